Background: an optimization exercise with open tools, aiming at small area. Do not read the settings as production practice.
Only simulation tests tie the RTL to the original design; equivalence was not proved.
The runs stand in the order in which they began. Some may have run side by side, so a run need not build on the results above it, and the first need not be the original design.
Not every run is shown, and edits may drop behaviour that the tests do not exercise.
Power and IR drop assume default switching activity.

File: design/flow/run.sh
#!/bin/bash
# synth_recipe.tcl (not shown) runs the flow's synth.tcl, then flattens the netlist and writes it again
# the make line also repeats each setting of config.mk as NAME=value (left out here)
make -C /OpenROAD-flow-scripts/flow DESIGN_CONFIG=/design/flow/config.mk WORK_HOME=/design/flow/orfs CLKGATE_MAP_FILE= SYNTH_SCRIPT=/design/flow/synth_recipe.tcl finish
File: design/flow/config.mk
export PLATFORM = sky130hd
export DESIGN_NAME = PE
export DESIGN_NICKNAME = PE
export VERILOG_FILES = /design/flow/design.v
export SDC_FILE = /design/flow/constraint.sdc
export NUM_CORES = 4
export LEC_CHECK = 0
export CAP_MARGIN = 20
export CORE_MARGIN = 2
export CORE_UTILIZATION = 35
export PLACE_DENSITY = 0.55
export SLEW_MARGIN = 20
File: design/flow/constraint.sdc
create_clock -name core_clock -period 10.0 [get_ports {clk_i}]
set_input_delay 2.0000 -clock core_clock [delete_from_list [all_inputs] [get_ports {clk_i}]]
set_output_delay 2.0000 -clock core_clock [all_outputs]
set_load 0.01 [all_outputs]
File: design/flow/design.v
module RAM_SP_generic 
#(
    parameter AddrWidth = 12,
    parameter DataWidth = 8,
    parameter Pipelined = 0
) (
    input  wire                     clk,
    input  wire                     cen,
    input  wire                     rdwen,
    input  wire  [AddrWidth-1:0]    a,
    input  wire  [DataWidth-1:0]    d,
    output reg   [DataWidth-1:0]    q
);
    reg     [DataWidth-1:0]     mem[0:(2**AddrWidth)-1];
    reg     [DataWidth-1:0]     memout;
    generate
    if (Pipelined) begin 
        always @(posedge clk) q <= memout;
    end else begin
        always @* q = memout;
    end
    endgenerate
    always @(posedge clk) begin
        if (!cen && !rdwen) begin
            mem[a] <= d;
        end
    end
    always @(posedge clk) begin
        if (!cen && rdwen) begin
            memout <= mem[a];
        end
    end
endmodule
module spad_mem
#(
    parameter AddrWidth = 4,
    parameter DataWidth = 8,
    parameter Depth     = 16,
    parameter Zero0     = 0
) (
    input  wire                     clk,
    input  wire                     re,
    input  wire                     we,
    input  wire  [AddrWidth-1:0]    a,
    input  wire  [DataWidth-1:0]    d,
    output reg   [DataWidth-1:0]    q
);
    reg     [DataWidth-1:0]     mem[Zero0:Depth-1];
    always @(posedge clk) begin
        if (we && a < Depth && (!Zero0 || a != 0)) begin
            mem[a] <= d;
        end
    end
    always @(posedge clk) begin
        if (re && !we) begin
            q <= (a < Depth && (!Zero0 || a != 0)) ? mem[a] : {DataWidth{1'b0}};
        end
    end
endmodule
module RAM_DP_RW_generic 
#(
    parameter AddrWidth = 16,
    parameter DataWidth = 32,
    parameter Pipelined = 0
) (
    input   wire                        clk_i,
    input   wire                        rd_en_a_i,
    input   wire                        rd_en_b_i,
    input   wire                        wr_en_a_i,
    input   wire                        wr_en_b_i,
    input   wire    [AddrWidth-1:0]     addr_r_a_i,
    input   wire    [AddrWidth-1:0]     addr_r_b_i,
    input   wire    [AddrWidth-1:0]     addr_w_a_i,
    input   wire    [AddrWidth-1:0]     addr_w_b_i,
    input   wire    [DataWidth-1:0]     data_a_i,
    input   wire    [DataWidth-1:0]     data_b_i,
    output  reg     [DataWidth-1:0]     data_a_o,
    output  reg     [DataWidth-1:0]     data_b_o
);
localparam Depth = 2 ** AddrWidth;
reg [DataWidth-1:0] mem [Depth];
reg [DataWidth-1:0] memout_a;
reg [DataWidth-1:0] memout_b;
always @(posedge clk_i) begin
    if (wr_en_a_i) begin
        mem[addr_w_a_i] <= data_a_i;
    end
    if (wr_en_b_i) begin
        mem[addr_w_b_i] <= data_b_i;
    end
end
always @(posedge clk_i) begin
    if (rd_en_a_i) begin
        memout_a <= mem[addr_r_a_i];
    end
    if (rd_en_b_i) begin
        memout_b <= mem[addr_r_b_i];
    end
end
generate
    if (Pipelined) begin 
        always @(posedge clk_i) begin
            data_a_o <= memout_a;
            data_b_o <= memout_b;
        end
    end else begin
        always @(*) begin
            data_a_o = memout_a;
            data_b_o = memout_b;
        end
    end
endgenerate
endmodule
module RAM_SP 
#(
    parameter AddrWidth = 16,
    parameter DataWidth = 32,
    parameter Pipelined = 0,
    parameter Implementation = 0
) (
    input   wire                        clk_i,
    input   wire                        rd_en_i,
    input   wire                        wr_en_i,
    input   wire    [AddrWidth-1:0]     addr_i,
    input   wire    [DataWidth-1:0]     data_i,
    output  wire    [DataWidth-1:0]     data_o
);
    wire                    clk;
    wire                    cen;
    wire                    rdwen;
    wire  [AddrWidth-1:0]   addr;
    wire  [DataWidth-1:0]   d;
    wire  [DataWidth-1:0]   q;
    assign clk          = clk_i;
    assign cen          = !(rd_en_i || wr_en_i);
    assign rdwen        = !wr_en_i;
    assign addr         = addr_i;
    assign d            = data_i;
    assign data_o = q;
        RAM_SP_generic #(
            .AddrWidth          (AddrWidth),
            .DataWidth          (DataWidth),
            .Pipelined          (Pipelined)
        ) impl (
            .clk                (clk),
            .cen                (cen),
            .rdwen              (rdwen),
            .a                  (addr),
            .d                  (d),
            .q                  (q)
        );
endmodule
module RAM_DP_RW 
#(
    parameter AddrWidth = 16,
    parameter DataWidth = 32,
    parameter Pipelined = 0,
    parameter Implementation = "generic"
) (
    input   wire                        clk_i,
    input   wire                        re_a_i,
    input   wire                        re_b_i,
    input   wire                        we_a_i,
    input   wire                        we_b_i,
    input   wire    [AddrWidth-1:0]     addr_r_a_i,
    input   wire    [AddrWidth-1:0]     addr_r_b_i,
    input   wire    [AddrWidth-1:0]     addr_w_a_i,
    input   wire    [AddrWidth-1:0]     addr_w_b_i,
    input   wire    [DataWidth-1:0]     data_a_i,
    input   wire    [DataWidth-1:0]     data_b_i,
    output  wire    [DataWidth-1:0]     data_a_o,
    output  wire    [DataWidth-1:0]     data_b_o
);
    RAM_DP_RW_generic #(
        .AddrWidth          (AddrWidth),
        .DataWidth          (DataWidth),
        .Pipelined          (Pipelined)
    ) impl (
        .clk_i              (clk_i),
        .rd_en_a_i          (re_a_i),
        .rd_en_b_i          (re_b_i),
        .wr_en_a_i          (we_a_i),
        .wr_en_b_i          (we_b_i),
        .addr_r_a_i         (addr_r_a_i),
        .addr_r_b_i         (addr_r_b_i),
        .addr_w_a_i         (addr_w_a_i),
        .addr_w_b_i         (addr_w_b_i),
        .data_a_i           (data_a_i),
        .data_b_i           (data_b_i),
        .data_a_o           (data_a_o),
        .data_b_o           (data_b_o)
    );
endmodule
`timescale 1ns / 1ps
module SPad_SP
#( 
  parameter DATA_WIDTH = 8,
  parameter ADDR_WIDTH = 10,
  parameter Implementation = 0
) ( 
  input                           clk_i,
  input                      re_i,
  input                      we_i,
  input   [ADDR_WIDTH-1:0]   addr_i,
  input   [DATA_WIDTH-1:0]   data_i,
  output  [DATA_WIDTH-1:0]   data_o
);
  RAM_SP #(
    .AddrWidth      (ADDR_WIDTH),
    .DataWidth      (DATA_WIDTH),
    .Pipelined      (0),
    .Implementation (Implementation)
  ) ram (
    .clk_i          (clk_i),
    .rd_en_i        (re_i),
    .wr_en_i        (we_i),
    .addr_i         (addr_i),
    .data_i         (data_i),
    .data_o         (data_o)
  );
endmodule
`timescale 1ns / 1ps
module SPad_DP_RW 
#( 
  parameter DATA_WIDTH = 8,
  parameter ADDR_WIDTH = 10,
  parameter Implementation = 0
) ( 
  input  wire                       clk_i,
  input  wire                       re_a_i,
  input  wire                       re_b_i,
  input  wire                       we_a_i,
  input  wire                       we_b_i,
  input  wire   [ADDR_WIDTH-1:0]    addr_r_a_i,
  input  wire   [ADDR_WIDTH-1:0]    addr_r_b_i,
  input  wire   [ADDR_WIDTH-1:0]    addr_w_a_i,
  input  wire   [ADDR_WIDTH-1:0]    addr_w_b_i,
  input  wire   [DATA_WIDTH-1:0]    data_a_i,
  input  wire   [DATA_WIDTH-1:0]    data_b_i,
  output wire   [DATA_WIDTH-1:0]    data_a_o,
  output wire   [DATA_WIDTH-1:0]    data_b_o
);
  RAM_DP_RW 
  #(
    .AddrWidth        (ADDR_WIDTH),
    .DataWidth        (DATA_WIDTH),
    .Pipelined        (0)
  ) ram (
    .clk_i            (clk_i),
    .re_a_i           (re_a_i),
    .re_b_i           (re_b_i),
    .we_a_i           (we_a_i),
    .we_b_i           (we_b_i),
    .addr_r_a_i       (addr_r_a_i),
    .addr_r_b_i       (addr_r_b_i),
    .addr_w_a_i       (addr_w_a_i),
    .addr_w_b_i       (addr_w_b_i),
    .data_a_i         (data_a_i),
    .data_b_i         (data_b_i),
    .data_a_o         (data_a_o),
    .data_b_o         (data_b_o)
  );
endmodule
`timescale 1ns / 1ps
module mux_iact 
#( 
    parameter WIDTH = 20,
    parameter I_COUNT = 3
) (
    input      [WIDTH*I_COUNT-1:0]  a_i,
    input      [I_COUNT-1:0]        b_i,
    output reg [I_COUNT-1:0]        c_o,
    input      [$clog2(I_COUNT)-1:0]sel_i,
    output reg [WIDTH-1:0]          a_o,
    output reg                      b_o,
    input                           c_i
);
integer j;
  wire [WIDTH-1:0] a_1;
  wire [WIDTH-1:0] a_2;
  wire [WIDTH-1:0] a_3;
  assign a_1 = a_i[(WIDTH)  -1:      0];
  assign a_2 = a_i[(WIDTH*2)-1:WIDTH  ];
  assign a_3 = a_i[(WIDTH*3)-1:WIDTH*2];
  always @(*) begin : configure_mux
    a_o = (sel_i == 0) ? a_1 : (sel_i == 1) ? a_2 : (sel_i == 2) ? a_3 : 0;
    b_o = b_i[sel_i];
    if(sel_i == I_COUNT)begin
      a_o = 0;
      b_o = 0;
    end
    for(j=0; j<I_COUNT; j=j+1)begin
      c_o[j] = c_i | (!(sel_i == j[1:0]));
    end
  end
endmodule
`timescale 1ns / 1ps
module mux2 
#( 
  parameter DATA_WIDTH = 20
) (
  input [DATA_WIDTH-1:0] a_in,
  input [DATA_WIDTH-1:0] b_in,
  input                  sel_i,
  output[DATA_WIDTH-1:0] y_o
);
  assign y_o = sel_i ? a_in : b_in;
endmodule
`timescale 1ns / 1ps
module multiplier 
#( 
  parameter DATA_WIDTH_FAC1 = 8,
  parameter DATA_WIDTH_FAC2 = 8,
  parameter DATA_WIDTH_PROD = 20,
  parameter Q_BITWIDTH      = $clog2(DATA_WIDTH_PROD)
) (
  input                                   clk_i,
  input                                   rst_ni,
  input                                   multiplier_en_i,
  input signed      [DATA_WIDTH_FAC1-1:0] factor_1,
  input signed      [DATA_WIDTH_FAC2-1:0] factor_2,
  output reg signed [DATA_WIDTH_PROD-1:0] product,
  input             [Q_BITWIDTH-1:0]      fraction_bit_i
);
  always@(posedge clk_i, negedge rst_ni) begin
    if(!rst_ni) begin  
      product <= 0;
    end else begin
      if(multiplier_en_i) begin
        product <= factor_1 * factor_2;
      end else begin
        product <= 0;
      end
    end
  end
endmodule
`timescale 1ns / 1ps
module adder 
#( 
  parameter DATA_WIDTH_SUM = 20
) (
  input                             clk_i,
  input                             rst_ni,
  input                             adder_en_i,
  input signed [DATA_WIDTH_SUM-1:0] summand_1_i,
  input signed [DATA_WIDTH_SUM-1:0] summand_2_i,
  output reg signed [DATA_WIDTH_SUM-1:0] sum_o
);
  always@(posedge clk_i, negedge rst_ni) begin
    if(!rst_ni) begin  
      sum_o<= 0;
    end else begin
      if(adder_en_i) begin
        sum_o <= summand_1_i + summand_2_i;
      end else begin  
        sum_o <= sum_o;
      end
    end
  end
endmodule
`timescale 1ns / 1ps
module data_pipeline 
#(
    parameter DATA_WIDTH                = 24,
    parameter FIRST_SPAD_ADDR           = 16,
    parameter FIRST_SPAD_DATA           = 7,
    parameter SECOND_SPAD_ADDR          = 96,
    parameter SECOND_SPAD_DATA          = 24,
    parameter FIRST_SPAD_ADDR_BITWIDTH  = $clog2(FIRST_SPAD_ADDR),
    parameter SECOND_SPAD_ADDR_BITWIDTH = $clog2(SECOND_SPAD_ADDR),
    parameter FIRST_SPAD_DATA_CYCLE     = DATA_WIDTH / FIRST_SPAD_DATA,
    parameter SECOND_SPAD_DATA_CYCLE    = DATA_WIDTH / SECOND_SPAD_DATA
) (
    input                                        clk_i,
    input                                        rst_ni,
    input                                        compute_i,
    input      [DATA_WIDTH-1 : 0]                data_i,
    input                                        enable_i,
    output reg [$clog2(FIRST_SPAD_ADDR+1)-1 : 0]  first_spad_words_o, 
    output reg [$clog2(SECOND_SPAD_ADDR+1)-1 : 0] second_spad_words_o, 
    output reg [FIRST_SPAD_ADDR_BITWIDTH-1 : 0]  first_spad_addr_o,
    output     [FIRST_SPAD_DATA-1 : 0]           first_spad_data_o,
    output reg                                   first_spad_en_o,
    output reg [SECOND_SPAD_ADDR_BITWIDTH-1 : 0] second_spad_addr_o,
    output     [SECOND_SPAD_DATA-1 : 0]          second_spad_data_o,
    output reg                                   second_spad_en_o
);
  enum bit [0:0] {   
    LOADING_ADDR     = 0,   
    LOADING_DATA     = 1    
  } fsm_mode;
  reg                                     current_state;   
  reg                                     fsm_state;   
  reg [DATA_WIDTH-1 : 0]                  data_storage;   
  reg [$clog2(SECOND_SPAD_ADDR) : 0]      address_temp;   
  reg [$clog2(FIRST_SPAD_DATA_CYCLE) : 0] cycle_counter;   
  genvar i;
  for(i=0; i<FIRST_SPAD_DATA; i=i+1) begin
    assign first_spad_data_o[i] = data_storage[i];   
  end
  for(i=0; i<SECOND_SPAD_DATA; i=i+1) begin
    assign second_spad_data_o[i] = data_storage[i];   
  end
  always@(*) begin:fsm_state_comb
    fsm_state = current_state;   
  end
  always@(posedge clk_i, negedge rst_ni) begin
    if (!rst_ni) begin  
      current_state         <= LOADING_ADDR;
      first_spad_words_o    <= 0;
      second_spad_words_o   <= 0;
      first_spad_addr_o     <= 0;
      first_spad_en_o       <= 0;
      second_spad_addr_o    <= 0;
      second_spad_en_o      <= 0;
      data_storage          <= 0;
      address_temp          <= 0;
      cycle_counter         <= 0;
    end
    else begin
      case(fsm_state)
        LOADING_ADDR : begin  
          second_spad_en_o  <= 0;
          second_spad_addr_o <= 0;
          if (enable_i == 1) begin
            first_spad_en_o   <= 1;
            first_spad_addr_o <= address_temp[FIRST_SPAD_ADDR_BITWIDTH-1:0];
            address_temp      <= address_temp + 1;
            cycle_counter     <= cycle_counter + 1;
            data_storage      <= data_storage >> FIRST_SPAD_DATA;
            if (cycle_counter == 0) begin
              data_storage  <= data_i;
              if ((data_i == 0) & (first_spad_data_o != 0)) begin
                first_spad_words_o <= ($clog2(FIRST_SPAD_ADDR+1)-1)'(first_spad_addr_o) + 1;
                current_state      <= LOADING_DATA;
                address_temp       <= 0;
                cycle_counter      <= 0;
              end
            end
            else begin
              if (((data_storage >> FIRST_SPAD_DATA) == 0) & (first_spad_data_o != 0)) begin
                first_spad_words_o <= ($clog2(FIRST_SPAD_ADDR+1)-1)'(first_spad_addr_o) + 1;
                current_state      <= LOADING_DATA;
                address_temp       <= 0;
                cycle_counter      <= 0;
              end
            end
            if (cycle_counter == (FIRST_SPAD_DATA_CYCLE[$clog2(FIRST_SPAD_DATA_CYCLE):0]-1)) begin
              cycle_counter <= 0;
            end
            if (address_temp == FIRST_SPAD_ADDR - 1) begin
              first_spad_words_o <= ($clog2(FIRST_SPAD_ADDR+1)-1)'(first_spad_addr_o) + 1;
              current_state      <= LOADING_DATA;
              address_temp       <= 0;
              cycle_counter      <= 0;
            end
          end
          else begin
            first_spad_en_o   <= 0;
            first_spad_addr_o <= 0;
          end
        end
        LOADING_DATA : begin  
          first_spad_en_o <= 0;
          first_spad_addr_o <= 0;
          if (enable_i == 1) begin
            second_spad_en_o    <= 1;
            second_spad_addr_o  <= address_temp[SECOND_SPAD_ADDR_BITWIDTH-1:0];
            second_spad_words_o <= ($clog2(SECOND_SPAD_ADDR+1))'(32'(second_spad_addr_o) + 2);
            address_temp        <= address_temp + 1;
            cycle_counter       <= cycle_counter + 1;
            data_storage        <= data_storage >> SECOND_SPAD_DATA;
            if (cycle_counter == 0) begin
              data_storage  <= data_i;
            end
            if (cycle_counter == SECOND_SPAD_DATA_CYCLE[$clog2(FIRST_SPAD_DATA_CYCLE):0] - 1) begin
              cycle_counter <= 0;
            end
            if (address_temp == SECOND_SPAD_ADDR - 1) begin
              if (enable_i == 1) begin
                current_state <= LOADING_ADDR;
              end
              address_temp    <= 0;
              cycle_counter   <= 0;
            end
          end else begin
            second_spad_en_o   <= 0;
            second_spad_addr_o <= 0;
          end
        end
        default : begin
          current_state <= LOADING_ADDR;   
        end
      endcase
      if (compute_i) begin  
        current_state         <= LOADING_ADDR;
        data_storage          <= 0;
        address_temp          <= 0;
        cycle_counter         <= 0;
      end
    end
  end
endmodule
`timescale 1ns / 1ps
module PE 
#(
  parameter         IS_TOPLEVEL             = 1,
  parameter         CREATE_VCD              = 0,
  parameter integer PARALLEL_MACS           = 2,
  parameter integer DATA_IACT_BITWIDTH      = 8,
  parameter integer DATA_WGHT_BITWIDTH      = 8,
  parameter integer DATA_PSUM_BITWIDTH      = 20,
  parameter integer DATA_IACT_IGNORE_ZEROS  = 4,
  parameter integer DATA_WGHT_IGNORE_ZEROS  = 4,
  parameter integer IACT_DATA_ADDR          = 16,
  parameter integer IACT_ADDR_ADDR          = 9,
  parameter integer WGHT_DATA_ADDR          = 96,
  parameter integer WGHT_ADDR_ADDR          = 16,
  parameter integer PSUM_ADDR               = 32,
  parameter integer TRANS_BITWIDTH_IACT     = 24,  
  parameter integer TRANS_BITWIDTH_WGHT     = 24,  
  parameter integer NUM_GLB_IACT            = 3,
  localparam integer IACT_ADDR_DATA          = $clog2(IACT_DATA_ADDR),
  localparam integer WGHT_ADDR_DATA          = $clog2(WGHT_DATA_ADDR),
  localparam integer IACT_ADDR_ADDR_BITWIDTH = $clog2(IACT_ADDR_ADDR),
  localparam integer IACT_ADDR_DATA_BITWIDTH = $clog2(IACT_ADDR_DATA),
  localparam integer IACT_DATA_DATA          = DATA_IACT_BITWIDTH + DATA_IACT_IGNORE_ZEROS,
  localparam integer IACT_DATA_ADDR_BITWIDTH = $clog2(IACT_DATA_ADDR),
  localparam integer IACT_DATA_DATA_BITWIDTH = $clog2(IACT_DATA_DATA),
  localparam integer WGHT_DATA_DATA          = (DATA_WGHT_BITWIDTH + DATA_WGHT_IGNORE_ZEROS) * PARALLEL_MACS,
  localparam integer WGHT_ADDR_ADDR_BITWIDTH = $clog2(WGHT_ADDR_ADDR),
  localparam integer WGHT_ADDR_DATA_BITWIDTH = $clog2(WGHT_ADDR_DATA),
  localparam integer WGHT_DATA_ADDR_BITWIDTH = $clog2(WGHT_DATA_ADDR),
  localparam integer WGHT_DATA_DATA_BITWIDTH = $clog2(WGHT_DATA_DATA),
  localparam integer PSUM_DATA               = DATA_PSUM_BITWIDTH,
  localparam integer PSUM_ADDR_BITWIDTH      = $clog2(PSUM_ADDR),
  localparam integer PSUM_DATA_BITWIDTH      = $clog2(PSUM_DATA),
  localparam integer PSUM_WORDS_PER_TRANSFER = PARALLEL_MACS,
  localparam integer TRANS_BITWIDTH_PSUM     = DATA_PSUM_BITWIDTH * PSUM_WORDS_PER_TRANSFER
) ( 
  input                                              clk_i,
  input                                              rst_ni,
  input       [$clog2(NUM_GLB_IACT)-1:0]             iact_select_i,
  input       [TRANS_BITWIDTH_IACT*NUM_GLB_IACT-1:0] iact_data_i,
  input       [NUM_GLB_IACT-1:0]                     iact_enable_i,
  output      [NUM_GLB_IACT-1:0]                     iact_ready_o,
  input       [TRANS_BITWIDTH_WGHT-1:0]              wght_data_i,
  input                                              wght_enable_i,
  output reg                                         wght_ready_o,
  input       [TRANS_BITWIDTH_PSUM-1:0]              psum_data_i,
  input                                              psum_enable_i,
  output                                             psum_ready_o,
  output      [TRANS_BITWIDTH_PSUM-1:0]              psum_data_o,
  output reg                                         psum_enable_o,
  input                                              psum_ready_i,
  input                                              compute_i,
  input                                              enable_stream_i,
  input       [7:0]                                  data_stream_i
);
  reg [$clog2(16)-1:0]                        current_state_computing;
  reg [IACT_ADDR_DATA-1 : 0]                  iact_addr_SPad_data_r;
  reg [IACT_DATA_DATA-1 : 0]                  iact_data_SPad_data_r;
  reg [WGHT_ADDR_DATA-1 : 0]                  wght_addr_SPad_data_r;
  reg [WGHT_DATA_DATA-1 : 0]                  wght_data_SPad_data_r;
  reg [IACT_ADDR_ADDR_BITWIDTH-1:0]           iact_addr_SPad_addr;
  reg [IACT_DATA_ADDR_BITWIDTH-1:0]           iact_data_SPad_addr;
  wire [WGHT_ADDR_ADDR_BITWIDTH-1:0]           wght_addr_SPad_addr;
  wire [WGHT_DATA_ADDR_BITWIDTH-1:0]           wght_data_SPad_addr;
  wire [DATA_IACT_BITWIDTH-1:0]                iact_data_spad_pay;
  wire [DATA_IACT_IGNORE_ZEROS-1:0]            iact_data_spad_oh;
  reg [DATA_IACT_IGNORE_ZEROS-1:0]            iact_oh_delay_1;
  reg [DATA_IACT_IGNORE_ZEROS-1:0]            iact_oh_delay_2;
  wire [DATA_WGHT_BITWIDTH-1:0]                wght_data_spad_pay_1;
  wire [DATA_WGHT_IGNORE_ZEROS-1:0]            wght_data_spad_oh_1;
  wire [DATA_WGHT_BITWIDTH-1:0]                wght_data_spad_pay_2;
  wire [DATA_WGHT_IGNORE_ZEROS-1:0]            wght_data_spad_oh_2;
  reg                                         psum_data_SPad_en_a_r;
  reg                                         psum_data_SPad_en_b_r;
  reg                                         psum_data_SPad_en_a_w;
  reg                                         psum_data_SPad_en_b_w;
  reg                                         psum_select;
  reg                                         psum_enable;
  reg [TRANS_BITWIDTH_PSUM/2-1:0]             psum_data_1_delay;
  reg [TRANS_BITWIDTH_PSUM/2-1:0]             psum_data_2_delay;
  reg                                         mux_iact_ready;
  reg                                         adder_1_en;
  reg                                         adder_2_en;
  reg                                         fast_cycle;
  reg                                         next_iact;
  reg                                         next_iact2;
  reg                                         computing;
  reg [TRANS_BITWIDTH_IACT-1:0]               mux_iact_a_o_w;
  reg                                         mux_iact_b_o_w;
  wire                                        mux_iact_c_i_w;
  reg [WGHT_ADDR_DATA-1 : 0]                  wght_addr_current;
  reg [IACT_ADDR_DATA-1 : 0]                  iact_addr_current;
  reg [IACT_ADDR_DATA-1 : 0]                  iact_addr_count;
  reg [DATA_IACT_BITWIDTH-1 : 0]              iact_data_current_1;
  reg [DATA_IACT_BITWIDTH-1 : 0]              iact_data_current_2;
  reg [DATA_IACT_BITWIDTH-1 : 0]              iact_data_current_3;
  reg                                         iact_addr_SPad_en_r;
  reg                                         iact_data_SPad_en_r;
  reg                                         wght_addr_SPad_en_r;
  reg                                         wght_data_SPad_en_r;
  wire [PSUM_ADDR_BITWIDTH-1 : 0]              psum_spad_addr_a_r;
  wire [PSUM_ADDR_BITWIDTH-1 : 0]              psum_spad_addr_b_r;
  reg [PSUM_ADDR_BITWIDTH-1 : 0]              psum_spad_addr_a_mem;
  reg [PSUM_ADDR_BITWIDTH-1 : 0]              psum_spad_addr_b_mem;
  reg [PSUM_ADDR_BITWIDTH-1 : 0]              psum_spad_addr_a_delay;
  reg [PSUM_ADDR_BITWIDTH-1 : 0]              psum_spad_addr_b_delay;
  wire [DATA_WGHT_BITWIDTH-1 : 0]              mult_1_fac_1;
  wire [DATA_IACT_BITWIDTH-1 : 0]              mult_1_fac_2;
  wire [DATA_WGHT_BITWIDTH-1 : 0]              mult_2_fac_1;
  wire [DATA_IACT_BITWIDTH-1 : 0]              mult_2_fac_2;
  reg [PSUM_ADDR-1:0]                         used_psum_memory;
  reg                                         use_psum_1;
  reg                                         use_psum_2;
  wire [PSUM_DATA-1 : 0]                       psum_spad_data_a_o;
  wire [PSUM_DATA-1 : 0]                       psum_spad_data_b_o;
  wire [DATA_PSUM_BITWIDTH-1 : 0]              adder_1_summand_1;
  wire [DATA_PSUM_BITWIDTH-1 : 0]              adder_2_summand_1;
  wire [DATA_PSUM_BITWIDTH-1 : 0]              adder_1_summand_2;
  wire [DATA_PSUM_BITWIDTH-1 : 0]              adder_2_summand_2;
  wire [DATA_PSUM_BITWIDTH-1 : 0]              mult_1_o_w;
  wire [DATA_PSUM_BITWIDTH-1 : 0]              mult_2_o_w;
  wire [DATA_PSUM_BITWIDTH-1 : 0]              adder_1_o_w;
  wire [DATA_PSUM_BITWIDTH-1 : 0]              adder_2_o_w;
  wire [IACT_ADDR_ADDR_BITWIDTH-1 : 0]         first_spad_iact_addr_w;
  wire [IACT_ADDR_DATA-1 : 0]                  first_spad_iact_data_w;
  wire                                         first_spad_iact_en_w;
  wire                                         fifo_iact_addr_spad_empty_w;
  wire                                         fifo_iact_addr_spad_full_w;
  wire [IACT_DATA_ADDR_BITWIDTH-1 : 0]         second_spad_iact_addr_w;
  wire [IACT_DATA_DATA-1 : 0 ]                 second_spad_iact_data_w;
  wire                                         second_spad_iact_en_w;
  wire [WGHT_ADDR_ADDR_BITWIDTH-1 : 0]         first_spad_wght_addr_w;
  wire [WGHT_ADDR_DATA-1 : 0]                  first_spad_wght_data_w;
  wire                                         first_spad_wght_en_w;
  wire [WGHT_DATA_ADDR_BITWIDTH-1 : 0]         second_spad_wght_addr_w;
  wire [WGHT_DATA_DATA-1 : 0 ]                 second_spad_wght_data_w;
  wire                                         second_spad_wght_en_w;
  reg [DATA_PSUM_BITWIDTH-1 : 0]              psum_spad_data_a_i;
  reg [DATA_PSUM_BITWIDTH-1 : 0]              psum_spad_data_b_i;
  reg [PSUM_ADDR_BITWIDTH-1 : 0]              psum_spad_addr_a_w;
  reg [PSUM_ADDR_BITWIDTH-1 : 0]              psum_spad_addr_b_w;
  reg                                         reuse_psum_spad_a;
  reg                                         reuse_psum_spad_b;
  reg [DATA_PSUM_BITWIDTH-1 : 0]              reused_data_a;
  reg [DATA_PSUM_BITWIDTH-1 : 0]              reused_data_b;
  wire                                        reuse_adder_data_a2a;
  wire                                        reuse_adder_data_a2b;
  wire                                        reuse_adder_data_b2a;
  wire                                        reuse_adder_data_b2b;
  reg                                         wght_addr_use_vec;
  reg [WGHT_ADDR_ADDR_BITWIDTH-1:0]           wght_addr_vec;
  reg                                         wght_data_use_vec;
  reg [WGHT_DATA_ADDR_BITWIDTH-1:0]           wght_data_vec;
  reg [WGHT_DATA_ADDR_BITWIDTH-1:0]           wght_data_start;
  reg [WGHT_DATA_ADDR_BITWIDTH-1:0]           wght_data_end;
  reg [WGHT_DATA_ADDR_BITWIDTH-1:0]           wght_data_end_pre;
  reg [WGHT_DATA_ADDR_BITWIDTH-1:0]           wght_data_start_pre;
  reg                                         wght_start_set;
  reg                                         wght_end_set;
  reg                                         next_end_set;
  wire [3 : 0]                                 first_spad_words_iact;
  wire [4 : 0]                                 second_spad_words_iact;
  wire [4 : 0]                                 first_spad_words_wght;
  wire [6 : 0]                                 second_spad_words_wght;
  reg                                         values_valid;
  wire                                         psum_data_SPad_en_a_w_i;
  wire                                         psum_data_SPad_en_b_w_i;
  reg                                         data_mode_reg;
  reg  [$clog2(DATA_PSUM_BITWIDTH)-1: 0]      fraction_bit_reg;
  reg  [1 : 0]                                current_state_stream;
  enum bit [1:0]{
    FIRST_PARAMS  = 0,
    SECOND_PARAMS = 1,
    THIRD_PARAMS  = 2,
    FOURTH_PARAMS = 3
  } fsm_mode_stream;
  enum bit [$clog2(16)-1:0]{
    IDLE               = 0,
    LOADING_1          = 1,
    LOADING_2          = 2,
    LOADING_3          = 3,
    LOADING_4          = 4,
    LOADING_5          = 5,
    CALCULATING        = 6,
    WAIT_TO_SEND_PSUM  = 7,
    SEND_PSUM          = 8
  } fsm_mode_computing;
  assign mux_iact_c_i_w = mux_iact_ready;
  assign {iact_data_spad_oh,iact_data_spad_pay} = iact_data_SPad_data_r;
  assign {wght_data_spad_oh_2,wght_data_spad_pay_2,wght_data_spad_oh_1,wght_data_spad_pay_1} = wght_data_SPad_data_r;
  assign psum_data_o = {adder_2_o_w,adder_1_o_w};
  assign wght_addr_SPad_addr = wght_addr_use_vec ? wght_addr_vec : iact_data_spad_oh;
  assign wght_data_SPad_addr = wght_data_use_vec ? wght_data_vec : wght_addr_SPad_data_r;
  assign mult_1_fac_1 = wght_data_spad_pay_1;
  assign mult_2_fac_1 = wght_data_spad_pay_2;
  assign mult_1_fac_2 = iact_data_current_3;
  assign mult_2_fac_2 = iact_data_current_3;
  assign reuse_adder_data_a2a = (psum_spad_addr_a_delay == psum_spad_addr_a_w) & (current_state_computing != SEND_PSUM);
  assign reuse_adder_data_a2b = (psum_spad_addr_b_delay == psum_spad_addr_a_w) & (current_state_computing != SEND_PSUM);
  assign reuse_adder_data_b2a = (psum_spad_addr_a_delay == psum_spad_addr_b_w) & (current_state_computing != SEND_PSUM);
  assign reuse_adder_data_b2b = (psum_spad_addr_b_delay == psum_spad_addr_b_w) & (current_state_computing != SEND_PSUM);
  assign adder_1_summand_1 =
                 !use_psum_1 ? 0 :
                (reuse_adder_data_a2a ? adder_1_o_w :
                (reuse_adder_data_b2a ? adder_2_o_w :
                (reuse_psum_spad_a ? reused_data_a :
                 psum_spad_data_a_o)));
  assign adder_2_summand_1 =
                 !use_psum_2 ? 0 :
                (reuse_adder_data_b2b ? adder_2_o_w :
                (reuse_adder_data_a2b ? adder_1_o_w :
                (reuse_psum_spad_b ? reused_data_b :
                 psum_spad_data_b_o)));
  assign psum_spad_data_a_i = adder_1_o_w;
  assign psum_spad_data_b_i = adder_2_o_w;
  assign psum_spad_addr_a_r = ((current_state_computing == WAIT_TO_SEND_PSUM) | (current_state_computing == SEND_PSUM)) ? 
                                psum_spad_addr_a_mem : 
                                wght_data_spad_oh_1 + psum_spad_addr_a_mem;
  assign psum_spad_addr_b_r = ((current_state_computing == WAIT_TO_SEND_PSUM) | (current_state_computing == SEND_PSUM)) ?
                                psum_spad_addr_b_mem :
                                wght_data_spad_oh_1 + wght_data_spad_oh_2 + psum_spad_addr_b_mem;
  assign psum_data_SPad_en_a_w_i = !psum_data_SPad_en_a_w ? 0 :
                                      !psum_data_SPad_en_a_r ? 1 :
                                       (psum_spad_addr_a_w == psum_spad_addr_a_r) ?  0 :
                                       (psum_spad_addr_a_w != psum_spad_addr_b_r) ?  1 : 0;
  assign psum_data_SPad_en_b_w_i = !psum_data_SPad_en_b_w ? 0 :
                                      !psum_data_SPad_en_b_r ? 1 :
                                       (psum_spad_addr_b_w == psum_spad_addr_b_r) ?  0 :
                                       (psum_spad_addr_b_w != psum_spad_addr_a_r) ?  1 : 0;
  assign psum_ready_o = psum_ready_i & psum_select;
  always @(posedge clk_i, negedge rst_ni) begin
    if (!rst_ni) begin
      data_mode_reg        <= 0;
      fraction_bit_reg     <= 0;
      current_state_stream <= 0;
    end else begin
      case (current_state_stream)
        FIRST_PARAMS : begin
          if (enable_stream_i) begin
            current_state_stream <= SECOND_PARAMS;
          end
        end
        SECOND_PARAMS : begin
          if (enable_stream_i) begin
            current_state_stream <= THIRD_PARAMS;
          end else begin
            current_state_stream <= FIRST_PARAMS;
          end
        end
        THIRD_PARAMS : begin
          if (enable_stream_i) begin
            current_state_stream <= FOURTH_PARAMS;
          end else begin
            current_state_stream <= FIRST_PARAMS;
          end
        end
        FOURTH_PARAMS : begin
          if (enable_stream_i) begin
            current_state_stream <= FIRST_PARAMS;
          end else begin
            current_state_stream <= FIRST_PARAMS;
          end
        end
        default : begin
        end
      endcase
    end
  end
  always @(posedge clk_i, negedge rst_ni) begin
    if (!rst_ni) begin
      current_state_computing   <= IDLE;
      iact_addr_SPad_addr       <= 0;
      iact_addr_SPad_en_r       <= 0;
      iact_addr_current         <= 0;
      iact_addr_count           <= 0;
      iact_data_SPad_addr       <= 0;
      iact_data_SPad_en_r       <= 0;
      wght_addr_SPad_en_r       <= 0;
      wght_addr_use_vec         <= 1;
      wght_data_use_vec         <= 1;
      wght_addr_vec             <= 0;
      wght_data_vec             <= 0;
      wght_data_start           <= 0;
      wght_start_set            <= 0;
      wght_data_end             <= 0;
      wght_data_end_pre         <= 0;
      wght_data_start_pre       <= 0;
      wght_end_set              <= 0;
      next_end_set              <= 0;
      wght_data_SPad_en_r       <= 0;
      psum_data_SPad_en_a_r     <= 0;
      psum_data_SPad_en_b_r     <= 0;
      psum_data_SPad_en_a_w     <= 0;
      psum_data_SPad_en_b_w     <= 0;
      iact_data_current_1       <= 0;
      iact_data_current_2       <= 0;
      iact_data_current_3       <= 0;
      iact_oh_delay_1           <= 0;
      iact_oh_delay_2           <= 0;
      computing                 <= 0;
      fast_cycle                <= 0;
      next_iact                 <= 0;
      next_iact2                <= 0;
      used_psum_memory          <= 0;
      use_psum_1                <= 0;
      use_psum_2                <= 0;
      adder_1_en                <= 0;
      adder_2_en                <= 0;
      mux_iact_ready            <= 1;
      wght_ready_o              <= 1;
      psum_select               <= 1;
      psum_data_1_delay         <= 0;
      psum_data_2_delay         <= 0;
      psum_enable               <= 0;
      psum_enable_o             <= 0;
      psum_spad_addr_a_mem      <= 0;
      psum_spad_addr_b_mem      <= 1;
      reuse_psum_spad_a         <= 0;
      reuse_psum_spad_b         <= 0;
      reused_data_a             <= 0;
      reused_data_b             <= 0;
      values_valid              <= 0;
      psum_spad_addr_a_delay    <= 0;
      psum_spad_addr_b_delay    <= 1;
      psum_spad_addr_a_w        <= 0;
      psum_spad_addr_b_w        <= 1;
    end else begin  
      {psum_data_2_delay,psum_data_1_delay} <= psum_data_i;
      if (psum_ready_i) begin
        psum_enable                         <= psum_enable_i;
      end else begin
        psum_enable                         <= 0;
      end
      psum_enable_o                         <= psum_enable;
      iact_oh_delay_1                       <= iact_data_spad_oh;
      iact_oh_delay_2                       <= iact_oh_delay_1;
      case (current_state_computing)
        IDLE : begin
          mux_iact_ready         <= 1;
          iact_addr_current      <= 0;
          iact_addr_count        <= 0;
          wght_ready_o           <= 1;
          wght_addr_vec          <= 0;
          wght_data_vec          <= 0;
          wght_data_start        <= 0;
          wght_start_set         <= 0;
          wght_data_end          <= 0;
          wght_data_end_pre      <= 0;
          wght_data_start_pre    <= 0;
          wght_end_set           <= 0;
          next_end_set           <= 0;
          fast_cycle             <= 0;
          next_iact              <= 0;
          next_iact2             <= 0;
          iact_addr_SPad_addr    <= 0;
          iact_addr_SPad_en_r    <= 0;
          iact_data_SPad_addr    <= 0;
          iact_data_SPad_en_r    <= 0;
          iact_oh_delay_1        <= 0;
          iact_oh_delay_2        <= 0;
          wght_addr_SPad_en_r    <= 0;
          wght_addr_use_vec      <= 1;
          wght_data_use_vec      <= 1;
          wght_data_SPad_en_r    <= 0;
          psum_data_SPad_en_a_r  <= computing;
          psum_data_SPad_en_b_r  <= computing;
          psum_data_SPad_en_a_w  <= 0;
          psum_data_SPad_en_b_w  <= 0;
          computing              <= 0;
          values_valid           <= 0;
          psum_spad_addr_a_delay <= 0;
          psum_spad_addr_b_delay <= 1;
          psum_spad_addr_a_w     <= 0;
          psum_spad_addr_b_w     <= 1;
          psum_spad_addr_a_mem   <= 0;
          psum_spad_addr_b_mem   <= 1;
          adder_1_en             <= 0;
          adder_2_en             <= 0;
          psum_select            <= 0;
          reuse_psum_spad_a      <= 0;
          reuse_psum_spad_b      <= 0;
          reused_data_a          <= 0;
          reused_data_b          <= 0;
          use_psum_1             <= 0;
          use_psum_2             <= 0;
          used_psum_memory       <= 0;
          if (psum_enable_i) begin
            current_state_computing    <= SEND_PSUM;
            adder_1_en       <= 1;
            adder_2_en       <= 1;
            psum_select      <= 1;
            use_psum_1       <= 0;
            use_psum_2       <= 0;
            used_psum_memory <= 0;
          end
          if (compute_i) begin 
            current_state_computing         <= LOADING_1;
            mux_iact_ready        <= 0;
            wght_ready_o          <= 0;
            iact_addr_SPad_addr   <= 0;
            iact_addr_SPad_en_r   <= 1;
            iact_data_SPad_addr   <= 0;
            iact_data_SPad_en_r   <= 1;
            psum_data_SPad_en_a_r <= 0;
            psum_data_SPad_en_b_r <= 0;
            wght_addr_use_vec     <= 0;
            wght_data_use_vec     <= 0;
            use_psum_1            <= 0;
            use_psum_2            <= 0;
            used_psum_memory      <= 0;
          end
        end
        LOADING_1 : begin
          current_state_computing       <= LOADING_2;
          iact_data_SPad_addr <= iact_data_SPad_addr + 1;
          wght_addr_SPad_en_r <= 1;
          iact_addr_SPad_addr <= iact_addr_SPad_addr + 1;
          psum_select         <= 0;
        end
        LOADING_2 : begin
          current_state_computing       <= LOADING_3;
          if (iact_addr_SPad_data_r == 0) begin
            if (iact_addr_SPad_addr == 4) begin
              current_state_computing         <= WAIT_TO_SEND_PSUM;
              computing             <= 0;
              psum_data_SPad_en_a_r <= 0;
              psum_data_SPad_en_b_r <= 0;
              psum_data_SPad_en_a_w <= 1;
              psum_data_SPad_en_b_w <= 1;
              values_valid          <= 0;
            end else begin
              current_state_computing       <= LOADING_1;
              iact_addr_SPad_addr <= iact_addr_SPad_addr + 1;
              iact_addr_SPad_en_r <= 1;
            end
          end else begin
            wght_data_SPad_en_r <= 1;
            wght_addr_vec       <= iact_data_spad_oh + 1;
            wght_addr_use_vec   <= 1;
            iact_data_current_1 <= iact_data_spad_pay;
            iact_data_SPad_addr <= iact_data_SPad_addr + 1;
            iact_addr_current   <= iact_addr_SPad_data_r;
            iact_addr_SPad_en_r <= 0;
            iact_addr_SPad_addr <= iact_addr_SPad_addr - 1;
          end
        end
        LOADING_3 : begin
          current_state_computing       <= LOADING_4;
          iact_data_SPad_addr <= iact_data_SPad_addr + 1;
          wght_addr_use_vec   <= 1;
          if (wght_addr_vec == iact_data_spad_oh) begin
            wght_addr_vec <= wght_addr_vec + 1;
          end else begin
            wght_addr_vec <= iact_data_spad_oh;
          end
          iact_data_current_1 <= iact_data_spad_pay;
          iact_data_current_2 <= iact_data_current_1;
          wght_data_start     <= wght_addr_SPad_data_r;
          iact_addr_SPad_en_r <= 0;
        end
        LOADING_4 : begin
          current_state_computing       <= LOADING_5;
          wght_data_end       <= wght_addr_SPad_data_r;
          wght_addr_use_vec   <= 1;
          iact_data_current_1 <= iact_data_spad_pay;
          iact_data_current_2 <= iact_data_current_1;
          iact_data_current_3 <= iact_data_current_2;
          wght_data_use_vec   <= 1;
          wght_data_vec       <= wght_data_start;
          if (iact_oh_delay_1 == iact_oh_delay_2 + 1) begin
            wght_data_end       <= wght_addr_SPad_data_r;
            wght_data_start_pre <= wght_addr_SPad_data_r;
            wght_start_set      <= 1;
          end else begin
            wght_addr_vec <= wght_addr_vec + 1;
          end
          iact_addr_SPad_en_r <= 0;
          if (iact_addr_current == 1) begin
            iact_addr_SPad_addr <= iact_addr_SPad_addr + 1;
          end
        end
        LOADING_5 : begin
          current_state_computing  <= CALCULATING;
          wght_start_set <= 1;
          computing      <= 1;
          if (wght_data_end > wght_data_start) begin
            values_valid       <= 1;
          end
          wght_data_vec      <= wght_data_vec + 1;
          if (wght_start_set) begin
            wght_data_end_pre <= wght_addr_SPad_data_r;
            wght_end_set      <= 1;
            if (iact_oh_delay_1 >= iact_oh_delay_2 + 1) begin
              wght_addr_vec     <= iact_oh_delay_1;
            end
          end else begin
            wght_data_start_pre<= wght_addr_SPad_data_r;
            fast_cycle         <= 1;
            wght_addr_vec     <= iact_oh_delay_1;
          end
          iact_addr_count     <= 1;
          iact_addr_SPad_en_r <= 0;
          if ((iact_addr_SPad_data_r == 0) & (iact_addr_current == 0)) begin
            iact_addr_SPad_en_r <= 1;
          end
        end
        CALCULATING : begin
          iact_addr_SPad_en_r   <= 0;
          iact_data_SPad_en_r   <= !mux_iact_ready;
          wght_addr_SPad_en_r   <= 1;
          wght_data_SPad_en_r   <= 1;
          psum_data_SPad_en_a_r <= computing;
          psum_data_SPad_en_b_r <= computing;
          psum_data_SPad_en_a_w <= 0;
          psum_data_SPad_en_b_w <= 0;
          reuse_psum_spad_a     <= 0;
          reuse_psum_spad_b     <= 0;
          reused_data_a         <= 0;
          reused_data_b         <= 0;
          computing             <= 1;
          values_valid          <= 1;
          wght_addr_use_vec     <= 1;
          wght_data_use_vec     <= 1;
          fast_cycle            <= 0;
          next_iact             <= 0;
          next_iact2            <= 0;
          psum_spad_addr_a_mem  <= psum_spad_addr_b_r + 1;
          psum_spad_addr_b_mem  <= psum_spad_addr_b_r + 2;
          if (wght_data_vec < (second_spad_words_wght - 1)) begin
            wght_data_vec <= wght_data_vec + 1;
          end else begin
            mux_iact_ready <= 1;
          end
          if (!next_iact || fast_cycle) begin
            if (wght_start_set) begin
              if (!wght_end_set) begin
                wght_data_end_pre <= wght_addr_SPad_data_r;
                wght_end_set      <= 1;
              end
            end else begin
              wght_data_start_pre <= wght_addr_SPad_data_r;
              wght_start_set <= 1;
              if ((first_spad_words_wght - 1) > wght_addr_vec) begin
                wght_addr_vec <= iact_oh_delay_1;
              end
            end
          end
          if ((wght_data_end <= wght_data_SPad_addr + 1) && !next_iact) begin
            wght_data_start <= wght_data_start_pre;
            wght_end_set    <= 0;
            wght_start_set  <= 0;
            if (wght_start_set) begin
              wght_data_start <= wght_data_start_pre;
              if (wght_data_vec < (second_spad_words_wght - 1)) begin
                wght_data_vec   <= wght_data_start_pre;
              end
            end
            if (wght_end_set) begin
              wght_data_end       <= wght_data_end_pre;
              wght_data_start_pre <= wght_addr_SPad_data_r;
            end else begin
              wght_data_end       <= wght_addr_SPad_data_r;
            end
            if (iact_oh_delay_1  <= iact_oh_delay_2 + 1) begin
              if ((first_spad_words_wght - 1) > wght_addr_vec) begin
                wght_addr_vec <= wght_addr_vec + 1;
              end
              if (wght_end_set) begin
                wght_data_start_pre <= wght_data_end_pre;
              end else begin
                wght_data_start_pre <= wght_addr_SPad_data_r;
              end
            end else begin
              if ((first_spad_words_wght - 1) > wght_addr_vec) begin
                wght_addr_vec <= iact_oh_delay_1;
              end
              wght_start_set <= 0;
            end
            if ((first_spad_words_wght - 1) > wght_addr_vec) begin
              wght_addr_vec <= wght_addr_vec + 1;
            end
            fast_cycle          <= 1;
            iact_data_SPad_addr <= iact_data_SPad_addr + 1;
            next_iact           <= 1;
            iact_addr_count     <= iact_addr_count + 1;
            if (((32'(iact_addr_count) + 1) >= 32'(iact_addr_current)) & ((32'(iact_addr_SPad_addr)+1) < first_spad_words_iact)) begin
              iact_addr_SPad_addr <= iact_addr_SPad_addr + 1;
              iact_addr_SPad_en_r <= 1;
            end
          end
          if (next_iact) begin
            next_iact2           <= iact_addr_SPad_en_r;
            iact_data_current_1  <= iact_data_spad_pay;
            iact_data_current_2  <= iact_data_current_1;
            iact_data_current_3  <= iact_data_current_2;
            psum_spad_addr_a_mem <= 0;
            psum_spad_addr_b_mem <= 1;
          end
          if (next_iact2) begin
            iact_addr_current <= iact_addr_SPad_data_r;
          end
          if (wght_data_end <= wght_data_vec) begin
            values_valid <= 0;
          end
          if (((32'(32'(iact_addr_count)) == 32'(32'(iact_addr_current)+1)) | (iact_addr_count == 0)) & (next_iact)) begin
            current_state_computing          <= WAIT_TO_SEND_PSUM;
            mux_iact_ready         <= 1;
            iact_data_current_3    <= 0;
            computing              <= 0;
            psum_data_SPad_en_a_r  <= 0;
            psum_data_SPad_en_b_r  <= 0;
            psum_data_SPad_en_a_w  <= 1;
            psum_data_SPad_en_b_w  <= 1;
            values_valid           <= 0;
          end else begin
            psum_data_SPad_en_a_w <= 1;
            psum_data_SPad_en_b_w <= 1;
          end
          if (psum_spad_addr_a_r == psum_spad_addr_a_w) begin
            reuse_psum_spad_a <= 1;
            reused_data_a     <= adder_1_o_w;
          end
          if (psum_spad_addr_b_r == psum_spad_addr_b_w) begin
            reuse_psum_spad_b <= 1;
            reused_data_b     <= adder_2_o_w;
          end
          if (psum_spad_addr_a_r == psum_spad_addr_b_w) begin
            reuse_psum_spad_a <= 1;
            reused_data_a     <= adder_2_o_w;
          end
          if (psum_spad_addr_b_r == psum_spad_addr_a_w) begin
            reuse_psum_spad_b <= 1;
            reused_data_b     <= adder_1_o_w;
          end
          adder_1_en <= 1;
          adder_2_en <= 1;
          if (used_psum_memory[(psum_spad_addr_a_r)]  == 1) begin 
            use_psum_1 <= 1;
          end else begin
            use_psum_1 <= 0;
            used_psum_memory[(psum_spad_addr_a_r)] <= 1;
          end
          if (used_psum_memory[(psum_spad_addr_b_r)]  == 1) begin 
            use_psum_2 <= 1;
          end else begin
            use_psum_2 <= 0;
            used_psum_memory[(psum_spad_addr_b_r)] <= 1;
          end
          psum_spad_addr_a_delay <= psum_spad_addr_a_r;
          psum_spad_addr_b_delay <= psum_spad_addr_b_r;
          psum_spad_addr_a_w     <= psum_spad_addr_a_delay;
          psum_spad_addr_b_w     <= psum_spad_addr_b_delay;
        end
        WAIT_TO_SEND_PSUM : begin
          iact_addr_SPad_addr    <= 0;
          iact_addr_SPad_en_r    <= 0;
          iact_data_SPad_addr    <= 0;
          iact_data_SPad_en_r    <= 0;
          wght_addr_SPad_en_r    <= 0;
          wght_data_SPad_en_r    <= 0;
          psum_data_SPad_en_a_r  <= 0;
          psum_data_SPad_en_b_r  <= 0;
          psum_data_SPad_en_a_w  <= 1;
          psum_data_SPad_en_b_w  <= 1;
          psum_spad_addr_a_mem   <= 0;
          psum_spad_addr_b_mem   <= 1;
          psum_spad_addr_a_delay <= psum_spad_addr_a_r;
          psum_spad_addr_b_delay <= psum_spad_addr_b_r;
          psum_spad_addr_a_w     <= psum_spad_addr_a_delay;
          psum_spad_addr_b_w     <= psum_spad_addr_b_delay;
          adder_1_en             <= computing;
          adder_2_en             <= computing;
          reuse_psum_spad_a      <= 0;
          reuse_psum_spad_b      <= 0;
          reused_data_a          <= 0;
          reused_data_b          <= 0;
          if (psum_spad_addr_a_r == psum_spad_addr_a_w) begin
            reuse_psum_spad_a <= 1;
            reused_data_a     <= adder_1_o_w;
          end
          if (psum_spad_addr_b_r == psum_spad_addr_b_w) begin
            reuse_psum_spad_b <= 1;
            reused_data_b     <= adder_2_o_w;
          end
          if (psum_spad_addr_a_r == psum_spad_addr_b_w) begin
            reuse_psum_spad_a <= 1;
            reused_data_a     <= adder_2_o_w;
          end
          if (psum_spad_addr_b_r == psum_spad_addr_a_w) begin
            reuse_psum_spad_b <= 1;
            reused_data_b     <= adder_1_o_w;
          end
          if (psum_select) begin
            psum_data_SPad_en_a_w <= 0;
            psum_data_SPad_en_b_w <= 0;
            psum_spad_addr_a_mem <= 0;
            psum_spad_addr_b_mem <= 1;
            psum_spad_addr_a_w   <= 2;
            psum_spad_addr_b_w   <= 3;
          end
          if (psum_enable_i) begin
            adder_1_en            <= 1;
            adder_2_en            <= 1;
            current_state_computing         <= SEND_PSUM;
            psum_data_SPad_en_a_w <= 1;
            psum_data_SPad_en_b_w <= 1;
            psum_spad_addr_a_mem  <= psum_spad_addr_a_r + 2;
            psum_spad_addr_b_mem  <= psum_spad_addr_b_r + 2;
            psum_spad_addr_a_w    <= psum_spad_addr_a_r;
            psum_spad_addr_b_w    <= psum_spad_addr_b_r;
            if (used_psum_memory[(psum_spad_addr_a_r)]  == 1) begin 
              use_psum_1    <= 1;
              used_psum_memory[(psum_spad_addr_a_r)]  <= 0;
            end else begin
              use_psum_1    <= 0;
            end
            if (used_psum_memory[(psum_spad_addr_b_r)]  == 1) begin 
              use_psum_2    <= 1;
              used_psum_memory[(psum_spad_addr_b_r)]  <= 0;
            end else begin
              use_psum_2    <= 0;
            end
          end else begin
            if (used_psum_memory[(psum_spad_addr_a_r)]  == 1) begin 
              use_psum_1 <= 1;
            end else begin
              use_psum_1 <= 0;
              used_psum_memory[(psum_spad_addr_a_r)] <= 1;
            end
            if (used_psum_memory[(psum_spad_addr_b_r)]  == 1) begin 
              use_psum_2 <= 1;
            end else begin
              use_psum_2 <= 0;
              used_psum_memory[(psum_spad_addr_b_r)] <= 1;
            end
          end
          computing   <= 0;
          psum_select <= !computing;
        end
        SEND_PSUM : begin
          psum_spad_addr_a_mem <= psum_spad_addr_a_r + 2;
          psum_spad_addr_b_mem <= psum_spad_addr_b_r + 2;
          psum_spad_addr_a_w   <= psum_spad_addr_a_r;
          psum_spad_addr_b_w   <= psum_spad_addr_b_r;
          adder_1_en           <= 1;
          adder_2_en           <= 1;
          psum_select          <= !computing;
          if (!psum_enable_i) begin
            current_state_computing <= IDLE;
            adder_1_en    <= 0;
            adder_2_en    <= 0;
          end
          if (used_psum_memory[(psum_spad_addr_a_r)]  == 1) begin 
            use_psum_1                              <= 1;
            used_psum_memory[(psum_spad_addr_a_r)]  <= 0;
          end else begin
            use_psum_1 <= 0;
          end
          if (used_psum_memory[(psum_spad_addr_b_r)]  == 1) begin 
            use_psum_2                              <= 1;
            used_psum_memory[(psum_spad_addr_b_r)]  <= 0;
          end else begin
            use_psum_2 <= 0;
          end
        end
        default : begin
        end
      endcase
    end
  end
  spad_mem #(
    .AddrWidth(IACT_ADDR_ADDR_BITWIDTH),
    .DataWidth(IACT_ADDR_DATA),
    .Depth    (IACT_ADDR_ADDR),
    .Zero0    (0)
  ) iact_addr_SPad (
    .clk(clk_i),
    .re (iact_addr_SPad_en_r),
    .we (first_spad_iact_en_w),
    .a  (iact_addr_SPad_addr | first_spad_iact_addr_w),
    .d  (first_spad_iact_data_w),
    .q  (iact_addr_SPad_data_r)
  );
  spad_mem #(
    .AddrWidth(IACT_DATA_ADDR_BITWIDTH),
    .DataWidth(IACT_DATA_DATA),
    .Depth    (12),
    .Zero0    (0)
  ) iact_data_SPad (
    .clk(clk_i),
    .re (iact_data_SPad_en_r),
    .we (second_spad_iact_en_w),
    .a  (iact_data_SPad_addr | second_spad_iact_addr_w),
    .d  (second_spad_iact_data_w),
    .q  (iact_data_SPad_data_r)
  );
  spad_mem #(
    .AddrWidth(WGHT_ADDR_ADDR_BITWIDTH),
    .DataWidth(WGHT_ADDR_DATA),
    .Depth    (WGHT_ADDR_ADDR),
    .Zero0    (1)
  ) weight_addr_SPad (
    .clk(clk_i),
    .re (wght_addr_SPad_en_r),
    .we (first_spad_wght_en_w),
    .a  (wght_addr_SPad_addr | first_spad_wght_addr_w),
    .d  (first_spad_wght_data_w),
    .q  (wght_addr_SPad_data_r)
  );
  spad_mem #(
    .AddrWidth(WGHT_DATA_ADDR_BITWIDTH),
    .DataWidth(WGHT_DATA_DATA),
    .Depth    (72),
    .Zero0    (0)
  ) weight_data_SPad (
    .clk(clk_i),
    .re (wght_data_SPad_en_r),
    .we (second_spad_wght_en_w),
    .a  (wght_data_SPad_addr | second_spad_wght_addr_w),
    .d  (second_spad_wght_data_w),
    .q  (wght_data_SPad_data_r)
  );
  SPad_DP_RW #(
    .DATA_WIDTH(PSUM_DATA),
    .ADDR_WIDTH(PSUM_ADDR_BITWIDTH)
    ,.Implementation("pe_psum")
  ) psum_SPad (
    .clk_i     (clk_i),
    .re_a_i    (psum_data_SPad_en_a_r || psum_enable_i),
    .re_b_i    (psum_data_SPad_en_b_r || psum_enable_i),
    .we_a_i    (psum_data_SPad_en_a_w_i),
    .we_b_i    (psum_data_SPad_en_b_w_i),
    .addr_r_a_i(psum_spad_addr_a_r),
    .addr_r_b_i(psum_spad_addr_b_r),
    .addr_w_a_i(psum_spad_addr_a_w),
    .addr_w_b_i(psum_spad_addr_b_w),
    .data_a_i  (psum_spad_data_a_i),
    .data_b_i  (psum_spad_data_b_i),
    .data_a_o  (psum_spad_data_a_o),
    .data_b_o  (psum_spad_data_b_o)
  );
  mux_iact #(
    .WIDTH  (TRANS_BITWIDTH_IACT),
    .I_COUNT(NUM_GLB_IACT)
  ) mux_iact ( 
    .a_i  (iact_data_i),
    .b_i  (iact_enable_i),
    .c_i  (mux_iact_c_i_w),
    .sel_i(iact_select_i),
    .a_o  (mux_iact_a_o_w),
    .b_o  (mux_iact_b_o_w),
    .c_o  (iact_ready_o)
  );
  data_pipeline #(
    .DATA_WIDTH      (TRANS_BITWIDTH_WGHT),
    .FIRST_SPAD_ADDR (WGHT_ADDR_ADDR),
    .FIRST_SPAD_DATA (WGHT_ADDR_DATA),
    .SECOND_SPAD_ADDR(WGHT_DATA_ADDR),
    .SECOND_SPAD_DATA(WGHT_DATA_DATA)
  ) wght_data_handler ( 
    .clk_i             (clk_i),
    .rst_ni            (rst_ni),
    .compute_i         (compute_i),
    .data_i            (wght_data_i),
    .enable_i          (wght_enable_i),
    .first_spad_words_o (first_spad_words_wght),
    .second_spad_words_o (second_spad_words_wght),
    .first_spad_addr_o (first_spad_wght_addr_w),
    .first_spad_data_o (first_spad_wght_data_w),
    .first_spad_en_o   (first_spad_wght_en_w),
    .second_spad_addr_o(second_spad_wght_addr_w),
    .second_spad_data_o(second_spad_wght_data_w),
    .second_spad_en_o  (second_spad_wght_en_w)
  );
  data_pipeline #(
    .DATA_WIDTH      (TRANS_BITWIDTH_IACT),
    .FIRST_SPAD_ADDR (IACT_ADDR_ADDR),
    .FIRST_SPAD_DATA (IACT_ADDR_DATA),
    .SECOND_SPAD_ADDR(IACT_DATA_ADDR),
    .SECOND_SPAD_DATA(IACT_DATA_DATA)
  ) iact_data_handler ( 
    .clk_i             (clk_i),
    .rst_ni            (rst_ni),
    .compute_i         (compute_i),
    .data_i            (mux_iact_a_o_w),
    .enable_i          (mux_iact_b_o_w),
    .first_spad_words_o (first_spad_words_iact),
    .second_spad_words_o (second_spad_words_iact),
    .first_spad_addr_o (first_spad_iact_addr_w),
    .first_spad_data_o (first_spad_iact_data_w),
    .first_spad_en_o   (first_spad_iact_en_w),
    .second_spad_addr_o(second_spad_iact_addr_w),
    .second_spad_data_o(second_spad_iact_data_w),
    .second_spad_en_o  (second_spad_iact_en_w)
  );
  multiplier #(
    .DATA_WIDTH_FAC1(DATA_WGHT_BITWIDTH),
    .DATA_WIDTH_FAC2(DATA_IACT_BITWIDTH),
    .DATA_WIDTH_PROD(DATA_PSUM_BITWIDTH)
  ) multiplier_1 (
    .clk_i          (clk_i),
    .rst_ni         (rst_ni),
    .multiplier_en_i(values_valid),
    .factor_1       (mult_1_fac_1), 
    .factor_2       (mult_1_fac_2),
    .product        (mult_1_o_w),
    .fraction_bit_i (fraction_bit_reg)
  );
  multiplier #(
    .DATA_WIDTH_FAC1(DATA_WGHT_BITWIDTH),
    .DATA_WIDTH_FAC2(DATA_IACT_BITWIDTH),
    .DATA_WIDTH_PROD(DATA_PSUM_BITWIDTH)
  ) multiplier_2 (
    .clk_i          (clk_i),
    .rst_ni         (rst_ni),
    .multiplier_en_i(values_valid),
    .factor_1       (mult_2_fac_1), 
    .factor_2       (mult_2_fac_2),
    .product        (mult_2_o_w),
    .fraction_bit_i (fraction_bit_reg)
  );
  adder #(
    .DATA_WIDTH_SUM(DATA_PSUM_BITWIDTH)
  ) adder_1 (
    .clk_i      (clk_i),
    .rst_ni     (rst_ni),
    .summand_1_i(adder_1_summand_1), 
    .summand_2_i(adder_1_summand_2),
    .sum_o      (adder_1_o_w),
    .adder_en_i (adder_1_en)
  );
  adder #(
    .DATA_WIDTH_SUM(DATA_PSUM_BITWIDTH)
  ) adder_2 (
    .clk_i      (clk_i),
    .rst_ni     (rst_ni),
    .summand_1_i(adder_2_summand_1), 
    .summand_2_i(adder_2_summand_2),
    .sum_o      (adder_2_o_w),
    .adder_en_i (adder_2_en)
  );
  mux2 #(
    .DATA_WIDTH(TRANS_BITWIDTH_PSUM)
  ) mux_psum (
    .a_in ({psum_data_2_delay,psum_data_1_delay}),
    .b_in ({mult_2_o_w,mult_1_o_w}),
    .sel_i(psum_select), 
    .y_o  ({adder_2_summand_2,adder_1_summand_2})
  );
endmodule
==> reports/qor.yml, run 1 <==
place:
  hpwl_um: 290000
  dp_slack_ps: 3700
  gp_congestion: 0.858
  placed_area_mm2: 0.159
  numPortBuffers: 192
critical_path:
  reg2reg_depth: 13
  cp_max_fo: 48
  r2r_start: "current_state_computing[3]"
  crit_path_start_kind: "flip-flop"
  endpoint_kind: "flip-flop"
  r2r_end: "psum_SPad.ram.impl.mem[6][19]"
  r2r_setup_slack_ps: 3570
  arrival_ps: 6970
  path_class: "reg -> reg"
  critPathRequiredTime_ps: 10540
global_routing:
  grt_pass1_vias: 98075
  grt_pass1_wl_um: 717000
  grt_usage: 0.224
  antenna_found_initial: 33
  grt_overflow_total: 0
  grt_max_degree: 152
timing:
  fin_crit_sh: 0.643
  hold_viol_final: 0
  fmax_mhz: 155
  fin_crit_ps: 6430
  setup_viol: 0
  rsz0062_at_grt: "false"
  setup_tns_ps: 0
  layout_setup_ws_ps: 3570
  hold_ws_ps: 352
  worst_pin_slew_ps: 1280
  skew_ps: 89.3
  finalMaxSlewViolations: 0
  relSlewSlack: 0.135
drt:
  vias: 101880
  wire_per_inst_um: 28.4
  wirelength_um: 502000
  vias_per_cell: 5.76
  drcViolationCount: 0
  dr.pass1.iters: 6
  drt_iter0_markers: 11731
  final_antenna_net_count: 0
worst_hold_path:
  hold_class: "reg -> reg"
  hold_path_end: "psum_enable_o"
  whs_path_depth: 0
  worstHoldStart: "psum_enable"
yosys:
  ys_ff_latch: 3179
  syn_nets: 12243
  netlist.area_leader.share: 0.550
  synth_cell_types: 94
  yosys_most_used_dff: "edfxtp_1"
  synth_top_cell_by_area: "edfxtp_1"
  synth_cells: 11784
  syn_area_mm2: 0.150
  synth_common_cells: "edfxtp_1 (2740), nand2_1 (1758), clkbuf_1 (724)"
  synth.area.top_cells: "edfxtp_1 (55%), dfrtp_1 (7.2%), mux2_2 (5.3%)"
  yosys_warnings: 13
  syn_avg_cell_area_um2: 12.7
  post-synth-top-count-cell: "edfxtp_1"
  async_flop_share: 0.138
  seq_area_frac_synth: 0.623
  synth_edf_count: 2740
clock_network:
  cts_tree: "done"
  cts_setup_buffers: 0
  cts_buffers: 335
  clk_path_buf_depth: 4
  h-tree-depth: 5
  path_clk_slew_ps: 60
  cts_resized: 0
  clkSinkCount: 3179
  root_buffer: "clkbuf_16"
  clk_latency_ps: 920
  cts_hold_buf: 0
floorplan:
  fp.dieH_um: 658
  core-area_mm2: 0.426
  std_cell_rows: 240
  ios: 202
  fp.dieW_um: 658
  die-area_mm2: 0.433
  start_util: 0.351
cells_and_area:
  design_area_mm2: 0.170
  drive_gt1_frac: 0.155
  layout.nets: 12190
  syn_to_final_growth_pct: 13.5
flow_run:
  drv_cap: 0
status:
  status: "finished clean"
[worst max path at each step]
stage | depth (start not counted) | endpoint | slack, ps | start
floorplan | 5 | iact_ready_o[1] | 4950 | iact_select_i[1]
global placement | 13 | psum_SPad.ram.impl.mem[7][13] | 3680 | current_state_computing[3]
detailed placement | 13 | psum_SPad.ram.impl.mem[6][11] | 3700 | current_state_computing[3]
CTS | 13 | psum_SPad.ram.impl.mem[6][5] | 3650 | current_state_computing[3]
global route | 13 | psum_SPad.ram.impl.mem[18][7] | 3360 | current_state_computing[3]
finish | 13 | psum_SPad.ram.impl.mem[6][19] | 3570 | current_state_computing[3]
[critical path: stages (launching register included)]
cell,delay (ps)
dfrtp_1,320
buf_4,290
nand3b_1,780
nand2_1,390
o221ai_4,860
inv_6,450
xnor2_1,240
nand4_1,190
buf_4,400
nor2b_1,270
o21ai_4,60
buf_4,380
o31ai_4,940
buf_4,400
[layer usage]
layer | vias up | global-route usage | share of wire | wire [um]
li1 | 44641 | - | - | -
met4 | 16 | 0.106 | 0.053 | 26400
met3 | 974 | 0.0313 | 0.069 | 34800
met1 | 52034 | 0.300 | 0.41 | 207000
met5 | - | 0 | 0.00020 | 100
met2 | 4215 | 0.361 | 0.47 | 233000
[cell type report]
| class | count | area, um2 |
|---|---|---|
| Multi-Input combinational cell | 7370 | 52600 |
| Clock inverter | 142 | 1340 |
| Clock buffer | 445 | 9110 |
| Sequential cell | 3179 | 93400 |
| Antenna cell | 9 | 22.5 |
| Inverter | 256 | 982 |
| Timing Repair Buffer | 589 | 5240 |
| Tap cell | 5687 | 7120 |
| Fill cell | 40010 | 257000 |
[cells in the final DEF, fill, tap and decap left out, drive strengths merged, types with 34 or more instances in the layout]
cell type and instances:
o211ai 34, a311oi 57, a311o 132, inv 262
ha 185, nand4 145, nor3 95, a211oi 79
a22o 119, nand2 1758, xor2 61, nor2 344
and3 216, dfrtp 431, clkbuf 445, fa 118
nand2b 42, clkinv 108, nor2b 88, xnor2 119
clkdlybuf4s50 189, a21oi 452, nor4 54, nand3 296
mux2i 241, and2 146, buf 400, edfxtp 2740
mux4 72, a221oi 115, o31ai 49, a22oi 705
mux2 733, a41oi 78, o21ai 400, a31oi 59
[state kept, by name, summed over array words and instances, names as in the netlist, 32 cells and up]
name	flops
weight_addr_SPad.mem	105
iact_data_SPad.mem	144
psum_SPad.ram.impl.mem	640
iact_addr_SPad.mem	36
weight_data_SPad.mem	1728
used_psum_memory	32
[logic make-up (layout without fill, tap and decap cells)]
| family | Yosys count | count (layout) | share of synthesized area |
|---|---|---|---|
| flip-flops | 3179 | 3179 | 0.623 |
| XOR/XNOR | 181 | 181 | 0.0107 |
| other | 0 | 9 | 0 |
| AO/OA/AOI/OAI | 2572 | 2572 | 0.122 |
| AND/OR/NAND/NOR | 3268 | 3268 | 0.0990 |
| adder cells (fa/ha/maj) | 303 | 303 | 0.0313 |
| multiplexers | 1046 | 1046 | 0.0821 |
| buffers and inverters | 1235 | 1432 | 0.0319 |
[metrics by stage]
| stage | std cells | utilization |
|---|---|---|
| floorplan | 11784 | - |
| global placement | 17081 | 0.374 |
| detailed placement | 17081 | 0.374 |
| CTS | 17668 | 0.398 |
| global route | 17674 | 0.398 |
| finish | 17677 | 0.398 |
Power of run 1 is not shown: default switching activity piles up to over one toggle a cycle in this logic, so the estimate is an artifact.
==> run 2, diff against run 1 <==
--- a/design/flow/design.v
+++ b/design/flow/design.v
@@ -45,17 +45,89 @@
     input  wire  [DataWidth-1:0]    d,
     output reg   [DataWidth-1:0]    q
 );
-    reg     [DataWidth-1:0]     mem[Zero0:Depth-1];
+    wire [Depth*DataWidth-1:0] mem;
+    wire [Depth*DataWidth-1:0] sel;
+    genvar w;
+    generate
+        for (w = 0; w < Depth; w = w + 1) begin : word
+            assign sel[w*DataWidth +: DataWidth] = {DataWidth{a == w}} & mem[w*DataWidth +: DataWidth];
+            if (Zero0 && w == 0) begin : zero
+                assign mem[w*DataWidth +: DataWidth] = {DataWidth{1'b0}};
+            end else begin : store
+                reg [DataWidth-1:0] m;
+                always @(posedge clk) begin
+                    if (we && a == w) begin
+                        m <= d;
+                    end
+                end
+                assign mem[w*DataWidth +: DataWidth] = m;
+            end
+        end
+    endgenerate
+    reg [DataWidth-1:0] rd;
+    integer i;
+    always @* begin
+        rd = {DataWidth{1'b0}};
+        for (i = 0; i < Depth; i = i + 1)
+            rd = rd | sel[i*DataWidth +: DataWidth];
+    end
     always @(posedge clk) begin
-        if (we && a < Depth && (!Zero0 || a != 0)) begin
-            mem[a] <= d;
+        if (re && !we) begin
+            q <= rd;
         end
     end
+endmodule
+module spad_ring
+#(
+    parameter AddrWidth = 7,
+    parameter DataWidth = 24,
+    parameter Base      = 0,
+    parameter Depth     = 72
+) (
+    input  wire                     clk,
+    input  wire                     re,
+    input  wire                     we,
+    input  wire  [AddrWidth-1:0]    a,
+    input  wire  [DataWidth-1:0]    d,
+    output wire  [DataWidth-1:0]    q
+);
+    localparam PW = $clog2(Depth);
+    reg     [Depth*DataWidth-1:0]   ring;
+    reg     [PW-1:0]                b;
+    wire                            in_range = (a >= Base) && (a < Base + Depth);
+    wire    [PW-1:0]                ai = a - Base;
+    wire                            wr = we && in_range;
+    always @(posedge clk) begin
+        ring <= {ring[(Depth-1)*DataWidth-1:0], wr ? d : ring[(Depth-1)*DataWidth +: DataWidth]};
+        b <= wr ? ai : ((b == Depth-1) ? {PW{1'b0}} : b + 1'b1);
+    end
+    wire [PW:0] diff  = {1'b0, b} - {1'b0, ai};
+    wire [PW:0] place = diff[PW] ? diff + Depth : diff;
+    reg [PW-1:0] rp;
+    reg          rz;
     always @(posedge clk) begin
         if (re && !we) begin
-            q <= (a < Depth && (!Zero0 || a != 0)) ? mem[a] : {DataWidth{1'b0}};
+            rp <= (place == Depth-1) ? {PW{1'b0}} : place[PW-1:0] + 1'b1;
+            rz <= !in_range;
+        end else begin
+            rp <= (rp == Depth-1) ? {PW{1'b0}} : rp + 1'b1;
         end
     end
+    wire [Depth*DataWidth-1:0] sel;
+    genvar g;
+    generate
+        for (g = 0; g < Depth; g = g + 1) begin : pl
+            assign sel[g*DataWidth +: DataWidth] = {DataWidth{rp == g}} & ring[g*DataWidth +: DataWidth];
+        end
+    endgenerate
+    reg [DataWidth-1:0] rd;
+    integer i;
+    always @* begin
+        rd = {DataWidth{1'b0}};
+        for (i = 0; i < Depth; i = i + 1)
+            rd = rd | sel[i*DataWidth +: DataWidth];
+    end
+    assign q = rz ? {DataWidth{1'b0}} : rd;
 endmodule
 module RAM_DP_RW_generic 
 #(
@@ -111,6 +183,60 @@
     end
 endgenerate
 endmodule
+module psum_mem
+#(
+    parameter AddrWidth = 5,
+    parameter DataWidth = 20
+) (
+    input   wire                        clk_i,
+    input   wire                        rd_en_a_i,
+    input   wire                        rd_en_b_i,
+    input   wire                        wr_en_a_i,
+    input   wire                        wr_en_b_i,
+    input   wire    [AddrWidth-1:0]     addr_r_a_i,
+    input   wire    [AddrWidth-1:0]     addr_r_b_i,
+    input   wire    [AddrWidth-1:0]     addr_w_a_i,
+    input   wire    [AddrWidth-1:0]     addr_w_b_i,
+    input   wire    [DataWidth-1:0]     data_a_i,
+    input   wire    [DataWidth-1:0]     data_b_i,
+    output  reg     [DataWidth-1:0]     data_a_o,
+    output  reg     [DataWidth-1:0]     data_b_o
+);
+localparam Depth = 2 ** AddrWidth;
+reg [Depth*DataWidth-1:0] mem;
+genvar w;
+generate
+    for (w = 0; w < Depth; w = w + 1) begin : word
+        wire sel_b = wr_en_b_i && (addr_w_b_i == w);
+        wire sel_a = wr_en_a_i && (addr_w_a_i == w) && !sel_b;
+        always @(posedge clk_i) begin
+            mem[w*DataWidth +: DataWidth] <=
+                ({DataWidth{sel_a}} & data_a_i) |
+                ({DataWidth{sel_b}} & data_b_i) |
+                ({DataWidth{!(sel_a || sel_b)}} & mem[w*DataWidth +: DataWidth]);
+        end
+    end
+endgenerate
+reg [AddrWidth-1:0] raddr_a;
+reg [AddrWidth-1:0] raddr_b;
+always @(posedge clk_i) begin
+    if (rd_en_a_i) begin
+        raddr_a <= addr_r_a_i;
+    end
+    if (rd_en_b_i) begin
+        raddr_b <= addr_r_b_i;
+    end
+end
+integer r;
+always @(*) begin
+    data_a_o = {DataWidth{1'b0}};
+    data_b_o = {DataWidth{1'b0}};
+    for (r = 0; r < Depth; r = r + 1) begin
+        data_a_o = data_a_o | ({DataWidth{raddr_a == r}} & mem[r*DataWidth +: DataWidth]);
+        data_b_o = data_b_o | ({DataWidth{raddr_b == r}} & mem[r*DataWidth +: DataWidth]);
+    end
+end
+endmodule
 module RAM_SP 
 #(
     parameter AddrWidth = 16,
@@ -322,12 +448,193 @@
   output reg signed [DATA_WIDTH_PROD-1:0] product,
   input             [Q_BITWIDTH-1:0]      fraction_bit_i
 );
+  wire [7:0] a = factor_1;
+  wire [7:0] b = factor_2;
+  wire n1 = a[0] & b[0];
+  wire n2 = a[1] & b[0];
+  wire n3 = a[2] & b[0];
+  wire n4 = a[3] & b[0];
+  wire n5 = a[4] & b[0];
+  wire n6 = a[5] & b[0];
+  wire n7 = a[6] & b[0];
+  wire n8 = ~(a[7] & b[0]);
+  wire n9 = a[0] & b[1];
+  wire n10 = a[1] & b[1];
+  wire n11 = a[2] & b[1];
+  wire n12 = a[3] & b[1];
+  wire n13 = a[4] & b[1];
+  wire n14 = a[5] & b[1];
+  wire n15 = a[6] & b[1];
+  wire n16 = ~(a[7] & b[1]);
+  wire n17 = a[0] & b[2];
+  wire n18 = a[1] & b[2];
+  wire n19 = a[2] & b[2];
+  wire n20 = a[3] & b[2];
+  wire n21 = a[4] & b[2];
+  wire n22 = a[5] & b[2];
+  wire n23 = a[6] & b[2];
+  wire n24 = ~(a[7] & b[2]);
+  wire n25 = a[0] & b[3];
+  wire n26 = a[1] & b[3];
+  wire n27 = a[2] & b[3];
+  wire n28 = a[3] & b[3];
+  wire n29 = a[4] & b[3];
+  wire n30 = a[5] & b[3];
+  wire n31 = a[6] & b[3];
+  wire n32 = ~(a[7] & b[3]);
+  wire n33 = a[0] & b[4];
+  wire n34 = a[1] & b[4];
+  wire n35 = a[2] & b[4];
+  wire n36 = a[3] & b[4];
+  wire n37 = a[4] & b[4];
+  wire n38 = a[5] & b[4];
+  wire n39 = a[6] & b[4];
+  wire n40 = ~(a[7] & b[4]);
+  wire n41 = a[0] & b[5];
+  wire n42 = a[1] & b[5];
+  wire n43 = a[2] & b[5];
+  wire n44 = a[3] & b[5];
+  wire n45 = a[4] & b[5];
+  wire n46 = a[5] & b[5];
+  wire n47 = a[6] & b[5];
+  wire n48 = ~(a[7] & b[5]);
+  wire n49 = a[0] & b[6];
+  wire n50 = a[1] & b[6];
+  wire n51 = a[2] & b[6];
+  wire n52 = a[3] & b[6];
+  wire n53 = a[4] & b[6];
+  wire n54 = a[5] & b[6];
+  wire n55 = a[6] & b[6];
+  wire n56 = ~(a[7] & b[6]);
+  wire n57 = ~(a[0] & b[7]);
+  wire n58 = ~(a[1] & b[7]);
+  wire n59 = ~(a[2] & b[7]);
+  wire n60 = ~(a[3] & b[7]);
+  wire n61 = ~(a[4] & b[7]);
+  wire n62 = ~(a[5] & b[7]);
+  wire n63 = ~(a[6] & b[7]);
+  wire n64 = a[7] & b[7];
+  wire n65 = n7 ^ n14;
+  wire n66 = n7 & n14;
+  wire n67 = n8 ^ n15 ^ n22;
+  wire n68 = (n8 & n15) | (n22 & (n8 ^ n15));
+  wire n69 = n29 ^ n36;
+  wire n70 = n29 & n36;
+  wire n71 = n16 ^ n23 ^ n30;
+  wire n72 = (n16 & n23) | (n30 & (n16 ^ n23));
+  wire n73 = n37 ^ n44 ^ n51;
+  wire n74 = (n37 & n44) | (n51 & (n37 ^ n44));
+  wire n75 = n24 ^ n31 ^ n38;
+  wire n76 = (n24 & n31) | (n38 & (n24 ^ n31));
+  wire n77 = n5 ^ n12;
+  wire n78 = n5 & n12;
+  wire n79 = n6 ^ n13 ^ n20;
+  wire n80 = (n6 & n13) | (n20 & (n6 ^ n13));
+  wire n81 = n27 ^ n34;
+  wire n82 = n27 & n34;
+  wire n83 = n21 ^ n28 ^ n35;
+  wire n84 = (n21 & n28) | (n35 & (n21 ^ n28));
+  wire n85 = n42 ^ n49 ^ n65;
+  wire n86 = (n42 & n49) | (n65 & (n42 ^ n49));
+  wire n87 = n43 ^ n50 ^ n57;
+  wire n88 = (n43 & n50) | (n57 & (n43 ^ n50));
+  wire n89 = n66 ^ n67 ^ n69;
+  wire n90 = (n66 & n67) | (n69 & (n66 ^ n67));
+  wire n91 = n58 ^ 1'b1 ^ n68;
+  wire n92 = (n58 & 1'b1) | (n68 & (n58 ^ 1'b1));
+  wire n93 = n70 ^ n71 ^ n73;
+  wire n94 = (n70 & n71) | (n73 & (n70 ^ n71));
+  wire n95 = n45 ^ n52 ^ n59;
+  wire n96 = (n45 & n52) | (n59 & (n45 ^ n52));
+  wire n97 = n72 ^ n74 ^ n75;
+  wire n98 = (n72 & n74) | (n75 & (n72 ^ n74));
+  wire n99 = n32 ^ n39 ^ n46;
+  wire n100 = (n32 & n39) | (n46 & (n32 ^ n39));
+  wire n101 = n53 ^ n60 ^ n76;
+  wire n102 = (n53 & n60) | (n76 & (n53 ^ n60));
+  wire n103 = n40 ^ n47 ^ n54;
+  wire n104 = (n40 & n47) | (n54 & (n40 ^ n47));
+  wire n105 = n4 ^ n11;
+  wire n106 = n4 & n11;
+  wire n107 = n19 ^ n26 ^ n33;
+  wire n108 = (n19 & n26) | (n33 & (n19 ^ n26));
+  wire n109 = n41 ^ n78 ^ n79;
+  wire n110 = (n41 & n78) | (n79 & (n41 ^ n78));
+  wire n111 = n80 ^ n82 ^ n83;
+  wire n112 = (n80 & n82) | (n83 & (n80 ^ n82));
+  wire n113 = n84 ^ n86 ^ n87;
+  wire n114 = (n84 & n86) | (n87 & (n84 ^ n86));
+  wire n115 = n88 ^ n90 ^ n91;
+  wire n116 = (n88 & n90) | (n91 & (n88 ^ n90));
+  wire n117 = n92 ^ n94 ^ n95;
+  wire n118 = (n92 & n94) | (n95 & (n92 ^ n94));
+  wire n119 = n96 ^ n98 ^ n99;
+  wire n120 = (n96 & n98) | (n99 & (n96 ^ n98));
+  wire n121 = n61 ^ n100 ^ n102;
+  wire n122 = (n61 & n100) | (n102 & (n61 ^ n100));
+  wire n123 = n48 ^ n55 ^ n62;
+  wire n124 = (n48 & n55) | (n62 & (n48 ^ n55));
+  wire n125 = n3 ^ n10;
+  wire n126 = n3 & n10;
+  wire n127 = n18 ^ n25 ^ n105;
+  wire n128 = (n18 & n25) | (n105 & (n18 ^ n25));
+  wire n129 = n77 ^ n106 ^ n107;
+  wire n130 = (n77 & n106) | (n107 & (n77 ^ n106));
+  wire n131 = n81 ^ n108 ^ n109;
+  wire n132 = (n81 & n108) | (n109 & (n81 ^ n108));
+  wire n133 = n85 ^ n110 ^ n111;
+  wire n134 = (n85 & n110) | (n111 & (n85 ^ n110));
+  wire n135 = n89 ^ n112 ^ n113;
+  wire n136 = (n89 & n112) | (n113 & (n89 ^ n112));
+  wire n137 = n93 ^ n114 ^ n115;
+  wire n138 = (n93 & n114) | (n115 & (n93 ^ n114));
+  wire n139 = n97 ^ n116 ^ n117;
+  wire n140 = (n97 & n116) | (n117 & (n97 ^ n116));
+  wire n141 = n101 ^ n118 ^ n119;
+  wire n142 = (n101 & n118) | (n119 & (n101 ^ n118));
+  wire n143 = n103 ^ n120 ^ n121;
+  wire n144 = (n103 & n120) | (n121 & (n103 ^ n120));
+  wire n145 = n104 ^ n122 ^ n123;
+  wire n146 = (n104 & n122) | (n123 & (n104 ^ n122));
+  wire n147 = n56 ^ n63 ^ n124;
+  wire n148 = (n56 & n63) | (n124 & (n56 ^ n63));
+  wire n149 = n2 ^ n9;
+  wire n150 = n2 & n9;
+  wire n151 = n17 ^ n125 ^ n150;
+  wire n152 = (n17 & n125) | (n150 & (n17 ^ n125));
+  wire n153 = n126 ^ n127 ^ n152;
+  wire n154 = (n126 & n127) | (n152 & (n126 ^ n127));
+  wire n155 = n128 ^ n129 ^ n154;
+  wire n156 = (n128 & n129) | (n154 & (n128 ^ n129));
+  wire n157 = n130 ^ n131 ^ n156;
+  wire n158 = (n130 & n131) | (n156 & (n130 ^ n131));
+  wire n159 = n132 ^ n133 ^ n158;
+  wire n160 = (n132 & n133) | (n158 & (n132 ^ n133));
+  wire n161 = n134 ^ n135 ^ n160;
+  wire n162 = (n134 & n135) | (n160 & (n134 ^ n135));
+  wire n163 = n136 ^ n137 ^ n162;
+  wire n164 = (n136 & n137) | (n162 & (n136 ^ n137));
+  wire n165 = n138 ^ n139 ^ n164;
+  wire n166 = (n138 & n139) | (n164 & (n138 ^ n139));
+  wire n167 = n140 ^ n141 ^ n166;
+  wire n168 = (n140 & n141) | (n166 & (n140 ^ n141));
+  wire n169 = n142 ^ n143 ^ n168;
+  wire n170 = (n142 & n143) | (n168 & (n142 ^ n143));
+  wire n171 = n144 ^ n145 ^ n170;
+  wire n172 = (n144 & n145) | (n170 & (n144 ^ n145));
+  wire n173 = n146 ^ n147 ^ n172;
+  wire n174 = (n146 & n147) | (n172 & (n146 ^ n147));
+  wire n175 = n64 ^ n148 ^ n174;
+  wire n176 = (n64 & n148) | (n174 & (n64 ^ n148));
+  wire n177 = 1'b1 ^ n176;
+  wire n178 = 1'b1 & n176;
+  wire [15:0] s = {n177, n175, n173, n171, n169, n167, n165, n163, n161, n159, n157, n155, n153, n151, n149, n1};
   always@(posedge clk_i, negedge rst_ni) begin
     if(!rst_ni) begin  
       product <= 0;
     end else begin
       if(multiplier_en_i) begin
-        product <= factor_1 * factor_2;
+        product <= {{(DATA_WIDTH_PROD-16){s[15]}}, s};
       end else begin
         product <= 0;
       end
@@ -346,12 +653,22 @@
   input signed [DATA_WIDTH_SUM-1:0] summand_2_i,
   output reg signed [DATA_WIDTH_SUM-1:0] sum_o
 );
+  reg [DATA_WIDTH_SUM:0]   carry;
+  reg [DATA_WIDTH_SUM-1:0] sum;
+  integer i;
+  always @* begin
+    carry[0] = 1'b0;
+    for (i = 0; i < DATA_WIDTH_SUM; i = i + 1) begin
+      sum[i]     = summand_1_i[i] ^ summand_2_i[i] ^ carry[i];
+      carry[i+1] = (summand_1_i[i] & summand_2_i[i]) | (carry[i] & (summand_1_i[i] ^ summand_2_i[i]));
+    end
+  end
   always@(posedge clk_i, negedge rst_ni) begin
     if(!rst_ni) begin  
       sum_o<= 0;
     end else begin
       if(adder_en_i) begin
-        sum_o <= summand_1_i + summand_2_i;
+        sum_o <= sum;
       end else begin  
         sum_o <= sum_o;
       end
@@ -1285,11 +1602,11 @@
     .d  (first_spad_iact_data_w),
     .q  (iact_addr_SPad_data_r)
   );
-  spad_mem #(
+  spad_ring #(
     .AddrWidth(IACT_DATA_ADDR_BITWIDTH),
     .DataWidth(IACT_DATA_DATA),
-    .Depth    (12),
-    .Zero0    (0)
+    .Base     (0),
+    .Depth    (12)
   ) iact_data_SPad (
     .clk(clk_i),
     .re (iact_data_SPad_en_r),
@@ -1311,11 +1628,11 @@
     .d  (first_spad_wght_data_w),
     .q  (wght_addr_SPad_data_r)
   );
-  spad_mem #(
+  spad_ring #(
     .AddrWidth(WGHT_DATA_ADDR_BITWIDTH),
     .DataWidth(WGHT_DATA_DATA),
-    .Depth    (72),
-    .Zero0    (0)
+    .Base     (0),
+    .Depth    (72)
   ) weight_data_SPad (
     .clk(clk_i),
     .re (wght_data_SPad_en_r),
@@ -1324,16 +1641,15 @@
     .d  (second_spad_wght_data_w),
     .q  (wght_data_SPad_data_r)
   );
-  SPad_DP_RW #(
-    .DATA_WIDTH(PSUM_DATA),
-    .ADDR_WIDTH(PSUM_ADDR_BITWIDTH)
-    ,.Implementation("pe_psum")
+  psum_mem #(
+    .AddrWidth(PSUM_ADDR_BITWIDTH),
+    .DataWidth(PSUM_DATA)
   ) psum_SPad (
     .clk_i     (clk_i),
-    .re_a_i    (psum_data_SPad_en_a_r || psum_enable_i),
-    .re_b_i    (psum_data_SPad_en_b_r || psum_enable_i),
-    .we_a_i    (psum_data_SPad_en_a_w_i),
-    .we_b_i    (psum_data_SPad_en_b_w_i),
+    .rd_en_a_i (psum_data_SPad_en_a_r || psum_enable_i),
+    .rd_en_b_i (psum_data_SPad_en_b_r || psum_enable_i),
+    .wr_en_a_i (psum_data_SPad_en_a_w_i),
+    .wr_en_b_i (psum_data_SPad_en_b_w_i),
     .addr_r_a_i(psum_spad_addr_a_r),
     .addr_r_b_i(psum_spad_addr_b_r),
     .addr_w_a_i(psum_spad_addr_a_w),
==> run 2 against run 1 <==
- the layout now fails its checks (negative setup slack)
- synthesized area shrank 17%
- sequential share of layout area shrank 10 points
- synthesized cell count shrank 3.1%
- fmax shrank 36%
- hold slack lost 110 ps
- sequential cell count shrank 42
- global-route usage grew 11 points
- via count grew 3.7%
- clock skew grew 56 ps
- final area shrank 13%
- cell count shrank 4.6%
- clock-buffer cell count grew 26
- critical path type unchanged
==> reports/qor.yml, run 2 <==
status:
  violations: "negative setup slack"
  status: "failed layout checks"  # was finished clean
timing:
  setup_tns_ps: -31.4  # was 0 ps
  rsz0062_at_grt: "true"  # was false
  finalMaxSlewViolations: 0  # unchanged
  fmax_mhz: 99.7  # was 155 MHz
  worst_pin_slew_ps: 1300  # was 1280 ps
  layout_setup_ws_ps: -31.4  # was 3570 ps
  setup_viol: 1  # was 0
  fin_crit_ps: 10030  # was 6430 ps
  fin_crit_sh: 1.00  # was 0.643
  skew_ps: 145  # was 89.3 ps
  relSlewSlack: 0.136  # was 0.135
  hold_viol_final: 0  # unchanged
cells_and_area:
  final_common_cell: "dfxtp_1"  # was edfxtp_1
  mostFrequentLayoutCells: "dfxtp_1 (2534), a22oi_1 (1474), mux2_2 (887)"  # was edfxtp_1 (2740), nand2_1 (1756), a22oi_1 (705)
  layout.nets: 12275  # was 12190
  stdcell_count: 16869  # was 17677
  reg_top3: "weight_data_SPad.ring (1728), psum_SPad.mem (640), iact_data_SPad.ring (144)"  # was weight_data_SPad.mem (1728), psum_SPad.ram.impl.mem (640), iact_data_SPad.mem (144)
  nFillCells: 33372  # was 40010
  drive_gt1_frac: 0.214  # was 0.155
  syn_to_final_growth_pct: 19.3  # was 13.5%
  largest_reg_flops: 1728  # unchanged
  final_core_util: 0.420  # was 0.398
  top_register: "weight_data_SPad.ring"  # was weight_data_SPad.mem
global_routing:
  use_met2: 0.497  # was 0.361
  grt_util_met1: 0.421  # was 0.300
  grt_max_degree: 144  # was 152
  grt_busiest_layer: "met2"  # unchanged
  grt_pass1_wl_um: 834000  # was 717000 um
  grt_usage: 0.330  # was 0.224
  gr-usage-met3: 0.0843  # was 0.0313
  grt_overflow_total: 0  # unchanged
  grt_pass1_vias: 102125  # was 98075
  antenna_found_initial: 33  # unchanged
drt:
  wirelength_um: 614000  # was 502000 um
  wire_per_inst_um: 36.4  # was 28.4 um
  final_antenna_net_count: 0  # unchanged
  dr.pass1.iters: 7  # was 6
  vias: 105673  # was 101880
  drt_iter0_markers: 16152  # was 11731
  drcViolationCount: 0  # unchanged
  vias_per_cell: 6.26  # was 5.76
critical_path:
  worstPathBufferInverterCount: 3  # was 5
  path_delay_family: "adder cells"  # was buffers and inverters
  endpoint_kind: "flip-flop"  # unchanged
  crit_path_start_kind: "flip-flop"  # unchanged
  r2r_start: "psum_SPad.raddr_a[2]"  # was current_state_computing[3]
  r2r_end: "adder_1.sum_o[19]"  # was psum_SPad.ram.impl.mem[6][19]
  path_class: "reg -> reg"  # unchanged
  arrival_ps: 10860  # was 6970 ps
  critPathRequiredTime_ps: 10830  # was 10540 ps
  worst_path_max_delay_cell: "edfxtp_1"  # was o31ai_4
  reg2reg_depth: 34  # was 13
  crit_path_frequent_cell: "fa_2"  # was buf_4
  r2r_setup_slack_ps: -30  # was 3570 ps
  slowest_delay_ps: 490  # was 940 ps
  cp_max_fo: 7  # was 48
worst_hold_path:
  hold_class: "reg -> reg"  # unchanged
  hold_path_end: "weight_data_SPad.ring[192]"  # was psum_enable_o
  worstHoldStart: "weight_data_SPad.ring[168]"  # was psum_enable
  whs_path_depth: 0  # unchanged
floorplan:
  ios: 202  # unchanged
  start_util: 0.352  # was 0.351
  fp.dieH_um: 600  # was 658 um
  std_cell_rows: 218  # was 240
  die-area_mm2: 0.359  # was 0.433 mm2
  core-area_mm2: 0.353  # was 0.426 mm2
  fp.dieW_um: 600  # was 658 um
power_and_ir_drop:
  power.internal_mw: 20.7
  switching_share: 0.232
  peakVddDrop_v: 0.000161
  power_frac_seq: 0.477
  p_leak_nw: 59.9
  combPwrFrac: 0.035
  p_per_area_mw_per_mm2: 182
  p_clk_frac: 0.487
  power.net_switching_mw: 6.23
yosys:
  synth.area.top_cells: "dfxtp_1 (41%), a22oi_1 (9.0%), dfrtp_1 (8.7%)"  # was edfxtp_1 (55%), dfrtp_1 (7.2%), mux2_2 (5.3%)
  synth_cells: 11424  # was 11784
  synth-compound-area-share: 0.161  # was 0.122
  synth_cell_types: 106  # was 94
  synth_xor_area_frac: 0.00917  # was 0.0107
  async_flop_share: 0.140  # was 0.138
  syn_area_mm2: 0.124  # was 0.150 mm2
  synthSimpleGateAreaFrac: 0.104  # was 0.0990
  synth_edf_count: 164  # was 2740
  synth_common_cells: "dfxtp_1 (2534), a22oi_1 (1484), mux2_2 (887)"  # was edfxtp_1 (2740), nand2_1 (1758), clkbuf_1 (724)
  synth_top_family_by_area: "compound AO/OA/AOI/OAI gates"  # unchanged
  yosys_most_used_dff: "dfxtp_1"  # was edfxtp_1
  yosys_warnings: 13  # unchanged
  post-synth-top-count-cell: "dfxtp_1"  # was edfxtp_1
  syn_nets: 11853  # was 12243
  ys_ff_latch: 3137  # was 3179
  synth_top_cell_by_area: "dfxtp_1"  # was edfxtp_1
  synth-adder-area-share: 0.0360  # was 0.0313
  synthMuxAreaShare: 0.117  # was 0.0821
  netlist.area_leader.share: 0.409  # was 0.550
  seq_area_frac_synth: 0.537  # was 0.623
  syn_avg_cell_area_um2: 10.9  # was 12.7 um2
clock_network:
  path_clk_slew_ps: 70  # was 60 ps
  cts_hold_buf: 0  # unchanged
  h-tree-depth: 5  # unchanged
  root_buffer: "clkbuf_16"  # unchanged
  cts_tree: "done"  # unchanged
  clk_latency_ps: 1000  # was 920 ps
  clkSinkCount: 3137  # was 3179
  clk_path_buf_depth: 4  # unchanged
  cts_buffers: 332  # was 335
place:
  numPortBuffers: 192  # unchanged
  hpwl_um: 403000  # was 290000 um
  gp_congestion: 1.02  # was 0.858
  dp_cells: 16175  # was 17081
flow_run:
  drv_cap: 0  # unchanged
-- run 2: cell count changes in the layout (fill, tap and decap cells not counted), moves of 110 or more --
| cell | change |
|---|---|
| nor2_1 | +110 |
| nor4_1 | +282 |
| buf_4 | +374 |
| edfxtp_1 | -2576 |
| a22oi_1 | +769 |
| o21ai_0 | -218 |
| nand2_1 | -930 |
| a311o_1 | -131 |
| and3_1 | -165 |
| dfxtp_1 | +2534 |
| mux2_2 | +186 |
| mux2i_1 | +205 |
-- run 2: timing repair --
| action | CTS | global route |
|---|---|---|
| pin swaps | 60 | 26 |
| setup endpoints to repair | 4 | 4 |
| gates resized for setup | 47 | 14 |
| gates cloned | 0 | 0 |
| buffers inserted | 15 | 53 |
-- run 2: routing by layer --
| metal | up-vias | share of wire |
|---|---|---|
| met5 | - | 0.00021 |
| met4 | 18 | 0.074 |
| met3 | 2039 | 0.11 |
| met2 | 7391 | 0.43 |
| met1 | 52993 | 0.39 |
| li1 | 43232 | - |
-- run 2: power groups by stage --
stage               Combinational, mW  Sequential (mW)  Clock [mW]
detailed placement              0.937             13.1           0
CTS                             0.944             12.8        13.2
global route                     1.04             12.8        13.7
finish                          0.953             12.8        13.1
floorplan                       0.608             13.0           0
global placement                0.899             13.1           0
-- run 2: per-stage QoR --
step | power (mW) | area (um2) | hold slack [ps] | setup slack, ps
6_report | 26.9 | 148000 | 242 | -31.4
5_1_grt | 27.6 | 148000 | 247 | -331
4_1_cts | 27.0 | 147000 | 248 | 10.5
3_5_place_dp | 14.0 | 135000 | 336 | -961
3_3_place_gp | 14.0 | 135000 | 332 | -1090
2_1_floorplan | 13.7 | 124000 | 330 | -4.41
-- run 2: worst max-delay path by stage --
stage / from / end / slack (ps) / cells after the start
global placement: psum_SPad.raddr_a[3] / adder_1.sum_o[19] / -1090 / 33
finish: psum_SPad.raddr_a[2] / adder_1.sum_o[19] / -30 / 34
CTS: psum_SPad.raddr_b[0] / adder_2.sum_o[19] / 10 / 37
detailed placement: psum_SPad.raddr_a[3] / adder_1.sum_o[19] / -960 / 33
floorplan: psum_SPad.raddr_b[2] / adder_2.sum_o[19] / -4 / 37
global route: psum_SPad.raddr_a[2] / adder_1.sum_o[19] / -330 / 34
-- run 2: cell families after synthesis --
family / count (synthesis)
AOI/OAI and AO/OA: 2767
xor gates and xnor gates: 126
and+or+nand+nor: 2622
DFF: 3137
adders and majority gates: 273
buffers and inverters: 1166
muxes: 1333
-- run 2: layout make-up --
class	instances	area (um2)	share of cell area
diodes	21	52.6	0.000355
repair buffers	1002	8770	0.0592
well taps	4730	5920	0.0400
flip-flops and latches	3137	66700	0.450
clock buffers	471	9740	0.0658
inverters	252	946	0.00639
clock inverters	135	1770	0.0119
multi-input cells	7121	54200	0.366

## afterwards: timing with drivers on the ports
The flow's constraints put no driver on any port. The routed layouts listed below were extracted and timed again, unchanged, in two steps. Step 1 (the two cells are an assumption about what drives the block):
set clk [get_ports {clk_i}]
set_driving_cell -lib_cell sky130_fd_sc_hd__clkbuf_16 $clk
set_driving_cell -lib_cell sky130_fd_sc_hd__buf_2 [delete_from_list [all_inputs] $clk]
Step 2, shift: input delay + t, output delay - t, t = (earliest + latest rising clock arrival at the registers) / 2. This alone moves slack from input paths to output paths. a / b / c = no drivers / after step 1 / after step 2; a / b = the first two.
run	shift t [ns]	setup WS [ns]	worst setup path after step 2	cell pins on the clock port's net
run 1	0.991	3.569 / 3.569 / 3.569	register to register	1
run 2	1.028	-0.031 / -0.031 / -0.031	register to register	1
